Context: an optimization exercise on an open-source flow, tuned for small area. The choices shown serve that exercise and are no tape-out recipe.
Only simulation tests tie the RTL to the original design; equivalence was not proved.
Order is by start time. A run may have started before the one above it ended, and the first run may already hold edits.
Some runs may be left out. An edit can pass the tests and still lose a function that they never use.
Power is estimated from default activity; no workload was simulated. The flow treats the clock pin as an ideal source, which a real chip does not have.

[run.sh]
#!/bin/bash
# synth_recipe.tcl (not shown) runs the flow's synth.tcl, then flattens the netlist and writes it again
# the make line also repeats each setting of config.mk as NAME=value (left out here)
make -C /OpenROAD-flow-scripts/flow DESIGN_CONFIG=/design/flow/config.mk WORK_HOME=/design/flow/orfs CLKGATE_MAP_FILE= SYNTH_SCRIPT=/design/flow/synth_recipe.tcl finish
[config.mk]
export PLATFORM = sky130hd
export DESIGN_NAME = pkt_data_shift
export DESIGN_NICKNAME = pkt_data_shift
export VERILOG_FILES = /design/flow/design.v
export SDC_FILE = /design/flow/constraint.sdc
export NUM_CORES = 4
export LEC_CHECK = 0
export CAP_MARGIN = 20
export CORE_AREA = 5 5 555 555
export DIE_AREA = 0 0 560 560
export SLEW_MARGIN = 20
[constraint.sdc]
create_clock -name core_clock -period 5.0 [get_ports {clk}]
set_input_delay 1.0000 -clock core_clock [delete_from_list [all_inputs] [get_ports {clk}]]
set_output_delay 1.0000 -clock core_clock [all_outputs]
set_load 0.01 [all_outputs]
[design.v]
module pkt_data_shift (
    input   logic           clk,
    input   logic           rst,
    input   logic           in_pkt_sop,
    input   logic           in_pkt_eop,
    input   logic           in_pkt_valid,
    input   logic [511:0]   in_pkt_data,
    input   logic [5:0]     in_pkt_empty,
    output  logic           in_pkt_ready,
    input   logic [251:0]   in_meta_data,
    input   logic           in_meta_valid,
    output  logic           in_meta_ready,
    output  logic           out_pkt_sop,
    output  logic           out_pkt_eop,
    output  logic           out_pkt_valid,
    output  logic [511:0]   out_pkt_data,
    output  logic [5:0]     out_pkt_empty,
    input   logic           out_pkt_ready,
    input   logic           out_pkt_almost_full,
    output  logic [251:0]   out_meta_data,
    output  logic           out_meta_valid,
    input   logic           out_meta_ready,
    input   logic           out_meta_almost_full
);
localparam PROT_UDP = 8'h11;
logic busy, pend, udp, first;
logic idle;
assign idle = !busy & !pend;
logic [5:0]     e_r;             
logic [175:0]   tl;              
logic           tmp_sop, tmp_eop, tmp_valid;
logic [5:0]     tmp_empty;
logic [511:0]   tmp_data;
logic proceed, acc, prot_udp, u, fit;
assign proceed  = in_meta_valid & !out_meta_almost_full & !out_pkt_almost_full;
assign in_pkt_ready  = busy | proceed;
assign in_meta_ready = in_pkt_sop & in_pkt_valid & in_pkt_ready;
assign acc      = !busy & proceed & in_pkt_valid & in_pkt_sop;
assign prot_udp = in_meta_data[251:244] == PROT_UDP;
assign u        = busy ? udp : prot_udp;
function automatic [7:0] cb(input integer k);
    cb = in_pkt_data[511-8*k -: 8];
endfunction
logic [175:0] tn;
always_comb begin
    for (int j = 0; j < 22; j++) begin
        if (j < 7)
            tn[175-8*j -: 8] = u ? in_pkt_data[511-8*(42+j) -: 8]
                             : (busy ? in_pkt_data[511-8*(47+j) -: 8] : in_meta_data[55-8*j -: 8]);
        else if (j < 17)
            tn[175-8*j -: 8] = u ? in_pkt_data[511-8*(42+j) -: 8] : in_pkt_data[511-8*(47+j) -: 8];
        else
            tn[175-8*j -: 8] = in_pkt_data[511-8*(42+j) -: 8];
    end
end
logic [5:0] e_src, n_empty;
logic       n_eop;
assign e_src   = pend ? e_r : in_pkt_empty;
assign n_empty = e_src + ((idle ? prot_udp : udp) ? 6'd42 : 6'd47);
assign fit     = ({1'b0, in_pkt_empty} + (udp ? 7'd42 : 7'd47)) >= 7'd64;
assign n_eop   = !busy | (in_pkt_eop & fit);
logic [63:0] kill;
always_comb begin
    for (int j = 0; j < 64; j++)
        kill[j] = n_eop & ({1'b0, n_empty} + 7'(j) >= 7'd64);
end
logic [511:0] n_data;
always_comb begin
    for (int j = 0; j < 64; j++) begin
        logic [7:0] b;
        if (j < 17)
            b = idle ? tn[175-8*j -: 8] : tl[175-8*j -: 8];
        else if (j < 22)
            b = (busy & !udp) ? in_pkt_data[511-8*(j-17) -: 8]
                              : (idle ? tn[175-8*j -: 8] : tl[175-8*j -: 8]);
        else
            b = udp ? in_pkt_data[511-8*(j-22) -: 8] : in_pkt_data[511-8*(j-17) -: 8];
        n_data[511-8*j -: 8] = b | {8{kill[j]}};
    end
end
always_ff @(posedge clk) begin
    e_r <= in_pkt_empty;
    if (!busy | in_pkt_valid)
        tl <= tn;
    tmp_data  <= n_data;
    tmp_empty <= n_eop ? n_empty : 6'd0;
    tmp_eop   <= n_eop;
    tmp_sop   <= idle | first;
end
always_ff @(posedge clk) begin
    if (rst) begin
        busy      <= 1'b0;
        pend      <= 1'b0;
        tmp_valid <= 1'b0;
    end else begin
        if (busy) begin
            tmp_valid <= in_pkt_valid;
            if (in_pkt_valid & in_pkt_eop) begin
                busy <= 1'b0;
                pend <= !fit;
            end
        end else begin
            tmp_valid <= pend | (acc & in_pkt_eop);
            busy      <= acc & !in_pkt_eop;
            pend      <= acc & in_pkt_eop & pend;
        end
    end
end
always_ff @(posedge clk) begin
    if (acc) begin
        udp   <= prot_udp;
        first <= 1'b1;
    end else if (busy & in_pkt_valid) begin
        first <= 1'b0;
    end
end
always_ff @(posedge clk) begin
    out_pkt_valid <= tmp_valid;
    out_pkt_sop   <= tmp_sop;
    out_pkt_eop   <= tmp_eop;
    out_pkt_empty <= tmp_empty;
    out_pkt_data  <= tmp_data;
end
always_ff @(posedge clk) begin
    if (rst)
        out_meta_valid <= 1'b0;
    else
        out_meta_valid <= in_meta_valid & in_meta_ready;
    out_meta_data <= in_meta_data;
end
endmodule
==> parameters.txt, run 1 <==
Parameter                              Value

Timing
  Worst clock skew ... 0.0668 ns
  Min Clock Period, post-route ... 4.35 ns
  Max-Slew Margin vs Limit ... 8.45%
  Highest achievable clock rate ... 0.230 GHz
  Worst hold slack after final layout ... 0.306 ns
  Final number of max-transition violations ... 0
  Number of hold-slack violations in the final timing report ... 0
  Final count of negative-setup-slack endpoints ... 0
  Final worst-path cycle share ... 86.9%
  Setup repair after global routing missed its margin ... false
  Transition time of the tightest slew-check pin ... 1.34 ns

Route
  Detailed-routing wirelength on met1 ... 113 mm
  Via Count ... 33800
  Per-cell routed wire length ... 34.7 um
  Pre-antenna DRT Iters ... 6
  Met2 wirelength from detailed routing ... 140 mm
  Final Routed Wirelength ... 316 mm
  Number of DRC violations after detailed-routing iteration 0 ... 2832
  Metal3 WL ... 37.6 mm
  DRC errors left ... 0
  Detail Route Antenna Nets ... 0
  Detailed-route vias per instance ... 3.71
  Top routing layer in use ... met5

Logic synthesis
  Mapped cell area ... 42900 um2
  Synthesized Nets ... 4014
  Gate count of the mapped netlist ... 3228
  EDFF count, synth ... 177
  Mean cell area of the mapped netlist ... 13.3 um2
  Count of state elements after synthesis ... 1481
  Yosys warns ... 1
  Yosys cell types ... 61
  Fraction of post-synthesis cell area in the top cell type by area ... 60.9%
  Share of synthesized flip-flops with an asynchronous set or reset ... 0%
  Main synth FF type ... sky130_fd_sc_hd__dfxtp_1
  Top cells by area, synth ... sky130_fd_sc_hd__dfxtp_1 61%, sky130_fd_sc_hd__edfxtp_1 12%, sky130_fd_sc_hd__mux2i_1 10%
  Largest area contributor in the netlist ... sky130_fd_sc_hd__dfxtp_1
  Synth cell count leaders ... 1304 x sky130_fd_sc_hd__dfxtp_1, 547 x sky130_fd_sc_hd__nand2_1, 444 x sky130_fd_sc_hd__mux2i_1, 177 x sky130_fd_sc_hd__edfxtp_1, 125 x sky130_fd_sc_hd__nand3_1
  Register area share after synthesis ... 73.2%
  Most frequent cell after synthesis ... sky130_fd_sc_hd__dfxtp_1

Clocking
  Worst-path clk slew ... 0.06 ns
  Buffer levels on the longest clock path ... 4
  Quantity of gates resized following cts ... 0
  CTS Buf Count ... 172
  Buffers inserted during post-CTS setup optimization ... 0
  Insertion delay to the later sink of the worst-skew pair ... 0.85 ns
  Clock net sink count ... 1481
  H-tree levels ... 4
  Cell chosen for the clock root ... sky130_fd_sc_hd__clkbuf_16
  CTS tree ... done
  Cts-stage hold buffer count ... 0

Critical path
  Crit. Startpoint ... in_meta_data[249]
  Setup crit start kind ... input port
  Worst reg2reg setup slack ... 0.87 ns
  Critical path data arrival time ... 5.05 ns
  Endpoint of the most critical register-to-register path ... tmp_data[421]
  Worst reg-to-reg path cell count ... 13
  Maximum fanout along the worst path ... 8
  Critical path endpoint category ... register
  Kind of critical path ... in -> reg
  Worst setup path endpoint ... tmp_data[421]
  WP data required ... 5.70 ns
  Worst R2R Start ... pend

GRT
  GRT Residual Overflow ... 0
  Total track usage ... 19.2%
  Number of global-route vias before repair ... 34700
  Global-route wire length before repair ... 390 mm
  Pin count of the biggest net entering global routing ... 121
  Number of antenna violations at the first check in global routing ... 104

Power
  Part of the power in combinational logic ... 13.0%
  Leakage power total ... 28.7 nW
  Sw Ratio ... 26.9%
  Clock Power Share ... 42.9%
  Switching power total ... 8.08 mW
  Power density over the cells ... 430 nW/um2
  Cell-internal power ... 22.0 mW
  Max IR drop VDD ... 0.266 mV
  Part of the power in registers ... 44.2%

Floorplanning
  Die footprint ... 314000 um2
  Overall die width ... 560 um
  Core region area ... 302000 um2
  Number of top-level pins ... 1556
  Chip height ... 560 um
  Initial Utilization ... 14.2%
  Site row count ... 202

Job
  Number of max-cap violations ... 0

Placement
  Routability-driven placement congestion ratio ... 1.10
  PortBufs ... 1553
  Placed wire-length estimate after detailed placement ... 270 mm
  Standard cell area after detailed placement ... 64000 um2

Layout
  Area growth from synthesis to layout ... 62.9%
  Number of nets in the final layout ... 5725
  Design Area, Final ... 69900 um2
  Ratio of cells with drive above 1 in the final layout ... 11.0%

Status
  Status ... no timing/DRC/antenna violations

Worst hold path
  Type of the tightest min-delay check ... reg -> reg
==> kinds of logic (layout without fill, tap and decap cells) <==
kind of cell | after synthesis | in the layout | share of synthesized area (%)
adders and majority gates | 6 | 6 | 0.175
AOI/OAI and AO/OA | 265 | 265 | 4.53
other | 0 | 49 | 0
muxes | 538 | 538 | 12.8
DFF | 1481 | 1481 | 73.2
buffers and inverters | 194 | 2042 | 1.87
and+or+nand+nor | 744 | 744 | 7.34
==> state kept, by name, indices dropped and copies added (netlist names) <==
register        cells
out_pkt_sop         1
busy                1
tmp_sop             1
tmp_eop             1
out_pkt_valid       1
out_pkt_data      512
out_meta_valid      1
out_pkt_eop         1
tl                176
e_r                 6
tmp_empty           6
out_pkt_empty       6
udp                 1
tmp_valid           1
tmp_data          512
first               1
pend                1
out_meta_data     252
==> worst max-delay path: stages <==
cell	delay, ns
sky130_fd_sc_hd__clkdlybuf4s50_1	0.45
sky130_fd_sc_hd__nor4b_1	0.37
sky130_fd_sc_hd__and4b_1	0.33
sky130_fd_sc_hd__mux2i_1	0.18
sky130_fd_sc_hd__ha_1	0.46
sky130_fd_sc_hd__buf_4	0.16
sky130_fd_sc_hd__nor2b_1	0.07
sky130_fd_sc_hd__nor2_4	0.10
sky130_fd_sc_hd__buf_4	0.17
sky130_fd_sc_hd__inv_1	0.12
sky130_fd_sc_hd__nor2_1	0.96
sky130_fd_sc_hd__nor2_2	0.21
sky130_fd_sc_hd__buf_12	0.24
sky130_fd_sc_hd__o21ai_0	0.20
==> final cells by class <==
cell class | count | area (um2)
fillers | 31900 | 232000
flip-flops and latches | 1481 | 31400
repair buffers | 1670 | 16600
multi-input cells | 1553 | 10700
well taps | 3978 | 4980
clock buffers | 233 | 4850
clock inverters | 78 | 897
inverters | 61 | 231
diodes | 49 | 123
==> power groups by stage <==
| stage | sequential [mW] | clock (mW) | combinational, mW |
|---|---|---|---|
| global placement | 13.5 | 0 | 3.94 |
| global route | 13.3 | 13.7 | 4.05 |
| CTS | 13.3 | 13.2 | 3.97 |
| floorplan | 13.6 | 0 | 0.664 |
| detailed placement | 13.5 | 0 | 3.95 |
| finish | 13.3 | 12.9 | 3.90 |
==> how the worst min path moves through the flow <==
stage / cells after the start / from / end / slack (ns)
final: 0 / tmp_data[6] / out_pkt_data[6] / 0.31
after global routing: 0 / tmp_data[6] / out_pkt_data[6] / 0.31
after CTS: 0 / tmp_data[466] / out_pkt_data[466] / 0.31
after detailed placement: 0 / tmp_data[125] / out_pkt_data[125] / 0.31
after global placement: 0 / tmp_data[466] / out_pkt_data[466] / 0.31
after floorplan: 0 / tmp_data[0] / out_pkt_data[0] / 0.31
==> cells in the final DEF (no fill, tap or decap), types with 9 or more instances in the layout <==
cell                              instances
sky130_fd_sc_hd__diode_2                 49
sky130_fd_sc_hd__o21a_1                  49
sky130_fd_sc_hd__clkbuf_1                33
sky130_fd_sc_hd__clkbuf_16              175
sky130_fd_sc_hd__clkdlybuf4s50_1       1553
sky130_fd_sc_hd__o221ai_1                24
sky130_fd_sc_hd__o21ai_1                 18
sky130_fd_sc_hd__mux2_2                  92
sky130_fd_sc_hd__o211ai_1                27
sky130_fd_sc_hd__nand2_1                546
sky130_fd_sc_hd__dfxtp_1               1303
sky130_fd_sc_hd__clkbuf_8                25
sky130_fd_sc_hd__o21ai_0                 65
sky130_fd_sc_hd__mux2i_1                442
sky130_fd_sc_hd__a22oi_1                 30
sky130_fd_sc_hd__nand3_1                125
sky130_fd_sc_hd__inv_1                   58
sky130_fd_sc_hd__a21oi_2                 10
sky130_fd_sc_hd__clkinv_2                24
sky130_fd_sc_hd__bufinv_16                9
sky130_fd_sc_hd__edfxtp_1               177
sky130_fd_sc_hd__buf_12                  18
sky130_fd_sc_hd__buf_4                   99
sky130_fd_sc_hd__nor2_1                  23
sky130_fd_sc_hd__o21ai_2                 12
sky130_fd_sc_hd__clkinvlp_4              10
==> through the flow <==
stage / total power [mW] / worst slack, ns / setup TNS (ns) / utilization, % / instances
after global routing: 31.1 / 0.602 / 0 / 23.1 / 9072
after CTS: 30.5 / 0.771 / 0 / 23.1 / 9054
after global placement: 17.4 / -0.149 / -1.67 / 21.2 / 8743
after detailed placement: 17.5 / -0.106 / -1.01 / 21.2 / 8743
after floorplan: 14.3 / 1.27 / 0 / - / 3228
final: 30.1 / 0.653 / 0 / 23.1 / 9103
==> metal layers <==
metal | GRT usage [%] | up-vias
met2 | 30.4 | 2142
li1 | - | 14500
met4 | 12.5 | 44
met3 | 9.10 | 553
met5 | 0 | -
met1 | 20.6 | 16500
==> run 2, diff against run 1 <==
--- a/design.v
+++ b/design.v
@@ -38,21 +38,26 @@
 assign acc      = !busy & proceed & in_pkt_valid & in_pkt_sop;
 assign prot_udp = in_meta_data[251:244] == PROT_UDP;
 assign u        = busy ? udp : prot_udp;
-function automatic [7:0] cb(input integer k);
-    cb = in_pkt_data[511-8*k -: 8];
-endfunction
 logic [175:0] tn;
-always_comb begin
-    for (int j = 0; j < 22; j++) begin
-        if (j < 7)
-            tn[175-8*j -: 8] = u ? in_pkt_data[511-8*(42+j) -: 8]
-                             : (busy ? in_pkt_data[511-8*(47+j) -: 8] : in_meta_data[55-8*j -: 8]);
-        else if (j < 17)
-            tn[175-8*j -: 8] = u ? in_pkt_data[511-8*(42+j) -: 8] : in_pkt_data[511-8*(47+j) -: 8];
-        else
-            tn[175-8*j -: 8] = in_pkt_data[511-8*(42+j) -: 8];
+genvar gj;
+generate
+    for (gj = 0; gj < 22; gj++) begin : g_tn
+        if (gj < 7) begin : g_m
+            pkt_data_shift_sel3 s [7:0] (
+                .a(in_pkt_data[511-8*(42+gj) -: 8]), .na(!u),
+                .b(in_pkt_data[511-8*(47+gj) -: 8]), .nb(u | !busy),
+                .c(in_meta_data[55-8*gj -: 8]),      .nc(u | busy),
+                .o(tn[175-8*gj -: 8]));
+        end else if (gj < 17) begin : g_s
+            pkt_data_shift_sel2 s [7:0] (
+                .a(in_pkt_data[511-8*(42+gj) -: 8]), .na(!u),
+                .b(in_pkt_data[511-8*(47+gj) -: 8]), .nb(u),
+                .o(tn[175-8*gj -: 8]));
+        end else begin : g_u
+            assign tn[175-8*gj -: 8] = in_pkt_data[511-8*(42+gj) -: 8];
+        end
     end
-end
+endgenerate
 logic [5:0] e_src, n_empty;
 logic       n_eop;
 assign e_src   = pend ? e_r : in_pkt_empty;
@@ -64,20 +69,48 @@
     for (int j = 0; j < 64; j++)
         kill[j] = n_eop & ({1'b0, n_empty} + 7'(j) >= 7'd64);
 end
-logic [511:0] n_data;
+logic [63:0] ns_a, ns_b, ns_c;
+logic        sel_c;
+assign sel_c = busy & !udp;
 always_comb begin
     for (int j = 0; j < 64; j++) begin
-        logic [7:0] b;
-        if (j < 17)
-            b = idle ? tn[175-8*j -: 8] : tl[175-8*j -: 8];
-        else if (j < 22)
-            b = (busy & !udp) ? in_pkt_data[511-8*(j-17) -: 8]
-                              : (idle ? tn[175-8*j -: 8] : tl[175-8*j -: 8]);
-        else
-            b = udp ? in_pkt_data[511-8*(j-22) -: 8] : in_pkt_data[511-8*(j-17) -: 8];
-        n_data[511-8*j -: 8] = b | {8{kill[j]}};
+        if (j < 17) begin
+            ns_a[j] = !idle | kill[j];               
+            ns_b[j] = idle | kill[j];                
+            ns_c[j] = 1'b1;
+        end else if (j < 22) begin
+            ns_a[j] = !idle | kill[j];               
+            ns_b[j] = idle | sel_c | kill[j];        
+            ns_c[j] = !sel_c | kill[j];              
+        end else begin
+            ns_a[j] = !udp | kill[j];                
+            ns_b[j] = udp | kill[j];                 
+            ns_c[j] = 1'b1;
+        end
     end
 end
+logic [511:0] n_data;
+generate
+    for (gj = 0; gj < 64; gj++) begin : g_nd
+        if (gj < 17) begin : g_t
+            pkt_data_shift_sel2 s [7:0] (
+                .a(tn[175-8*gj -: 8]), .na(ns_a[gj]),
+                .b(tl[175-8*gj -: 8]), .nb(ns_b[gj]),
+                .o(n_data[511-8*gj -: 8]));
+        end else if (gj < 22) begin : g_m
+            pkt_data_shift_sel3 s [7:0] (
+                .a(tn[175-8*gj -: 8]), .na(ns_a[gj]),
+                .b(tl[175-8*gj -: 8]), .nb(ns_b[gj]),
+                .c(in_pkt_data[511-8*(gj-17) -: 8]), .nc(ns_c[gj]),
+                .o(n_data[511-8*gj -: 8]));
+        end else begin : g_h
+            pkt_data_shift_sel2 s [7:0] (
+                .a(in_pkt_data[511-8*(gj-22) -: 8]), .na(ns_a[gj]),
+                .b(in_pkt_data[511-8*(gj-17) -: 8]), .nb(ns_b[gj]),
+                .o(n_data[511-8*gj -: 8]));
+        end
+    end
+endgenerate
 always_ff @(posedge clk) begin
     e_r <= in_pkt_empty;
     if (!busy | in_pkt_valid)
@@ -129,3 +162,15 @@
     out_meta_data <= in_meta_data;
 end
 endmodule
+module pkt_data_shift_sel2 (
+    input  logic a, na, b, nb,
+    output logic o
+);
+assign o = (a | na) & (b | nb);
+endmodule
+module pkt_data_shift_sel3 (
+    input  logic a, na, b, nb, c, nc,
+    output logic o
+);
+assign o = (a | na) & (b | nb) & (c | nc);
+endmodule
==> flow/run.sh (new file) <==
#!/bin/bash
# Standard ORFS layout (standard.sh) with two changes:
#  * the port buffers are buf_1 cells instead of the resizer's default pick
#  * CTS without dummy loads
# The full make output goes to standard.log; ORFS keeps per-step logs in orfs/logs.
set -uo pipefail
bash standard.sh \
  'BUFFER_PORTS_ARGS=-buffer_cell sky130_fd_sc_hd__buf_1' \
  'CTS_ARGS=-sink_clustering_enable -repair_clock_nets -dont_use_dummy_load' \
  finish > standard.log 2>&1
==> standard.sh (new file) <==
#!/bin/bash
# synth_recipe.tcl (not shown) runs the flow's synth.tcl, then flattens the netlist and writes it again
# the make line also repeats each setting of config.mk as NAME=value (left out here)
make -C /OpenROAD-flow-scripts/flow DESIGN_CONFIG=/design/flow/config.mk WORK_HOME=/design/flow/orfs CLKGATE_MAP_FILE= SYNTH_SCRIPT=/design/flow/synth_recipe.tcl "${@:-finish}"
--- a/config.mk
+++ b/config.mk
@@ -6,6 +6,8 @@
 export NUM_CORES = 4
 export LEC_CHECK = 0
 export CAP_MARGIN = 20
-export CORE_AREA = 5 5 555 555
-export DIE_AREA = 0 0 560 560
+export CORE_AREA = 5 5 435 435
+export DIE_AREA = 0 0 440 440
 export SLEW_MARGIN = 20
+export SYNTH_HIERARCHICAL = 1
+export SYNTH_MINIMUM_KEEP_SIZE = 0
removed: run.sh
==> parameters.txt, run 2 <==
Parameter                              Value

Floorplanning
  Core region area ... 183000 um2
  Number of top-level pins ... 1556
  Die footprint ... 194000 um2
  Initial Utilization ... 21.6%
  Overall die width ... 440 um
  Chip height ... 440 um
  Site row count ... 157

Route
  Number of DRC violations after detailed-routing iteration 0 ... 2977
  Detail Route Antenna Nets ... 0
  Per-cell routed wire length ... 34.6 um
  DRC errors left ... 0
  Pre-antenna DRT Iters ... 5
  Final Routed Wirelength ... 246 mm
  Via Count ... 32200
  Detailed-route vias per instance ... 4.54

Clocking
  Buffers inserted during post-CTS setup optimization ... 0
  H-tree levels ... 4
  Buffer levels on the longest clock path ... 3
  CTS Buf Count ... 158
  Cell chosen for the clock root ... sky130_fd_sc_hd__clkbuf_16
  Cts-stage hold buffer count ... 0
  Clock net sink count ... 1481
  Worst-path clk slew ... 0.06 ns
  Quantity of gates resized following cts ... 0
  CTS tree ... done
  Insertion delay to the later sink of the worst-skew pair ... 0.82 ns

Logic synthesis
  Most frequent cell after synthesis ... sky130_fd_sc_hd__dfxtp_1
  Share of synthesized flip-flops with an asynchronous set or reset ... 0%
  Yosys warns ... 7
  Yosys cell types ... 64
  Count of state elements after synthesis ... 1481
  Mean cell area of the mapped netlist ... 14.9 um2
  Largest area contributor in the netlist ... sky130_fd_sc_hd__dfxtp_1
  Mapped cell area ... 39700 um2
  Fraction of post-synthesis cell area in the top cell type by area ... 65.8%
  Synthesized Nets ... 3456
  Synth cell count leaders ... 1304 x sky130_fd_sc_hd__dfxtp_1, 552 x sky130_fd_sc_hd__o22a_1, 219 x sky130_fd_sc_hd__nor2_1, 177 x sky130_fd_sc_hd__edfxtp_1, 96 x sky130_fd_sc_hd__o22ai_1
  Gate count of the mapped netlist ... 2670
  Top cells by area, synth ... sky130_fd_sc_hd__dfxtp_1 66%, sky130_fd_sc_hd__edfxtp_1 13%, sky130_fd_sc_hd__o22a_1 12%
  EDFF count, synth ... 177
  Register area share after synthesis ... 79.2%
  Main synth FF type ... sky130_fd_sc_hd__dfxtp_1

Power
  Clock Power Share ... 38.2%
  Power density over the cells ... 469 nW/um2
  Sw Ratio ... 25.4%
  Power consumption ... 26.0 mW
  Cell-internal power ... 19.4 mW
  Leakage power total ... 20.3 nW
  Switching power total ... 6.60 mW
  Part of the power in combinational logic ... 10.2%
  Max IR drop VDD ... 0.273 mV
  Part of the power in registers ... 51.6%

Timing
  Final number of max-transition violations ... 0
  Number of hold-slack violations in the final timing report ... 0
  Worst hold slack after final layout ... 0.268 ns
  Min Clock Period, post-route ... 4.47 ns
  Final setup margin ... 0.532 ns
  Final worst-path cycle share ... 89.4%
  Max-Slew Margin vs Limit ... 33.7%
  Transition time of the tightest slew-check pin ... 0.998 ns
  Final count of negative-setup-slack endpoints ... 0
  Highest achievable clock rate ... 0.224 GHz
  Worst clock skew ... 0.0940 ns
  Setup repair after global routing missed its margin ... false

Placement
  Placed wire-length estimate after detailed placement ... 205 mm
  PortBufs ... 1553
  Routability-driven placement congestion ratio ... 1.01
  Pre-CTS setup slack ... -0.389 ns

Job
  Number of max-cap violations ... 0

Status
  Status ... no timing/DRC/antenna violations

Layout
  Most frequent standard cell in the layout excluding fill and tap cells ... sky130_fd_sc_hd__buf_1
  Area growth from synthesis to layout ... 39.5%
  Fill count ... 19000
  Ratio of cells with drive above 1 in the final layout ... 10.3%
  Number of nets in the final layout ... 5410
  Final design utilization ... 30.2%
  Largest registers ... out_pkt_data: 512 flops, tmp_data: 512 flops, out_meta_data: 252 flops
  Highest-count cells in the layout ignoring fill and taps ... 1553 x sky130_fd_sc_hd__buf_1, 1304 x sky130_fd_sc_hd__dfxtp_1, 552 x sky130_fd_sc_hd__o22a_1

GRT
  Total track usage ... 24.1%
  GRT Residual Overflow ... 0
  Pin count of the biggest net entering global routing ... 105
  Number of antenna violations at the first check in global routing ... 92
  Number of global-route vias before repair ... 31800
  Global-route wire length before repair ... 307 mm

Critical path
  Worst R2R Start ... pend
  Worst reg2reg setup slack ... 0.96 ns
  Worst reg-to-reg path cell count ... 15
  Critical path data arrival time ... 5.16 ns
  WP data required ... 5.69 ns
  Maximum fanout along the worst path ... 7
  Setup crit start kind ... input port
  Critical path endpoint category ... register
  Kind of critical path ... in -> reg
  Endpoint of the most critical register-to-register path ... tmp_data[352]

Worst hold path
  Type of the tightest min-delay check ... reg -> reg
  Launch instance of the worst min-delay path ... tmp_data[377]
  Cell depth of the worst hold path ... 0
  Terminating pin of the worst hold path ... out_pkt_data[377]
## run 2: kinds of logic (layout without fill, tap and decap cells)
logic type	Yosys count	count (layout)	share of synthesized area, %
multiplexers	11	11	0.306
flip-flops	1481	1481	79.2
AND/OR/NAND/NOR	328	328	3.47
XOR/XNOR	1	1	0.0221
adder cells (fa/ha/maj)	6	6	0.189
AO/OA/AOI/OAI	789	789	16.3
other	0	24	0
buffers and inverters	54	2006	0.548
## run 2: Yosys stat by module (local to each module, per instance)
module               area (um2)  flops+latches
pkt_data_shift            33500           1481
pkt_data_shift_sel2        8.76              0
pkt_data_shift_sel3        13.8              0
## run 2: metal layers
metal  vias to the layer above  track usage (%)  wire [um]
li1                      13800                -          -
met1                     16200             30.1      97900
met2                      1954             37.2     109000
met3                       347             11.1      30600
met4                        12             6.94       7570
met5                         -             1.03        340
## run 2: cell type report
| class | instances | area [um2] | share of cell area [%] |
|---|---|---|---|
| multi-input combinational | 1135 | 8170 | 14.7 |
| inverter | 17 | 68.8 | 0.124 |
| clock buffer | 158 | 3950 | 7.14 |
| tap | 2464 | 3080 | 5.57 |
| sequential | 1481 | 31400 | 56.7 |
| antenna | 24 | 60.1 | 0.108 |
| timing repair buffer | 1831 | 8630 | 15.6 |
## run 2: worst max-delay path, stage by stage
cell and delay, ns:
sky130_fd_sc_hd__buf_1 0.20, sky130_fd_sc_hd__nor4b_1 0.35, sky130_fd_sc_hd__buf_4 0.20, sky130_fd_sc_hd__and4b_1 0.36, sky130_fd_sc_hd__buf_4 0.17, sky130_fd_sc_hd__mux2i_1 0.09, sky130_fd_sc_hd__ha_1 0.23, sky130_fd_sc_hd__inv_1 0.07
sky130_fd_sc_hd__ha_1 0.29, sky130_fd_sc_hd__inv_1 0.12, sky130_fd_sc_hd__buf_4 0.17, sky130_fd_sc_hd__o21ai_1 0.73, sky130_fd_sc_hd__nor3_1 0.10, sky130_fd_sc_hd__o221ai_1 0.34, sky130_fd_sc_hd__buf_4 0.20, sky130_fd_sc_hd__nand2_1 0.07
sky130_fd_sc_hd__buf_4 0.19, sky130_fd_sc_hd__o22ai_1 0.17, sky130_fd_sc_hd__nor2_1 0.09
## run 2: per-stage QoR
stage          instance area, um2  std cells  TNS [ns]
2_1_floorplan               39700       2670         0
3_3_place_gp                51400       6928    -12.80
3_5_place_dp                51400       6928     -7.93
4_1_cts                     55300       7086         0
5_1_grt                     55400       7098         0
6_report                    55400       7110         0
## run 2: power by group through the flow
stage,registers (mW),clock network [mW],logic (mW)
global placement,13.6,0,2.64
detailed placement,13.6,0,2.64
CTS,13.4,10.2,2.65
global route,13.5,10.6,2.77
floorplan,13.6,0,0.624
finish,13.4,9.93,2.64
## run 2: how the worst max path moves through the flow
stage | from | end | cells after the start | slack [ns]
2_1_floorplan | in_meta_data[249] | tmp_data[448] | 7 | 0.29
3_3_place_gp | in_meta_data[251] | tmp_data[352] | 19 | -0.46
3_5_place_dp | in_meta_data[251] | tmp_data[352] | 19 | -0.39
4_1_cts | in_meta_data[251] | tmp_data[352] | 19 | 0.48
5_1_grt | in_meta_data[251] | tmp_data[352] | 19 | 0.32
6_report | in_meta_data[251] | tmp_data[352] | 19 | 0.53
==> run 3, diff against run 2 <==
==> flow/run.sh (replaced) <==
#!/bin/bash
# Standard ORFS layout (standard.sh) with two changes:
#  * the port buffers are buf_1 cells instead of the resizer's default pick
#  * CTS without dummy loads, larger sink clusters
# The full make output goes to standard.log; ORFS keeps per-step logs in orfs/logs.
set -uo pipefail
bash standard.sh \
  'BUFFER_PORTS_ARGS=-buffer_cell sky130_fd_sc_hd__buf_1' \
  'CTS_ARGS=-sink_clustering_enable -repair_clock_nets -dont_use_dummy_load -buf_list sky130_fd_sc_hd__clkbuf_16 -sink_clustering_size 26 -sink_clustering_max_diameter 100' \
  finish > standard.log 2>&1
==> parameters.txt, run 3 <==
Parameter                              Value

Status
  Status ... no timing/DRC/antenna violations

Clocking
  CTS tree ... done
  Cell chosen for the clock root ... sky130_fd_sc_hd__clkbuf_16
  Worst-path clk slew ... 0.10 ns
  Insertion delay to the later sink of the worst-skew pair ... 0.74 ns
  CTS Buf Count ... 75
  H-tree levels ... 3
  Clock net sink count ... 1481
  Buffer levels on the longest clock path ... 3
  Buffers inserted during post-CTS setup optimization ... 0
  Quantity of gates resized following cts ... 0
  Cts-stage hold buffer count ... 0

GRT
  Number of global-route vias before repair ... 30900
  Pin count of the biggest net entering global routing ... 105
  Number of antenna violations at the first check in global routing ... 87
  Total track usage ... 23.8%
  GRT Residual Overflow ... 0
  Global-route wire length before repair ... 304 mm

Timing
  Worst clock skew ... 0.153 ns
  Transition time of the tightest slew-check pin ... 0.972 ns
  Setup repair after global routing missed its margin ... false
  Max-Slew Margin vs Limit ... 35.4%
  Sum Neg Setup Slack ... 0 ns
  Number of hold-slack violations in the final timing report ... 0
  Final worst-path cycle share ... 90.6%
  Highest achievable clock rate ... 0.221 GHz
  Final count of negative-setup-slack endpoints ... 0
  Final number of max-transition violations ... 0
  Final setup margin ... 0.469 ns
  Worst hold slack after final layout ... 0.280 ns
  Min Clock Period, post-route ... 4.53 ns

Job
  Number of max-cap violations ... 0

Logic synthesis
  Register area share after synthesis ... 79.2%
  Mapped cell area ... 39700 um2
  Main synth FF type ... sky130_fd_sc_hd__dfxtp_1
  Yosys warns ... 7
  Fraction of post-synthesis cell area in the top cell type by area ... 65.8%
  Mean cell area of the mapped netlist ... 14.9 um2
  Most frequent cell after synthesis ... sky130_fd_sc_hd__dfxtp_1
  Yosys cell types ... 64
  Synthesized Nets ... 3456
  EDFF count, synth ... 177
  Synth cell count leaders ... 1304 x sky130_fd_sc_hd__dfxtp_1, 552 x sky130_fd_sc_hd__o22a_1, 219 x sky130_fd_sc_hd__nor2_1, 177 x sky130_fd_sc_hd__edfxtp_1, 96 x sky130_fd_sc_hd__o22ai_1
  Count of state elements after synthesis ... 1481
  Share of synthesized flip-flops with an asynchronous set or reset ... 0%
  Gate count of the mapped netlist ... 2670
  Largest area contributor in the netlist ... sky130_fd_sc_hd__dfxtp_1
  Top cells by area, synth ... sky130_fd_sc_hd__dfxtp_1 66%, sky130_fd_sc_hd__edfxtp_1 13%, sky130_fd_sc_hd__o22a_1 12%

Placement
  Routability-driven placement congestion ratio ... 1.01
  Placed wire-length estimate after detailed placement ... 205 mm
  Placed Cells incl. Taps ... 6928
  Standard cell area after detailed placement ... 51400 um2
  PortBufs ... 1553
  Pre-CTS setup slack ... -0.389 ns

Power
  Cell-internal power ... 16.5 mW
  Part of the power in registers ... 59.5%
  Clock Power Share ... 28.8%
  Power density over the cells ... 422 nW/um2
  Switching power total ... 5.95 mW
  Sw Ratio ... 26.5%
  Power consumption ... 22.5 mW
  Leakage power total ... 19.3 nW
  Part of the power in combinational logic ... 11.7%
  Max IR drop VDD ... 0.301 mV

Critical path
  Critical path, cell by cell ... buf_1 > nor4b_1 > buf_4 > and4b_1 > buf_4 > mux2i_1 > ha_1 > inv_1 > ha_1 > inv_1 > buf_4 > o21ai_1 > nor3_1 > o221ai_1 > buf_4 > nand2_1 > buf_4 > o22ai_1 > nor2_1
  Kind of critical path ... in -> reg
  Critical path data arrival time ... 5.16 ns
  Max incr delay on CP ... 0.71 ns
  Slowest-stage cell, CP ... sky130_fd_sc_hd__o21ai_1
  Worst reg2reg setup slack ... 1.05 ns
  Maximum fanout along the worst path ... 7
  Setup crit start kind ... input port
  Critical path endpoint category ... register
  Worst R2R Start ... pend
  Worst reg-to-reg path cell count ... 15
  Endpoint of the most critical register-to-register path ... tmp_data[352]
  CP most frequent cell ... sky130_fd_sc_hd__buf_4
  WP data required ... 5.63 ns

Layout
  Fill count ... 19200
  Area growth from synthesis to layout ... 34.2%
  Layout Cells excl Fill ... 7020
  Number of nets in the final layout ... 5327
  Highest-count cells in the layout ignoring fill and taps ... 1553 x sky130_fd_sc_hd__buf_1, 1304 x sky130_fd_sc_hd__dfxtp_1, 552 x sky130_fd_sc_hd__o22a_1
  Storage element area ... 31400 um2
  Most frequent standard cell in the layout excluding fill and tap cells ... sky130_fd_sc_hd__buf_1
  Area of combinational cells with multiple inputs ... 8170 um2
  Design Area, Final ... 53300 um2
  Largest registers ... out_pkt_data: 512 flops, tmp_data: 512 flops, out_meta_data: 252 flops
  Final design utilization ... 29.0%
  Ratio of cells with drive above 1 in the final layout ... 8.64%

Floorplanning
  Initial Utilization ... 21.6%
  Overall die width ... 440 um
  Number of top-level pins ... 1556
  Die footprint ... 194000 um2
  Core region area ... 183000 um2
  Site row count ... 157
  Chip height ... 440 um

Route
  Pre-antenna DRT Iters ... 5
  Number of DRC violations after detailed-routing iteration 0 ... 3118
  Final Routed Wirelength ... 244 mm
  DRC errors left ... 0
  Detail Route Antenna Nets ... 0
  Per-cell routed wire length ... 34.7 um
  Via Count ... 31800
  Detailed-route vias per instance ... 4.52

Worst hold path
  Cell depth of the worst hold path ... 0
  Launch instance of the worst min-delay path ... tmp_data[52]
  Terminating pin of the worst hold path ... out_pkt_data[52]
  Type of the tightest min-delay check ... reg -> reg
[run 3: cell types whose count changed in the layout (fill, tap and decap cells not counted)]
cell                        delta
sky130_fd_sc_hd__diode_2       -7
sky130_fd_sc_hd__clkbuf_16    -83
[run 3: how the worst max path moves through the flow]
stage	start	endpoint	slack (ns)	cells after the start
after floorplan	in_meta_data[249]	tmp_data[448]	0.29	7
after global placement	in_meta_data[251]	tmp_data[352]	-0.46	19
after detailed placement	in_meta_data[251]	tmp_data[352]	-0.39	19
after CTS	in_meta_data[251]	tmp_data[352]	0.44	19
after global routing	in_meta_data[251]	tmp_data[352]	0.27	19
final	in_meta_data[251]	tmp_data[352]	0.47	19
[run 3: cells by family after synthesis]
family | synth area share [%]
AND/OR/NAND/NOR | 3.47
adder cells (fa/ha/maj) | 0.189
flip-flops | 79.2
XOR/XNOR | 0.0221
AO/OA/AOI/OAI | 16.3
multiplexers | 0.306
buffers and inverters | 0.548
[run 3: layout make-up]
| type | instances | area share (%) |
|---|---|---|
| Antenna cell | 17 | 0.0798 |
| Tap cell | 2464 | 5.79 |
| Inverter | 17 | 0.129 |
| Sequential cell | 1481 | 59.0 |
| Multi-Input combinational cell | 1135 | 15.3 |
| Clock buffer | 75 | 3.52 |
| Timing Repair Buffer | 1831 | 16.2 |
[run 3: per-module statistics from Yosys, one instance, submodules excluded]
module               cell area (um2)  cells inside
pkt_data_shift                 33500          1830
pkt_data_shift_sel2             8.76             1
pkt_data_shift_sel3             13.8             3
[run 3: per-layer routing]
layer,part of all wire [%],track usage (%),vias to the layer above,wire length [um]
li1,-,-,13600,-
met1,41,30.5,16000,99500
met2,45,37.1,1845,109000
met3,12,9.68,286,28200
met4,2.6,6.14,12,6440
met5,0.15,1.11,-,360
[run 3: worst max-delay path: cells and delay by family]
family | cells | cell delay (ns)
buffers and inverters | 8 | 1.32
AOI/OAI and AO/OA | 3 | 1.24
and+or+nand+nor | 5 | 0.97
adders and majority gates | 2 | 0.51
muxes | 1 | 0.09
[run 3: power groups by stage]
stage	Sequential (mW)	Combinational, mW	Clock, mW
finish	13.4	2.64	6.47
global route	13.4	2.77	7.07
CTS	13.4	2.65	6.66
detailed placement	13.6	2.64	0
global placement	13.6	2.64	0
floorplan	13.6	0.624	0
==> run 4, diff against run 3 <==
--- a/design.v
+++ b/design.v
@@ -24,6 +24,7 @@
 );
 localparam PROT_UDP = 8'h11;
 logic busy, pend, udp, first;
+logic g;                         
 logic idle;
 assign idle = !busy & !pend;
 logic [5:0]     e_r;             
@@ -69,23 +70,21 @@
     for (int j = 0; j < 64; j++)
         kill[j] = n_eop & ({1'b0, n_empty} + 7'(j) >= 7'd64);
 end
-logic [63:0] ns_a, ns_b, ns_c;
+logic [63:0] ns_a, ns_b, ns_c, ns_d;
 logic        sel_c;
 assign sel_c = busy & !udp;
 always_comb begin
     for (int j = 0; j < 64; j++) begin
-        if (j < 17) begin
-            ns_a[j] = !idle | kill[j];               
-            ns_b[j] = idle | kill[j];                
+        if (j < 22) begin
+            ns_a[j] = !idle | kill[j];                   
+            ns_b[j] = idle | g | (j >= 17 && sel_c) | kill[j];   
+            ns_c[j] = !g | (j >= 17 && sel_c) | kill[j];         
+            ns_d[j] = !sel_c | kill[j];                          
+        end else begin
+            ns_a[j] = !udp | kill[j];                    
+            ns_b[j] = udp | kill[j];                     
             ns_c[j] = 1'b1;
-        end else if (j < 22) begin
-            ns_a[j] = !idle | kill[j];               
-            ns_b[j] = idle | sel_c | kill[j];        
-            ns_c[j] = !sel_c | kill[j];              
-        end else begin
-            ns_a[j] = !udp | kill[j];                
-            ns_b[j] = udp | kill[j];                 
-            ns_c[j] = 1'b1;
+            ns_d[j] = 1'b1;
         end
     end
 end
@@ -93,15 +92,17 @@
 generate
     for (gj = 0; gj < 64; gj++) begin : g_nd
         if (gj < 17) begin : g_t
-            pkt_data_shift_sel2 s [7:0] (
-                .a(tn[175-8*gj -: 8]), .na(ns_a[gj]),
-                .b(tl[175-8*gj -: 8]), .nb(ns_b[gj]),
-                .o(n_data[511-8*gj -: 8]));
-        end else if (gj < 22) begin : g_m
             pkt_data_shift_sel3 s [7:0] (
                 .a(tn[175-8*gj -: 8]), .na(ns_a[gj]),
                 .b(tl[175-8*gj -: 8]), .nb(ns_b[gj]),
-                .c(in_pkt_data[511-8*(gj-17) -: 8]), .nc(ns_c[gj]),
+                .c(tmp_data[511-8*gj -: 8]), .nc(ns_c[gj]),
+                .o(n_data[511-8*gj -: 8]));
+        end else if (gj < 22) begin : g_m
+            pkt_data_shift_sel4 s [7:0] (
+                .a(tn[175-8*gj -: 8]), .na(ns_a[gj]),
+                .b(tl[175-8*gj -: 8]), .nb(ns_b[gj]),
+                .c(tmp_data[511-8*gj -: 8]), .nc(ns_c[gj]),
+                .d(in_pkt_data[511-8*(gj-17) -: 8]), .nd(ns_d[gj]),
                 .o(n_data[511-8*gj -: 8]));
         end else begin : g_h
             pkt_data_shift_sel2 s [7:0] (
@@ -113,8 +114,8 @@
 endgenerate
 always_ff @(posedge clk) begin
     e_r <= in_pkt_empty;
-    if (!busy | in_pkt_valid)
-        tl <= tn;
+    tl <= tn;
+    g  <= busy & !in_pkt_valid;
     tmp_data  <= n_data;
     tmp_empty <= n_eop ? n_empty : 6'd0;
     tmp_eop   <= n_eop;
@@ -174,3 +175,9 @@
 );
 assign o = (a | na) & (b | nb) & (c | nc);
 endmodule
+module pkt_data_shift_sel4 (
+    input  logic a, na, b, nb, c, nc, d, nd,
+    output logic o
+);
+assign o = (a | na) & (b | nb) & (c | nc) & (d | nd);
+endmodule
==> flow/run.sh (replaced) <==
#!/bin/bash
# Standard ORFS layout (standard.sh) with these changes:
#  * the port buffers are buf_1 cells instead of the resizer's default pick
#  * CTS without dummy loads, larger sink clusters
#  * pins may sit one routing track apart, so that the ports fit on a smaller die
# The full make output goes to standard.log; ORFS keeps per-step logs in orfs/logs.
set -uo pipefail
bash standard.sh \
  'BUFFER_PORTS_ARGS=-buffer_cell sky130_fd_sc_hd__buf_1' \
  'CTS_ARGS=-sink_clustering_enable -repair_clock_nets -dont_use_dummy_load -buf_list sky130_fd_sc_hd__clkbuf_16 -sink_clustering_size 26 -sink_clustering_max_diameter 100' \
  'PLACE_PINS_ARGS=-min_distance 1 -min_distance_in_tracks' \
  finish > standard.log 2>&1
--- a/config.mk
+++ b/config.mk
@@ -6,8 +6,10 @@
 export NUM_CORES = 4
 export LEC_CHECK = 0
 export CAP_MARGIN = 20
-export CORE_AREA = 5 5 435 435
-export DIE_AREA = 0 0 440 440
+export CORE_AREA = 5 5 335 335
+export DIE_AREA = 0 0 340 340
+export GPL_TIMING_DRIVEN = 0
+export SETUP_SLACK_MARGIN = 0.4
 export SLEW_MARGIN = 20
 export SYNTH_HIERARCHICAL = 1
 export SYNTH_MINIMUM_KEEP_SIZE = 0
==> parameters.txt, run 4 <==
Parameter                              Value

Route
  Detailed-route vias per instance ... 5.01
  Pre-antenna DRT Iters ... 5
  Per-cell routed wire length ... 25.8 um
  Number of DRC violations after detailed-routing iteration 0 ... 1698
  Final Routed Wirelength ... 157 mm
  Detail Route Antenna Nets ... 0
  DRC errors left ... 0
  Via Count ... 30400

Floorplanning
  Core region area ... 109000 um2
  Chip height ... 340 um
  Site row count ... 121
  Number of top-level pins ... 1556
  Overall die width ... 340 um
  Initial Utilization ... 35.5%
  Die footprint ... 116000 um2

Timing
  Setup repair after global routing missed its margin ... true
  Highest achievable clock rate ... 0.221 GHz
  Final setup margin ... 0.481 ns
  Number of hold-slack violations in the final timing report ... 0
  Final count of negative-setup-slack endpoints ... 0
  Final worst-path cycle share ... 90.4%
  Min Clock Period, post-route ... 4.52 ns
  Final number of max-transition violations ... 0
  Transition time of the tightest slew-check pin ... 1.41 ns
  Worst clock skew ... 0.0539 ns
  Max-Slew Margin vs Limit ... 5.93%

GRT
  Pin count of the biggest net entering global routing ... 138
  Number of global-route vias before repair ... 30500
  Global-route wire length before repair ... 215 mm
  Total track usage ... 25.5%
  Number of antenna violations at the first check in global routing ... 65
  GRT Residual Overflow ... 0

Layout
  Number of nets in the final layout ... 5375
  Area growth from synthesis to layout ... 27.0%
  Highest-count cells in the layout ignoring fill and taps ... 1554 x sky130_fd_sc_hd__buf_1, 1481 x sky130_fd_sc_hd__dfxtp_1, 446 x sky130_fd_sc_hd__nor2_1
  Ratio of cells with drive above 1 in the final layout ... 4.80%
  Largest registers ... out_pkt_data: 512 flops, tmp_data: 512 flops, out_meta_data: 252 flops
  Fill count ... 10500
  Most frequent standard cell in the layout excluding fill and tap cells ... sky130_fd_sc_hd__buf_1

Logic synthesis
  Yosys cell types ... 57
  Synthesized Nets ... 3728
  Mean cell area of the mapped netlist ... 13.1 um2
  Mapped cell area ... 38500 um2
  Register area share after synthesis ... 77.0%
  Count of state elements after synthesis ... 1482
  Fraction of post-synthesis cell area in the top cell type by area ... 77.0%
  Synth cell count leaders ... 1481 x sky130_fd_sc_hd__dfxtp_1, 454 x sky130_fd_sc_hd__nor2_1, 416 x sky130_fd_sc_hd__o22a_1, 272 x sky130_fd_sc_hd__o22ai_1, 87 x sky130_fd_sc_hd__nand2_1
  Top cells by area, synth ... sky130_fd_sc_hd__dfxtp_1 77%, sky130_fd_sc_hd__o22a_1 9.5%, sky130_fd_sc_hd__nor2_1 4.4%
  Main synth FF type ... sky130_fd_sc_hd__dfxtp_1
  Most frequent cell after synthesis ... sky130_fd_sc_hd__dfxtp_1
  Largest area contributor in the netlist ... sky130_fd_sc_hd__dfxtp_1
  Yosys warns ... 7
  Share of synthesized flip-flops with an asynchronous set or reset ... 0%
  EDFF count, synth ... 1
  Gate count of the mapped netlist ... 2942

Critical path
  Critical path endpoint category ... register
  Critical path data arrival time ... 5.08 ns
  Worst R2R Start ... udp
  Worst reg-to-reg path cell count ... 14
  Endpoint of the most critical register-to-register path ... tmp_data[171]
  Maximum fanout along the worst path ... 10
  Kind of critical path ... in -> reg
  Worst reg2reg setup slack ... 0.59 ns
  Setup crit start kind ... input port
  WP data required ... 5.56 ns

Clocking
  Cell chosen for the clock root ... sky130_fd_sc_hd__clkbuf_16
  CTS tree ... done
  H-tree levels ... 3
  Buffer levels on the longest clock path ... 3
  CTS Buf Count ... 69
  Worst-path clk slew ... 0.09 ns
  Insertion delay to the later sink of the worst-skew pair ... 0.67 ns
  Clock net sink count ... 1482

Worst hold path
  Launch instance of the worst min-delay path ... tmp_data[8]
  Terminating pin of the worst hold path ... out_pkt_data[8]
  Type of the tightest min-delay check ... reg -> reg
  Cell depth of the worst hold path ... 0

Power
  Power density over the cells ... 432 nW/um2
  Power consumption ... 21.1 mW
  Max IR drop VDD ... 0.320 mV
  Leakage power total ... 18.0 nW

Placement
  Routability-driven placement congestion ratio ... 0.967
  Placed wire-length estimate after detailed placement ... 125 mm
  Pre-CTS setup slack ... -1.01 ns
  PortBufs ... 1553

Status
  Status ... no timing/DRC/antenna violations

Job
  Number of max-cap violations ... 0
-- run 4: cell count changes after synthesis, sizes merged, moves of 14 or more --
cell and delta:
o21ai +18, o22ai +176, o211ai -36, dfxtp +177
o22a -136, nor2 +236, nand3 -14, nand2 +43
edfxtp -176, a21oi +24
-- run 4: what timing repair did --
action                                  4_1_cts  5_1_grt
gates resized for setup                      82       43
setup buffers                                 5        2
endpoints found under the setup margin      461      289
hold buffers                                  0        0
pin swaps                                     2        7
-- run 4: cell families (layout without fill, tap and decap cells) --
group | count (synthesis) | in the layout | synth area share [%]
xor gates and xnor gates | 2 | 2 | 0.0942
buffers and inverters | 49 | 1694 | 0.633
and+or+nand+nor | 588 | 588 | 6.12
adders and majority gates | 6 | 6 | 0.195
DFF | 1482 | 1482 | 77.0
muxes | 8 | 8 | 0.237
AOI/OAI and AO/OA | 807 | 807 | 15.7
other | 0 | 67 | 0
-- run 4: per-module statistics from Yosys, one instance, submodules excluded --
| module | copies in the design | cell area (um2) | flops+latches |
|---|---|---|---|
| pkt_data_shift_sel4 | 40 | 16.3 | 0 |
| pkt_data_shift_sel3 | 192 | 13.8 | 0 |
| pkt_data_shift | 1 | 31600 | 1482 |
| pkt_data_shift_sel2 | 416 | 8.76 | 0 |
-- run 4: worst max path at each step --
stage,from,endpoint,slack (ns),cells after the start
after detailed placement,in_meta_data[247],tmp_data[433],-1.01,17
after global routing,in_meta_data[247],tmp_data[171],0.36,16
final,in_meta_data[247],tmp_data[171],0.48,16
after CTS,pend,tmp_data[37],0.14,12
after floorplan,in_meta_data[247],tmp_data[432],0.65,7
after global placement,udp,tmp_data[386],-3.81,8
-- run 4: critical path, cell delays in order --
cell	delay (ns)
sky130_fd_sc_hd__buf_1	0.08
sky130_fd_sc_hd__or4_1	0.68
sky130_fd_sc_hd__nor2_1	0.26
sky130_fd_sc_hd__mux2i_1	0.15
sky130_fd_sc_hd__ha_1	0.30
sky130_fd_sc_hd__inv_1	0.10
sky130_fd_sc_hd__ha_1	0.21
sky130_fd_sc_hd__and2b_1	0.25
sky130_fd_sc_hd__nor3_4	0.25
sky130_fd_sc_hd__xnor2_4	0.16
sky130_fd_sc_hd__nand2_4	0.21
sky130_fd_sc_hd__inv_4	0.10
sky130_fd_sc_hd__nand2_1	0.11
sky130_fd_sc_hd__buf_2	0.40
sky130_fd_sc_hd__nand3_1	0.45
sky130_fd_sc_hd__o22a_1	0.34
-- run 4: power by group --
part	internal [mW]	switching (mW)
registers	12.7	0.257
logic	0.669	1.45
clock network	2.49	3.55
-- run 4: through the flow --
stage / instance area (um2) / util [%] / hold slack (ns) / TNS, ns / instances
final: 48900 / 45.1 / 0.279 / 0 / 6068
after global routing: 48900 / 45.0 / 0.278 / 0 / 6054
after CTS: 48500 / 44.7 / 0.274 / 0 / 5998
after detailed placement: 46400 / 42.8 / 0.312 / -146.75 / 5924
after global placement: 46200 / 42.5 / 0.310 / -799.76 / 5909
after floorplan: 38600 / - / 0.310 / 0 / 2942
-- run 4: layout make-up --
class / count / area, um2 / area share, %
Antenna cell: 67 / 168 / 0.343
Buffer: 27 / 185 / 0.379
Clock buffer: 69 / 1730 / 3.53
Inverter: 22 / 96.3 / 0.197
Multi-Input combinational cell: 1411 / 9110 / 18.6
Sequential cell: 1482 / 29700 / 60.7
Tap cell: 1414 / 1770 / 3.62
Timing Repair Buffer: 1576 / 6180 / 12.6
-- run 4: routing by layer --
| metal | up-vias | wire [um] | track usage, % | part of all wire [%] |
|---|---|---|---|---|
| met5 | - | 69 | 0 | 0.044 |
| met4 | 10 | 15800 | 21.7 | 10 |
| met3 | 566 | 13800 | 8.40 | 8.8 |
| met2 | 1621 | 70200 | 40.2 | 45 |
| met1 | 14400 | 56800 | 27.6 | 36 |
| li1 | 13800 | - | - | - |
==> run 5, diff against run 4 <==
--- a/design.v
+++ b/design.v
@@ -65,10 +65,21 @@
 assign n_empty = e_src + ((idle ? prot_udp : udp) ? 6'd42 : 6'd47);
 assign fit     = ({1'b0, in_pkt_empty} + (udp ? 7'd42 : 7'd47)) >= 7'd64;
 assign n_eop   = !busy | (in_pkt_eop & fit);
+logic [63:0] th;                 
+logic        uo;                 
+assign uo = idle ? prot_udp : udp;
+always_comb begin
+    for (int k = 0; k < 64; k++)
+        th[k] = e_src >= 6'(k);
+end
 logic [63:0] kill;
 always_comb begin
-    for (int j = 0; j < 64; j++)
-        kill[j] = n_eop & ({1'b0, n_empty} + 7'(j) >= 7'd64);
+    for (int j = 0; j < 64; j++) begin
+        logic ki, kb;
+        ki = uo ? ((22 - j <= 0) ? 1'b1 : th[22 - j]) : ((17 - j <= 0) ? 1'b1 : th[17 - j]);
+        kb = udp ? ((86 - j >= 64) ? 1'b0 : th[86 - j]) : ((81 - j >= 64) ? 1'b0 : th[81 - j]);
+        kill[j] = busy ? (in_pkt_eop & kb) : ki;
+    end
 end
 logic [63:0] ns_a, ns_b, ns_c, ns_d;
 logic        sel_c;
--- a/config.mk
+++ b/config.mk
@@ -9,7 +9,7 @@
 export CORE_AREA = 5 5 335 335
 export DIE_AREA = 0 0 340 340
 export GPL_TIMING_DRIVEN = 0
-export SETUP_SLACK_MARGIN = 0.4
+export SETUP_SLACK_MARGIN = 0.2
 export SLEW_MARGIN = 20
 export SYNTH_HIERARCHICAL = 1
 export SYNTH_MINIMUM_KEEP_SIZE = 0
==> parameters.txt, run 5 <==
Parameter                              Value

Status
  Status ... no timing/DRC/antenna violations

Power
  Sw Ratio ... 22.5%
  Leakage power total ... 17.3 nW
  Switching power total ... 4.35 mW
  Max IR drop VDD ... 0.259 mV
  Power density over the cells ... 390 nW/um2
  Cell-internal power ... 14.9 mW
  Clock Power Share ... 31.4%
  Part of the power in combinational logic ... 5.4%
  Power consumption ... 19.3 mW
  Part of the power in registers ... 63.3%

Logic synthesis
  Top cells by area, synth ... sky130_fd_sc_hd__dfxtp_1 75%, sky130_fd_sc_hd__o22a_1 9.3%, sky130_fd_sc_hd__nor2_1 4.4%
  Mean cell area of the mapped netlist ... 12.8 um2
  Main synth FF type ... sky130_fd_sc_hd__dfxtp_1
  Yosys warns ... 7
  Largest area contributor in the netlist ... sky130_fd_sc_hd__dfxtp_1
  Mapped cell area ... 39300 um2
  Share of synthesized flip-flops with an asynchronous set or reset ... 0%
  Gate count of the mapped netlist ... 3082
  Register area share after synthesis ... 75.4%
  Count of state elements after synthesis ... 1482
  Synth cell count leaders ... 1481 x sky130_fd_sc_hd__dfxtp_1, 465 x sky130_fd_sc_hd__nor2_1, 416 x sky130_fd_sc_hd__o22a_1, 273 x sky130_fd_sc_hd__o22ai_1, 78 x sky130_fd_sc_hd__nand2_1
  Synthesized Nets ... 3868
  Most frequent cell after synthesis ... sky130_fd_sc_hd__dfxtp_1
  Fraction of post-synthesis cell area in the top cell type by area ... 75.4%
  EDFF count, synth ... 1
  Yosys cell types ... 67

Route
  Number of DRC violations after detailed-routing iteration 0 ... 2228
  Via Count ... 32300
  Final Routed Wirelength ... 167 mm
  Detail Route Antenna Nets ... 0
  Per-cell routed wire length ... 26.9 um
  Detailed-route vias per instance ... 5.19
  Pre-antenna DRT Iters ... 6
  DRC errors left ... 0

Critical path
  Critical path, cell by cell ... clkbuf_1 > inv_1 > nor2_1 > clkbuf_1 > inv_4 > nand2_8 > clkinvlp_4 > buf_12 > o22a_1 > nor2_1 > nor2_1
  Slowest-stage cell, CP ... sky130_fd_sc_hd__clkbuf_1
  Buffers & Inverters on Critical Path ... 6
  Critical path data arrival time ... 5.07 ns
  Kind of critical path ... reg -> reg
  Kind of cell adding the most delay to the critical path ... buffers and inverters
  CP most frequent cell ... sky130_fd_sc_hd__nor2_1
  Setup crit start kind ... register
  Maximum fanout along the worst path ... 48
  WP data required ... 5.52 ns
  Max incr delay on CP ... 0.59 ns
  Critical path endpoint category ... register

Timing
  Worst clock skew ... 0.0527 ns
  Sum Neg Setup Slack ... 0 ns
  Setup repair after global routing missed its margin ... false
  Highest achievable clock rate ... 0.220 GHz
  Final number of max-transition violations ... 0
  Max-Slew Margin vs Limit ... 25.3%
  Final count of negative-setup-slack endpoints ... 0
  Worst hold slack after final layout ... 0.291 ns
  Final setup margin ... 0.452 ns
  Min Clock Period, post-route ... 4.55 ns
  Transition time of the tightest slew-check pin ... 1.11 ns
  Final worst-path cycle share ... 91.0%
  Number of hold-slack violations in the final timing report ... 0

GRT
  Most used routing layer in global routing ... met2
  GRT Residual Overflow ... 0
  Number of antenna violations at the first check in global routing ... 69
  Global routing usage on met3 ... 8.65%
  Global-route wire length before repair ... 230 mm
  Number of global-route vias before repair ... 32600
  Pin count of the biggest net entering global routing ... 91
  Met1 Track Usage GR ... 29.0%
  Total track usage ... 27.3%
  GRT met2 Usage ... 43.2%

Floorplanning
  Chip height ... 340 um
  Site row count ... 121
  Overall die width ... 340 um
  Die footprint ... 116000 um2
  Number of top-level pins ... 1556
  Core region area ... 109000 um2
  Initial Utilization ... 36.2%

Clocking
  Clock net sink count ... 1482
  Cell chosen for the clock root ... sky130_fd_sc_hd__clkbuf_16
  CTS tree ... done
  Worst-path clk slew ... 0.09 ns
  H-tree levels ... 3
  CTS Buf Count ... 69
  Cts-stage hold buffer count ... 0
  Buffers inserted during post-CTS setup optimization ... 0
  Quantity of gates resized following cts ... 0
  Insertion delay to the later sink of the worst-skew pair ... 0.67 ns
  Buffer levels on the longest clock path ... 3

Layout
  Number of nets in the final layout ... 5528
  Highest-count cells in the layout ignoring fill and taps ... 1555 x sky130_fd_sc_hd__buf_1, 1481 x sky130_fd_sc_hd__dfxtp_1, 465 x sky130_fd_sc_hd__nor2_1
  Ratio of cells with drive above 1 in the final layout ... 3.40%
  Largest registers ... out_pkt_data: 512 flops, tmp_data: 512 flops, out_meta_data: 252 flops
  Design Area, Final ... 49400 um2
  Area growth from synthesis to layout ... 25.5%
  Most frequent standard cell in the layout excluding fill and tap cells ... sky130_fd_sc_hd__buf_1

Placement
  PortBufs ... 1553
  Placed wire-length estimate after detailed placement ... 133 mm
  Routability-driven placement congestion ratio ... 0.995
  Standard cell area after detailed placement ... 47500 um2
  Pre-CTS setup slack ... 0.590 ns

Worst hold path
  Type of the tightest min-delay check ... reg -> reg

Job
  Number of max-cap violations ... 0
==> run 5: area by class of cell <==
type	instances	area [um2]
Multi-Input combinational cell	1534	9570
Clock buffer	69	1730
Timing Repair Buffer	1589	6220
Sequential cell	1482	29700
Inverter	16	66.3
Tap cell	1414	1770
Buffer	50	204
Fill cell	10600	59200
Antenna cell	63	158
==> run 5: Yosys stat by module (local to each module, per instance) <==
module | flops+latches | cell area [um2] | cells
pkt_data_shift_sel2 | 0 | 8.76 | 1
pkt_data_shift | 1482 | 32400 | 1970
pkt_data_shift_sel4 | 0 | 16.3 | 3
pkt_data_shift_sel3 | 0 | 13.8 | 3
==> run 5: worst paths after layout <==
check | from | to | slack, ns | depth (start not counted)
min reg2reg | tmp_data[308] | out_pkt_data[308] | 0.29 | 0
min | tmp_data[308] | out_pkt_data[308] | 0.29 | 0
max reg2reg | busy | tmp_data[412] | 0.45 | 11
max | busy | tmp_data[412] | 0.45 | 11
==> run 5: power groups by stage <==
stage                     logic (mW)  clock network, mW  registers, mW
final                           1.03               6.05           12.2
after global routing            1.10               6.65           12.2
after CTS                       1.02               6.24           12.2
after detailed placement        1.02                  0           12.5
after global placement         0.999                  0           12.5
after floorplan                0.254                  0           12.6
==> run 5: logic make-up after synthesis <==
group                    count (synthesis)  share of synthesized area, %
AND/OR/NAND/NOR                        651                          6.93
flip-flops                            1482                          75.4
buffers and inverters                   66                         0.671
multiplexers                             8                         0.229
XOR/XNOR                                 2                        0.0445
AO/OA/AOI/OAI                          867                          16.5
adder cells (fa/ha/maj)                  6                         0.191
==> run 5: stage by stage <==
stage | cells | util, %
finish | 6217 | 45.5
global route | 6215 | 45.5
CTS | 6154 | 45.4
detailed placement | 6085 | 43.8
floorplan | 3082 | -
global placement | 6049 | 43.3
==> run 5: routing by layer <==
layer  vias up  part of all wire (%)  routed length, um
li1      14500                     -                  -
met1     15300                    35              59000
met4        14                    11              18100
met5         -                 0.062                103
met3       653                   8.9              14800
met2      1791                    45              75300
==> run 6, diff against run 5 <==
--- a/design.v
+++ b/design.v
@@ -65,21 +65,10 @@
 assign n_empty = e_src + ((idle ? prot_udp : udp) ? 6'd42 : 6'd47);
 assign fit     = ({1'b0, in_pkt_empty} + (udp ? 7'd42 : 7'd47)) >= 7'd64;
 assign n_eop   = !busy | (in_pkt_eop & fit);
-logic [63:0] th;                 
-logic        uo;                 
-assign uo = idle ? prot_udp : udp;
-always_comb begin
-    for (int k = 0; k < 64; k++)
-        th[k] = e_src >= 6'(k);
-end
 logic [63:0] kill;
 always_comb begin
-    for (int j = 0; j < 64; j++) begin
-        logic ki, kb;
-        ki = uo ? ((22 - j <= 0) ? 1'b1 : th[22 - j]) : ((17 - j <= 0) ? 1'b1 : th[17 - j]);
-        kb = udp ? ((86 - j >= 64) ? 1'b0 : th[86 - j]) : ((81 - j >= 64) ? 1'b0 : th[81 - j]);
-        kill[j] = busy ? (in_pkt_eop & kb) : ki;
-    end
+    for (int j = 0; j < 64; j++)
+        kill[j] = n_eop & ({1'b0, n_empty} + 7'(j) >= 7'd64);
 end
 logic [63:0] ns_a, ns_b, ns_c, ns_d;
 logic        sel_c;
==> parameters.txt, run 6 <==
Parameter                              Value

Logic synthesis
  Register area share after synthesis ... 77.0%
  Largest area contributor in the netlist ... sky130_fd_sc_hd__dfxtp_1
  Mean cell area of the mapped netlist ... 13.1 um2
  Yosys warns ... 7
  Yosys cell types ... 57
  Fraction of post-synthesis cell area in the top cell type by area ... 77.0%
  Main synth FF type ... sky130_fd_sc_hd__dfxtp_1
  Synthesized Nets ... 3728
  Gate count of the mapped netlist ... 2942
  Share of synthesized flip-flops with an asynchronous set or reset ... 0%
  Mapped cell area ... 38500 um2
  Count of state elements after synthesis ... 1482
  Most frequent cell after synthesis ... sky130_fd_sc_hd__dfxtp_1
  Synth cell count leaders ... 1481 x sky130_fd_sc_hd__dfxtp_1, 454 x sky130_fd_sc_hd__nor2_1, 416 x sky130_fd_sc_hd__o22a_1, 272 x sky130_fd_sc_hd__o22ai_1, 87 x sky130_fd_sc_hd__nand2_1
  Top cells by area, synth ... sky130_fd_sc_hd__dfxtp_1 77%, sky130_fd_sc_hd__o22a_1 9.5%, sky130_fd_sc_hd__nor2_1 4.4%
  EDFF count, synth ... 1

Layout
  Largest registers ... out_pkt_data: 512 flops, tmp_data: 512 flops, out_meta_data: 252 flops
  Area growth from synthesis to layout ... 26.6%
  Fill count ... 10500
  Design Area, Final ... 48800 um2
  Most frequent standard cell in the layout excluding fill and tap cells ... sky130_fd_sc_hd__buf_1
  Highest-count cells in the layout ignoring fill and taps ... 1554 x sky130_fd_sc_hd__buf_1, 1481 x sky130_fd_sc_hd__dfxtp_1, 447 x sky130_fd_sc_hd__nor2_1
  Number of nets in the final layout ... 5374
  Storage element area ... 29700 um2
  Ratio of cells with drive above 1 in the final layout ... 4.40%
  Area of combinational cells with multiple inputs ... 8950 um2

Route
  Pre-antenna DRT Iters ... 5
  Detail Route Antenna Nets ... 0
  Per-cell routed wire length ... 25.6 um
  Detailed-route vias per instance ... 5.00
  DRC errors left ... 0
  Number of DRC violations after detailed-routing iteration 0 ... 1743
  Via Count ... 30300
  Final Routed Wirelength ... 155 mm

Clocking
  Insertion delay to the later sink of the worst-skew pair ... 0.67 ns
  Cts-stage hold buffer count ... 0
  Buffer levels on the longest clock path ... 3
  Worst-path clk slew ... 0.10 ns
  CTS tree ... done
  CTS Buf Count ... 69
  H-tree levels ... 3
  Clock net sink count ... 1482
  Cell chosen for the clock root ... sky130_fd_sc_hd__clkbuf_16

Floorplanning
  Die footprint ... 116000 um2
  Core region area ... 109000 um2
  Overall die width ... 340 um
  Number of top-level pins ... 1556
  Site row count ... 121
  Chip height ... 340 um
  Initial Utilization ... 35.5%

Timing
  Final number of max-transition violations ... 0
  Worst clock skew ... 0.0626 ns
  Number of hold-slack violations in the final timing report ... 0
  Setup repair after global routing missed its margin ... true
  Final count of negative-setup-slack endpoints ... 0
  Min Clock Period, post-route ... 4.81 ns
  Final worst-path cycle share ... 96.2%
  Max-Slew Margin vs Limit ... 15.1%
  Transition time of the tightest slew-check pin ... 1.27 ns
  Highest achievable clock rate ... 0.208 GHz
  Final setup margin ... 0.190 ns

Critical path
  Critical Path Stages ... 17
  Worst setup path endpoint ... tmp_data[433]
  Worst reg-to-reg path cell count ... 17
  Worst R2R Start ... pend
  Crit. Startpoint ... in_meta_data[247]
  Critical path, cell by cell ... buf_1 > or4_1 > nor2_1 > mux2i_1 > ha_1 > inv_1 > ha_1 > and2b_1 > nor3_4 > xnor2_4 > nand2_2 > inv_2 > nand2_2 > clkbuf_4 > o21ai_2 > o22ai_1 > nor2_1
  Buffers & Inverters on Critical Path ... 4
  Max incr delay on CP ... 0.67 ns
  Critical path data arrival time ... 5.40 ns
  Setup crit start kind ... input port
  Critical path endpoint category ... register
  Endpoint of the most critical register-to-register path ... tmp_data[433]
  Kind of critical path ... in -> reg
  Slowest-stage cell, CP ... sky130_fd_sc_hd__or4_1
  Kind of cell adding the most delay to the critical path ... simple AND/OR/NAND/NOR gates
  WP data required ... 5.59 ns
  Worst reg2reg setup slack ... 0.33 ns
  Maximum fanout along the worst path ... 10

GRT
  Number of antenna violations at the first check in global routing ... 68
  Number of global-route vias before repair ... 30300
  GRT Residual Overflow ... 0
  Pin count of the biggest net entering global routing ... 75
  Total track usage ... 25.2%
  Global-route wire length before repair ... 212 mm

Placement
  Pre-CTS setup slack ... -0.958 ns
  Routability-driven placement congestion ratio ... 0.953
  PortBufs ... 1553
  Placed wire-length estimate after detailed placement ... 124 mm
  Standard cell area after detailed placement ... 46500 um2

Power
  Leakage power total ... 18.0 nW
  Power density over the cells ... 432 nW/um2
  Max IR drop VDD ... 0.305 mV

Status
  Status ... no timing/DRC/antenna violations

Worst hold path
  Type of the tightest min-delay check ... reg -> reg

Job
  Number of max-cap violations ... 0
-- run 6: worst min path at each step --
stage | start | to | slack (ns) | depth (start not counted)
after floorplan | tmp_data[0] | out_pkt_data[0] | 0.31 | 0
after global placement | tmp_data[233] | out_pkt_data[233] | 0.31 | 0
after detailed placement | tmp_data[123] | out_pkt_data[123] | 0.31 | 0
after CTS | tmp_empty[2] | out_pkt_empty[2] | 0.28 | 0
after global routing | tmp_empty[2] | out_pkt_empty[2] | 0.28 | 0
final | tmp_empty[2] | out_pkt_empty[2] | 0.27 | 0
-- run 6: modules after synthesis (local to each module, per instance) --
| module | copies in the design | area, um2 | cells |
|---|---|---|---|
| pkt_data_shift_sel3 | 192 | 13.8 | 3 |
| pkt_data_shift_sel4 | 40 | 16.3 | 3 |
| pkt_data_shift | 1 | 31600 | 1830 |
| pkt_data_shift_sel2 | 416 | 8.76 | 1 |
-- run 6: cells by family after synthesis --
kind of cell / share of synthesized area, %
AOI/OAI and AO/OA: 15.7
and+or+nand+nor: 6.12
buffers and inverters: 0.633
muxes: 0.237
xor gates and xnor gates: 0.0942
adders and majority gates: 0.195
DFF: 77.0
-- run 6: final cells by class --
| type | instances | area share [%] |
|---|---|---|
| sequential | 1482 | 60.9 |
| multi-input combinational | 1411 | 18.3 |
| timing repair buffer | 1575 | 12.7 |
| tap | 1414 | 3.63 |
| clock buffer | 69 | 3.54 |
| buffer | 27 | 0.359 |
| antenna | 66 | 0.339 |
| inverter | 22 | 0.192 |
-- run 6: per-layer routing --
| metal | part of all wire [%] | global-route usage, % | vias to the layer above |
|---|---|---|---|
| li1 | - | - | 13800 |
| met1 | 37 | 27.9 | 14300 |
| met2 | 45 | 39.4 | 1630 |
| met3 | 9.0 | 8.41 | 550 |
| met4 | 9.5 | 20.3 | 10 |
| met5 | 0.048 | 0.625 | - |
-- run 6: metrics by stage --
step	util [%]	power, mW	hold slack (ns)	cells	TNS, ns
2_1_floorplan	-	14.0	0.310	2942	0
3_3_place_gp	42.5	15.2	0.310	5909	-973.12
3_5_place_dp	42.8	15.3	0.312	5923	-135.31
4_1_cts	44.5	21.2	0.275	5992	0
5_1_grt	44.9	21.9	0.281	6051	0
6_report	44.9	21.1	0.272	6066	0
-- run 6: timing repair --
action	CTS	global route
buffers inserted	0	6
gates resized for setup	55	29
endpoints found under the setup margin	332	185
pin swaps	0	3
-- run 6: where the power goes --
part / total, mW / switching (mW) / internal (mW)
logic: 2.08 / 1.42 / 0.660
clock network: 6.02 / 3.54 / 2.48
registers: 13.0 / 0.258 / 12.7
==> run 7, diff against run 6 <==
--- a/flow/run.sh
+++ b/flow/run.sh
@@ -7,6 +7,6 @@
 set -uo pipefail
 bash standard.sh \
   'BUFFER_PORTS_ARGS=-buffer_cell sky130_fd_sc_hd__buf_1' \
-  'CTS_ARGS=-sink_clustering_enable -repair_clock_nets -dont_use_dummy_load -buf_list sky130_fd_sc_hd__clkbuf_16 -sink_clustering_size 26 -sink_clustering_max_diameter 100' \
+  'CTS_ARGS=-sink_clustering_enable -repair_clock_nets -dont_use_dummy_load -buf_list sky130_fd_sc_hd__clkbuf_16 -sink_clustering_size 30 -sink_clustering_max_diameter 100' \
   'PLACE_PINS_ARGS=-min_distance 1 -min_distance_in_tracks' \
   finish > standard.log 2>&1
--- a/config.mk
+++ b/config.mk
@@ -9,7 +9,7 @@
 export CORE_AREA = 5 5 335 335
 export DIE_AREA = 0 0 340 340
 export GPL_TIMING_DRIVEN = 0
-export SETUP_SLACK_MARGIN = 0.2
+export SETUP_SLACK_MARGIN = 0.4
 export SLEW_MARGIN = 20
 export SYNTH_HIERARCHICAL = 1
 export SYNTH_MINIMUM_KEEP_SIZE = 0
==> parameters.txt, run 7 <==
Parameter                              Value

Status
  Status ... no timing/DRC/antenna violations

Logic synthesis
  Simple-Gate Fraction of Synth Area ... 6.12%
  Post-synthesis share of cell area spent on xor and xnor gates ... 0.0942%
  Compound-cell area share of the yosys netlist ... 15.7%
  Fraction of post-synthesis cell area in the top cell type by area ... 77.0%
  Mapped cell area ... 38500 um2
  Largest area contributor in the netlist ... sky130_fd_sc_hd__dfxtp_1
  Most frequent cell after synthesis ... sky130_fd_sc_hd__dfxtp_1
  Synth cell count leaders ... 1481 x sky130_fd_sc_hd__dfxtp_1, 454 x sky130_fd_sc_hd__nor2_1, 416 x sky130_fd_sc_hd__o22a_1, 272 x sky130_fd_sc_hd__o22ai_1, 87 x sky130_fd_sc_hd__nand2_1
  Yosys warns ... 7
  Post-synthesis share of cell area spent on full adders, half adders and majority gates ... 0.195%
  Share of synthesized flip-flops with an asynchronous set or reset ... 0%
  Largest family of logic cells by synthesized area ... compound AO/OA/AOI/OAI gates
  Main synth FF type ... sky130_fd_sc_hd__dfxtp_1
  Top cells by area, synth ... sky130_fd_sc_hd__dfxtp_1 77%, sky130_fd_sc_hd__o22a_1 9.5%, sky130_fd_sc_hd__nor2_1 4.4%
  Register area share after synthesis ... 77.0%
  Count of state elements after synthesis ... 1482
  Gate count of the mapped netlist ... 2942
  Synthesized Nets ... 3728
  Mean cell area of the mapped netlist ... 13.1 um2
  EDFF count, synth ... 1
  Yosys cell types ... 57
  Portion of netlist area occupied by mux cells ... 0.237%

Layout
  Ratio of cells with drive above 1 in the final layout ... 4.39%
  Highest-count cells in the layout ignoring fill and taps ... 1554 x sky130_fd_sc_hd__buf_1, 1481 x sky130_fd_sc_hd__dfxtp_1, 447 x sky130_fd_sc_hd__nor2_1
  Number of nets in the final layout ... 5363
  Fill count ... 10500
  Storage element area ... 29700 um2
  Most frequent standard cell in the layout excluding fill and tap cells ... sky130_fd_sc_hd__buf_1
  Final design utilization ... 44.7%
  Largest registers ... out_pkt_data: 512 flops, tmp_data: 512 flops, out_meta_data: 252 flops
  Area growth from synthesis to layout ... 26.0%
  Area of combinational cells with multiple inputs ... 9070 um2
  Layout Cells excl Fill ... 6049
  Design Area, Final ... 48600 um2

Critical path
  Setup crit start kind ... input port
  Kind of cell adding the most delay to the critical path ... simple AND/OR/NAND/NOR gates
  WP data required ... 5.62 ns
  Slowest-stage cell, CP ... sky130_fd_sc_hd__nor2_1
  Kind of critical path ... in -> reg
  Worst reg2reg setup slack ... 0.66 ns
  Maximum fanout along the worst path ... 10
  Buffers & Inverters on Critical Path ... 3
  Critical path, cell by cell ... buf_1 > or4_1 > nor2_1 > mux2i_1 > ha_1 > nor2_1 > a211o_1 > and2_1 > buf_2 > buf_6 > nor2_1 > a21oi_2 > o22a_1
  CP most frequent cell ... sky130_fd_sc_hd__nor2_1
  Max incr delay on CP ... 0.99 ns
  Critical path data arrival time ... 5.10 ns
  Critical path endpoint category ... register

GRT
  Number of antenna violations at the first check in global routing ... 65
  Number of global-route vias before repair ... 30300
  Global-route wire length before repair ... 214 mm
  Pin count of the biggest net entering global routing ... 138
  GRT Residual Overflow ... 0
  Total track usage ... 25.4%

Placement
  PortBufs ... 1553
  Placed wire-length estimate after detailed placement ... 125 mm
  Pre-CTS setup slack ... -1.01 ns
  Routability-driven placement congestion ratio ... 0.967
  Placed Cells incl. Taps ... 5924
  Standard cell area after detailed placement ... 46400 um2

Floorplanning
  Core region area ... 109000 um2
  Chip height ... 340 um
  Overall die width ... 340 um
  Site row count ... 121
  Number of top-level pins ... 1556
  Initial Utilization ... 35.5%
  Die footprint ... 116000 um2

Timing
  Number of hold-slack violations in the final timing report ... 0
  Max-Slew Margin vs Limit ... 12.1%
  Sum Neg Setup Slack ... 0 ns
  Final number of max-transition violations ... 0
  Highest achievable clock rate ... 0.223 GHz
  Final worst-path cycle share ... 89.6%
  Transition time of the tightest slew-check pin ... 1.31 ns
  Worst clock skew ... 0.0598 ns
  Final count of negative-setup-slack endpoints ... 0
  Final setup margin ... 0.518 ns
  Setup repair after global routing missed its margin ... true
  Min Clock Period, post-route ... 4.48 ns

Clocking
  H-tree levels ... 2
  CTS tree ... done
  Buffer levels on the longest clock path ... 3
  Insertion delay to the later sink of the worst-skew pair ... 0.73 ns
  CTS Buf Count ... 58
  Cell chosen for the clock root ... sky130_fd_sc_hd__clkbuf_16
  Worst-path clk slew ... 0.11 ns
  Clock net sink count ... 1482

Route
  Via Count ... 30400
  Final Routed Wirelength ... 156 mm
  Detailed-route vias per instance ... 5.03
  DRC errors left ... 0
  Per-cell routed wire length ... 25.9 um
  Number of DRC violations after detailed-routing iteration 0 ... 1726
  Pre-antenna DRT Iters ... 7
  Detail Route Antenna Nets ... 0

Power
  Power density over the cells ... 425 nW/um2
  Max IR drop VDD ... 0.284 mV
  Leakage power total ... 17.8 nW

Worst hold path
  Type of the tightest min-delay check ... reg -> reg

Job
  Number of max-cap violations ... 0
==> run 7: power by group <==
| group | total [mW] | internal (mW) | switching [mW] | leakage, nW |
|---|---|---|---|---|
| Combinational | 2.10 | 0.665 | 1.44 | 4.72 |
| Clock | 5.58 | 2.08 | 3.50 | 0.715 |
| Sequential | 13.0 | 12.7 | 0.257 | 12.4 |
==> run 7: modules after synthesis (local to each module, per instance) <==
module / times used / area (um2)
pkt_data_shift: 1 / 31600
pkt_data_shift_sel3: 192 / 13.8
pkt_data_shift_sel2: 416 / 8.76
pkt_data_shift_sel4: 40 / 16.3
==> run 7: worst paths after layout <==
path / from / end / cells past startpoint
worst min-delay path: tmp_data[230] / out_pkt_data[230] / 0
worst min register to register: tmp_data[230] / out_pkt_data[230] / 0
worst max register to register: udp / tmp_data[419] / 12
worst max-delay path: in_meta_data[247] / tmp_data[40] / 13
==> run 7: final cells by class <==
type / instances / share of cell area (%)
Clock buffer: 58 / 2.99
Tap cell: 1414 / 3.64
Timing Repair Buffer: 1575 / 12.7
Multi-Input combinational cell: 1411 / 18.7
Buffer: 27 / 0.366
Antenna cell: 60 / 0.309
Inverter: 22 / 0.198
Sequential cell: 1482 / 61.1
==> run 7: routing by layer <==
| layer | vias to the layer above | global-route usage (%) | share of wire [%] |
|---|---|---|---|
| met5 | - | 0 | 0.061 |
| met4 | 12 | 21.1 | 9.9 |
| met3 | 565 | 8.42 | 8.9 |
| met2 | 1586 | 40.2 | 45 |
| met1 | 14500 | 27.7 | 36 |
| li1 | 13800 | - | - |
==> run 7: what timing repair did <==
item | CTS | global route
resized for setup | 76 | 39
buffers inserted | 4 | 2
endpoints found under the setup margin | 471 | 264
hold buffers | 0 | 0
pin swaps | 2 | 2
cloned | 0 | 0
==> run 7: per-stage QoR <==
stage / power (mW) / hold WS, ns
after global placement: 15.2 / 0.310
after CTS: 20.8 / 0.268
after floorplan: 14.0 / 0.310
final: 20.6 / 0.278
after global routing: 21.4 / 0.282
after detailed placement: 15.3 / 0.312
==> run 7: cells by family (layout without fill, tap and decap cells) <==
| kind of cell | Yosys count | in the layout |
|---|---|---|
| flops | 1482 | 1482 |
| fa+ha+maj | 6 | 6 |
| simple gates | 588 | 588 |
| xor+xnor | 2 | 2 |
| mux | 8 | 8 |
| compound gates | 807 | 807 |
| buf+inv | 49 | 1682 |
| other cells | 0 | 60 |

port drivers added, routing unchanged:
In the flow no input, the clock included, has a driving cell. The finished layouts below were timed again as built, in two steps. Step 1: set_driving_cell puts a clkbuf_16 on clk and a buf_2 on each other input, an assumption about the parent block. Step 2 times the ports against the registers' clock, not the clock port: input delays grow and output delays shrink by t, the midpoint of the rising clock arrivals with the driver on. Slacks: ideal ports / drivers / drivers and shift; pairs: ideal ports / drivers.
run	shift t [ns]	setup WS [ns]	slew at the worst register clock pin (ns)
run 1	0.897	0.653 / 0.712 / -0.186	0.08 / 0.08
run 2	0.867	0.532 / 0.595 / -0.273	0.07 / 0.07
run 3	0.760	0.469 / 0.535 / -0.225	0.11 / 0.11
run 4	0.711	0.481 / 0.522 / -0.189	0.10 / 0.10
run 5	0.710	0.452 / 0.452 / 0.452	0.11 / 0.11
run 6	0.710	0.190 / 0.239 / -0.471	0.10 / 0.10
run 7	0.755	0.518 / 0.559 / -0.196	0.12 / 0.12
With both steps, setup timing fails in 6 of these runs, where it was met with ideal ports. For run 1, which loses most, drivers alone change the setup slack by +0.059 ns; drivers and shift together by -0.839 ns.
